Background: an optimization exercise with open tools, aiming at small area. Do not read the settings as production practice.
Only simulation tests tie the RTL to the original design; equivalence was not proved.
Runs are listed by start time; runs that overlapped did not see each other's results, and the first one shown may already differ from the original design.
The series may have gaps, and a smaller design here may also do less where the tests do not look. No driver is modelled on the clock port, so clocking that relies on it looks cheaper here than on a real chip.

--- design/flow/design.v ---
`timescale 1ns / 1ps
module neuron_eval (
    input [31:0] a,
    input [8:0] P,
    input [8:0] L,
    input [8:0] T,
    input [1:0] We,
    input [1:0] Wo,
    output spike
);
    wire s1, c2;
    fa_m u_s1 (.x(a[0]), .y(a[2]), .z(a[4]), .s(s1), .c(c2));
    wire s3, c4;
    fa_m u_s3 (.x(a[6]), .y(a[8]), .z(a[10]), .s(s3), .c(c4));
    wire s5, c6;
    fa_m u_s5 (.x(a[12]), .y(a[14]), .z(a[16]), .s(s5), .c(c6));
    wire s7, c8;
    fa_m u_s7 (.x(a[18]), .y(a[20]), .z(a[22]), .s(s7), .c(c8));
    wire s9, c10;
    fa_m u_s9 (.x(a[24]), .y(a[26]), .z(a[28]), .s(s9), .c(c10));
    wire s11, c12;
    fa_m u_s11 (.x(a[30]), .y(s1), .z(s3), .s(s11), .c(c12));
    wire s13, c14;
    fa_m u_s13 (.x(s5), .y(s7), .z(s9), .s(s13), .c(c14));
    wire s15, c16;
    ha_m u_s15 (.x(s11), .y(s13), .s(s15), .c(c16));
    wire s17, c18;
    fa_m u_s17 (.x(c2), .y(c4), .z(c6), .s(s17), .c(c18));
    wire s19, c20;
    fa_m u_s19 (.x(c8), .y(c10), .z(c12), .s(s19), .c(c20));
    wire s21, c22;
    fa_m u_s21 (.x(c14), .y(c16), .z(s17), .s(s21), .c(c22));
    wire s23, c24;
    ha_m u_s23 (.x(s19), .y(s21), .s(s23), .c(c24));
    wire s25, c26;
    fa_m u_s25 (.x(c18), .y(c20), .z(c22), .s(s25), .c(c26));
    wire s27, c28;
    ha_m u_s27 (.x(c24), .y(s25), .s(s27), .c(c28));
    wire s29, c30;
    ha_m u_s29 (.x(c26), .y(c28), .s(s29), .c(c30));
    wire s31, c32;
    fa_m u_s31 (.x(a[1]), .y(a[3]), .z(a[5]), .s(s31), .c(c32));
    wire s33, c34;
    fa_m u_s33 (.x(a[7]), .y(a[9]), .z(a[11]), .s(s33), .c(c34));
    wire s35, c36;
    fa_m u_s35 (.x(a[13]), .y(a[15]), .z(a[17]), .s(s35), .c(c36));
    wire s37, c38;
    fa_m u_s37 (.x(a[19]), .y(a[21]), .z(a[23]), .s(s37), .c(c38));
    wire s39, c40;
    fa_m u_s39 (.x(a[25]), .y(a[27]), .z(a[29]), .s(s39), .c(c40));
    wire s41, c42;
    fa_m u_s41 (.x(a[31]), .y(s31), .z(s33), .s(s41), .c(c42));
    wire s43, c44;
    fa_m u_s43 (.x(s35), .y(s37), .z(s39), .s(s43), .c(c44));
    wire s45, c46;
    ha_m u_s45 (.x(s41), .y(s43), .s(s45), .c(c46));
    wire s47, c48;
    fa_m u_s47 (.x(c32), .y(c34), .z(c36), .s(s47), .c(c48));
    wire s49, c50;
    fa_m u_s49 (.x(c38), .y(c40), .z(c42), .s(s49), .c(c50));
    wire s51, c52;
    fa_m u_s51 (.x(c44), .y(c46), .z(s47), .s(s51), .c(c52));
    wire s53, c54;
    ha_m u_s53 (.x(s49), .y(s51), .s(s53), .c(c54));
    wire s55, c56;
    fa_m u_s55 (.x(c48), .y(c50), .z(c52), .s(s55), .c(c56));
    wire s57, c58;
    ha_m u_s57 (.x(c54), .y(s55), .s(s57), .c(c58));
    wire s59, c60;
    ha_m u_s59 (.x(c56), .y(c58), .s(s59), .c(c60));
    wire ae0 = We[0] & s15;
    wire ao0 = Wo[0] & s45;
    wire ne0 = ~(We[1] & s15);
    wire no0 = ~(Wo[1] & s45);
    wire ae1 = We[0] & s23;
    wire ao1 = Wo[0] & s53;
    wire ne1 = ~(We[1] & s23);
    wire no1 = ~(Wo[1] & s53);
    wire ae2 = We[0] & s27;
    wire ao2 = Wo[0] & s57;
    wire ne2 = ~(We[1] & s27);
    wire no2 = ~(Wo[1] & s57);
    wire ae3 = We[0] & s29;
    wire ao3 = Wo[0] & s59;
    wire ne3 = ~(We[1] & s29);
    wire no3 = ~(Wo[1] & s59);
    wire ae4 = We[0] & c30;
    wire ao4 = Wo[0] & c60;
    wire ne4 = ~(We[1] & c30);
    wire no4 = ~(Wo[1] & c60);
    wire s61, c62;
    fa_m u_s61 (.x(P[0]), .y(L[0]), .z(ae0), .s(s61), .c(c62));
    wire s63, c64;
    ha_m u_s63 (.x(ao0), .y(s61), .s(s63), .c(c64));
    wire s65, c66;
    fa_m u_s65 (.x(P[1]), .y(L[1]), .z(ne0), .s(s65), .c(c66));
    wire s67, c68;
    fa_m u_s67 (.x(no0), .y(ae1), .z(ao1), .s(s67), .c(c68));
    wire s69, c70;
    fa_m u_s69 (.x(c62), .y(c64), .z(s65), .s(s69), .c(c70));
    wire s71, c72;
    ha_m u_s71 (.x(s67), .y(s69), .s(s71), .c(c72));
    wire s73, c74;
    fa_m u_s73 (.x(P[2]), .y(L[2]), .z(ne1), .s(s73), .c(c74));
    wire s75, c76;
    fa_m u_s75 (.x(no1), .y(ae2), .z(ao2), .s(s75), .c(c76));
    wire s77, c78;
    fa_m u_s77 (.x(c66), .y(c68), .z(c70), .s(s77), .c(c78));
    wire s79, c80;
    fa_m u_s79 (.x(c72), .y(s73), .z(s75), .s(s79), .c(c80));
    wire s81, c82;
    ha_m u_s81 (.x(s77), .y(s79), .s(s81), .c(c82));
    wire s83, c84;
    fa_m u_s83 (.x(P[3]), .y(L[3]), .z(ne2), .s(s83), .c(c84));
    wire s85, c86;
    fa_m u_s85 (.x(no2), .y(ae3), .z(ao3), .s(s85), .c(c86));
    wire s87, c88;
    fa_m u_s87 (.x(c74), .y(c76), .z(c78), .s(s87), .c(c88));
    wire s89, c90;
    fa_m u_s89 (.x(c80), .y(c82), .z(s83), .s(s89), .c(c90));
    wire s91, c92;
    fa_m u_s91 (.x(s85), .y(s87), .z(s89), .s(s91), .c(c92));
    wire s93, c94;
    fa_m u_s93 (.x(P[4]), .y(L[4]), .z(ne3), .s(s93), .c(c94));
    wire s95, c96;
    fa_m u_s95 (.x(no3), .y(ae4), .z(ao4), .s(s95), .c(c96));
    wire s97, c98;
    fa_m u_s97 (.x(c84), .y(c86), .z(c88), .s(s97), .c(c98));
    wire s99, c100;
    fa_m u_s99 (.x(c90), .y(c92), .z(s93), .s(s99), .c(c100));
    wire s101, c102;
    fa_m u_s101 (.x(s95), .y(s97), .z(s99), .s(s101), .c(c102));
    wire s103, c104;
    fa_m u_s103 (.x(P[5]), .y(L[5]), .z(ne4), .s(s103), .c(c104));
    wire s105, c106;
    fa_m u_s105 (.x(no4), .y(c94), .z(c96), .s(s105), .c(c106));
    wire s107, c108;
    fa_m u_s107 (.x(c98), .y(c100), .z(c102), .s(s107), .c(c108));
    wire s109, c110;
    fa_m u_s109 (.x(s103), .y(s105), .z(s107), .s(s109), .c(c110));
    wire s111, c112;
    fa_m u_s111 (.x(P[6]), .y(L[6]), .z(c104), .s(s111), .c(c112));
    wire s113, c114;
    fa_m u_s113 (.x(c106), .y(c108), .z(c110), .s(s113), .c(c114));
    wire s115, c116;
    ha_m u_s115 (.x(s111), .y(s113), .s(s115), .c(c116));
    wire s117, c118;
    fa_m u_s117 (.x(P[7]), .y(L[7]), .z(c112), .s(s117), .c(c118));
    wire s119, c120;
    fa_m u_s119 (.x(c114), .y(c116), .z(s117), .s(s119), .c(c120));
    wire s121, c122;
    fa_m u_s121 (.x(P[8]), .y(L[8]), .z(c118), .s(s121), .c(c122));
    wire s123, c124;
    ha_m u_s123 (.x(c120), .y(s121), .s(s123), .c(c124));
    wire [8:0] Vf = {s123, s119, s115, s109, s101, s91, s81, s71, s63};
    assign spike = Vf > {~T[8], T[7:0]};
endmodule
module fa_m (input x, input y, input z, output s, output c);
    assign s = x ^ y ^ z;
    assign c = (x & y) | (z & (x ^ y));
endmodule
module ha_m (input x, input y, output s, output c);
    assign s = x ^ y;
    assign c = x & y;
endmodule
`timescale 1ns / 1ps
module neuron_network (
    input clk_i,
    input wb_rst_i,
    input wbs_cyc_i,
    input wbs_stb_i,
    input wbs_we_i,
    input [3:0] wbs_sel_i,
    input [31:0] wbs_adr_i,
    input [31:0] wbs_dat_i,
    output reg wbs_ack_o,
    output [31:0] wbs_dat_o
);
    wire [31:0] adr = wbs_adr_i;
    wire wr = wbs_cyc_i & wbs_stb_i & wbs_we_i;
    wire rd = wbs_cyc_i & wbs_stb_i & ~wbs_we_i & (adr[18:17] == 2'b10);
    wire [31:0] lane = {{8{wbs_sel_i[3]}}, {8{wbs_sel_i[2]}}, {8{wbs_sel_i[1]}}, {8{wbs_sel_i[0]}}};
    wire in_hit0 = wr & (adr[31:2] == 30'h20000000);
    wire in_hit1 = wr & (adr[31:2] == 30'h20004000);
    reg [31:0] in0, in1;
    reg vin0, vin1;
    always @(posedge clk_i or posedge wb_rst_i)
        if (wb_rst_i) begin
            vin0 <= 1'b0;
            vin1 <= 1'b0;
        end else begin
            if (in_hit0) vin0 <= 1'b1;
            if (in_hit1) vin1 <= 1'b1;
        end
    genvar b;
    generate
        for (b = 0; b < 4; b = b + 1) begin : in_lane
            always @(posedge clk_i) begin
                if (in_hit0 & (wbs_sel_i[b] | ~vin0)) in0[8*b +: 8] <= wbs_dat_i[8*b +: 8] & lane[8*b +: 8];
                if (in_hit1 & (wbs_sel_i[b] | ~vin1)) in1[8*b +: 8] <= wbs_dat_i[8*b +: 8] & lane[8*b +: 8];
            end
        end
    endgenerate
    wire preg = wr & (adr[31:17] == 15'h4001) & (adr[15:12] == 4'h0);
    wire [5:0] word = adr[7:2];
    wire [31:0] d0 = wbs_dat_i & lane & {32{word == 6'd0}};
    wire [31:0] d1 = wbs_dat_i & lane & {32{word == 6'd1}};
    wire [31:0] d2 = wbs_dat_i & lane & {32{word == 6'd2}};
    wire [31:0] d3 = wbs_dat_i & lane & {32{word == 6'd3}};
    wire [7:0] p_hi = d1[31:24] + 8'd66;
    wire [3:0] w0l = wbs_sel_i & {4{word == 6'd0}};
    wire [3:0] w1l = wbs_sel_i & {4{word == 6'd1}};
    wire [3:0] w2l = wbs_sel_i & {4{word == 6'd2}};
    wire [3:0] w3l = wbs_sel_i & {4{word == 6'd3}};
    reg sel;   
    always @(posedge clk_i or posedge wb_rst_i)
        if (wb_rst_i) sel <= 1'b0;
        else sel <= adr[16];
    wire [31:0] g0 = in0 & {32{vin0 & ~sel}};
    wire [31:0] g1 = in1 & {32{vin1 & sel}};
    wire [15:0] f;        
    wire [15:0] v1all;    
    reg [15:0] pre0, pre1;
    genvar c, n;
    generate
        for (n = 0; n < 16; n = n + 1) begin : neuron
            wire [31:0] mask [0:1];
            wire [8:0] pot [0:1];
            wire [8:0] leak [0:1];
            wire [8:0] thr [0:1];
            wire [1:0] we_ [0:1];
            wire [1:0] wo_ [0:1];
            wire vld [0:1];
            for (c = 0; c < 2; c = c + 1) begin : core
                wire hit = preg & (adr[16] == c) & (adr[11:8] == n);
                reg v;
                always @(posedge clk_i or posedge wb_rst_i)
                    if (wb_rst_i) v <= 1'b0;
                    else if (hit) v <= 1'b1;
                reg [31:0] m;
                reg [8:0] p, l, t;
                reg [1:0] we, wo;
                always @(posedge clk_i) begin
                    if (hit & (w0l[0] | ~v)) m[7:0] <= d0[7:0];
                    if (hit & (w0l[1] | ~v)) m[15:8] <= d0[15:8];
                    if (hit & (w0l[2] | ~v)) m[23:16] <= d0[23:16];
                    if (hit & (w0l[3] | ~v)) m[31:24] <= d0[31:24];
                    if (hit & (w1l[3] | ~v)) p[8:1] <= p_hi;
                    if (hit & (w1l[2] | ~v)) p[0] <= d1[23];
                    if (hit & (w1l[0] | ~v)) we <= d1[6:5];
                    if (hit & (w2l[3] | ~v)) wo <= d2[29:28];
                    if (hit & (w2l[1] | ~v)) l[8:7] <= d2[9:8];
                    if (hit & (w2l[0] | ~v)) l[6:0] <= d2[7:1];
                    if (hit & (w2l[0] | ~v)) t[8] <= d2[0];
                    if (hit & (w3l[3] | ~v)) t[7:0] <= d3[31:24];
                end
                assign mask[c] = m;
                assign pot[c] = p;
                assign leak[c] = l;
                assign thr[c] = t;
                assign we_[c] = we;
                assign wo_[c] = wo;
                assign vld[c] = v;
            end
            assign v1all[n] = vld[1];
            wire [31:0] a = (mask[0] & g0) | (mask[1] & g1);
            wire [8:0] P = sel ? pot[1] : pot[0];
            wire [8:0] L = sel ? leak[1] : leak[0];
            wire [8:0] T = sel ? thr[1] : thr[0];
            wire [1:0] We = sel ? we_[1] : we_[0];
            wire [1:0] Wo = sel ? wo_[1] : wo_[0];
            wire V_ok = sel ? vld[1] : vld[0];
            wire f_raw;
            neuron_eval ev (
                .a(a), .P(P), .L(L), .T(T), .We(We), .Wo(Wo), .spike(f_raw)
            );
            assign f[n] = V_ok & f_raw;
        end
    endgenerate
    always @(posedge clk_i) begin
        if (~sel) pre0 <= f;
        if (sel) pre1 <= f;
    end
    wire [15:0] spike0 = sel ? pre0 : f;
    wire [15:0] spike1 = sel ? f : (pre1 & v1all);
    reg [15:0] out0, out1;
    reg vout0, vout1;
    always @(posedge clk_i or posedge wb_rst_i)
        if (wb_rst_i) begin
            vout0 <= 1'b0;
            vout1 <= 1'b0;
        end else begin
            if (adr[20]) vout0 <= 1'b1;
            if (adr[21]) vout1 <= 1'b1;
        end
    always @(posedge clk_i) begin
        if (adr[20]) out0 <= spike0;
        if (adr[21]) out1 <= spike1;
    end
    wire m0 = adr[31:2] == 30'h20010000;
    wire m1 = adr[31:2] == 30'h20014000;
    reg [15:0] dat;
    always @(posedge clk_i or posedge wb_rst_i)
        if (wb_rst_i) begin
            wbs_ack_o <= 1'b0;
            dat <= 16'h0000;
        end else if (rd) begin
            wbs_ack_o <= 1'b1;
            dat <= (out0 & {16{m0 & vout0}}) | (out1 & {16{m1 & vout1}});
        end
    assign wbs_dat_o = {16'h0000, dat};
endmodule
--- design/flow/run.sh ---
#!/bin/bash
# synth_recipe.tcl (not shown) runs the flow's synth.tcl, then flattens the netlist and writes it again
# the make line also repeats each setting of config.mk as NAME=value (left out here)
make -C /OpenROAD-flow-scripts/flow DESIGN_CONFIG=/design/flow/config.mk WORK_HOME=/design/flow/orfs CLKGATE_MAP_FILE= SYNTH_SCRIPT=/design/flow/synth_recipe.tcl finish
--- design/flow/config.mk ---
export PLATFORM = sky130hd
export DESIGN_NAME = neuron_network
export DESIGN_NICKNAME = neuron_network
export VERILOG_FILES = /design/flow/design.v
export SDC_FILE = /design/flow/constraint.sdc
export NUM_CORES = 4
export LEC_CHECK = 0
export CAP_MARGIN = 20
export CORE_MARGIN = 2
export CORE_UTILIZATION = 40
export SLEW_MARGIN = 20
export SYNTH_HIERARCHICAL = 1
export SYNTH_MINIMUM_KEEP_SIZE = 0
--- design/flow/constraint.sdc ---
create_clock -name core_clock -period 10.0 [get_ports {clk_i}]
set_input_delay 2.0000 -clock core_clock [delete_from_list [all_inputs] [get_ports {clk_i}]]
set_output_delay 2.0000 -clock core_clock [all_outputs]
set_load 0.01 [all_outputs]
==> results of run 1 <==
-- per-layer routing --
metal  up-vias  wire length, um  share of wire [%]
met3       560            30200                8.9
met2      2910           162000                 48
met1     31700           133000                 39
met5         -               78              0.023
met4        14            12900                3.8
li1      24000                -                  -
-- flip-flops by register name, indices dropped and copies added, names as in the netlist, 16 cells and up --
register        count
neuron.core.m    1024
in1                32
pre0               16
neuron.core.p     288
pre1               16
dat                16
neuron.core.l     288
neuron.core.v      32
out1               16
neuron.core.wo     64
neuron.core.t     288
out0               16
in0                32
neuron.core.we     64
-- kinds of logic (layout without fill, tap and decap cells) --
logic type	Yosys count	count (layout)	synth area share, %
AOI/OAI and AO/OA	1033	1033	6.88
xor gates and xnor gates	5	5	0.0417
adders and majority gates	1137	1137	19.1
buffers and inverters	479	1051	1.92
DFF	2198	2198	62.4
muxes	528	528	5.62
other	1	30	0.00357
and+or+nand+nor	781	781	4.02
-- path summary, 6_finish.rpt --
| kind | to | slack (ns) | cells after the start |
|---|---|---|---|
| min reg2reg | dat[7]$_DFFE_PP0P_ | 0.44 | 2 |
| max reg2reg | out1[4]$_DFFE_PP_ | -0.74 | 35 |
| max in group asynchronous | neuron[7].core[0].v$_DFFE_PP0P_ | 7.27 | 3 |
| min in group asynchronous | neuron[15].core[1].v$_DFFE_PP0P_ | 1.57 | 2 |
| min | dat[7]$_DFFE_PP0P_ | 0.44 | 2 |
| max | out1[4]$_DFFE_PP_ | -0.74 | 35 |
-- synthesized netlist by cell type, types with 2 or more instances --
cell      count  share of area [%]
a21oi_1     408                1.9
dfxtp_1      16               0.30
nor2b_1      54               0.32
o21ai_1      16              0.076
buf_4        20               0.14
and4_1       16               0.13
and4b_1       2              0.019
fa_1        784                 15
mux2i_1      32               0.30
a31oi_1      16              0.095
a22oi_1      16               0.11
dfrtp_1      54                1.3
xor2_1        3              0.025
nand2_2       3              0.018
xnor2_1       2              0.017
inv_1       144               0.51
nor4_1        3              0.018
mux2_2      496                5.3
nor4_4        2              0.040
nand2b_1     36               0.21
and2_1      224                1.3
or2_2         2              0.012
a22o_1      512                4.3
clkbuf_1    174               0.62
nand3_1      29               0.14
o21a_1       16               0.11
buf_1        24              0.086
buf_2       117               0.56
a21o_1       16               0.11
o21ai_0      32               0.15
nor3_1        4              0.019
nand3_2       4              0.038
nor4_2        3              0.036
edfxtp_1   2128                 61
nand2_1     258               0.92
nor2_1       51               0.18
nand4_1      19               0.11
and3_1       64               0.38
ha_1        353                4.2
nor3_4        3              0.046
-- final cells by class --
class | instances | area share, %
sequential | 2198 | 53.1
multi-input combinational | 3500 | 32.2
clock buffer | 266 | 4.73
timing repair buffer | 487 | 4.52
tap | 3515 | 3.56
clock inverter | 154 | 1.33
inverter | 144 | 0.439
antenna | 14 | 0.0284
-- metrics by stage --
step,setup TNS (ns),instance area [um2],utilization [%],setup slack (ns)
after floorplan,-0.0182,106000,-,-0.0182
after global placement,-47.54,114000,43.5,-0.947
after detailed placement,-51.99,114000,43.5,-1.03
after CTS,-37.15,122000,46.6,-0.805
after global routing,-53.43,123000,47.1,-1.02
final,-38.36,123000,47.1,-0.740
-- Yosys stat by module (local to each module, per instance) --
| module | area, um2 | times used | flops+latches | cells inside |
|---|---|---|---|---|
| ha_m | 12.5 | 208 | 0 | 1 |
| fa_m | 20.0 | 784 | 0 | 1 |
| neuron_network | 81700 | 1 | 2198 | 4370 |
| neuron_eval | 318 | 16 | 0 | 50 |
-- timing repair --
item,4_1_cts,5_1_grt
setup endpoints to repair,64,64
cloned,2,4
gates resized for setup,194,189
endpoints found under the hold margin,0,0
pin swaps,64,356
buffers inserted,5,45
-- worst max-delay path: cells and delay by family (launching register included) --
kind | cells | cell delay [ns]
adder cells (fa/ha/maj) | 20 | 7.64
AND/OR/NAND/NOR | 7 | 1.06
buffers and inverters | 5 | 0.74
flip-flops | 1 | 0.53
AO/OA/AOI/OAI | 2 | 0.24
multiplexers | 1 | 0.15
==> results.toml, run 1 <==
[clock_network]
clock-root-buffer = "clkbuf_16"
clk_pin_slew_ns = 0.06
clock-sinks = 2198
clkLatencyLatePin_ns = 0.91
cts_tree = "yes"
cts_hold_buf = 0
htree_levels = 4
cts_buffers = 222
cts_buffer_depth = 3

[synth]
synth-edff-count = 2128
avgSynthCellArea_um2 = 17.1
ys_warn_count = 7
syn-cell-area_um2 = 105000
ys_types = 46
async_flop_share_pct = 2.46
synth_ff_type = "edfxtp_1"
ys_ff_latch = 2198
synth_seq_area_share_pct = 62.4
postSynthCellCount = 6162

[sta]
finalCritPeriodShare_pct = 107
hold_slack_ns = 0.441
final_max_slew_viol_count = 0
setup_viol = 64
grt_setup_unrepaired = "yes"
period_needed_ns = 10.74
skew_ns = 0.0736
fin_ws_ns = -0.740
slew_headroom_pct = 20.8
fmax_mhz = 93.1
final_hold_viol_count = 0
tightest_slew_ns = 1.19

[global_routing]
globalRoute.busiestLayer = "met2"
first_global_vias = 60100
globalRouteMet2Util_pct = 41.2
gr-usage-met1_pct = 33.5
antenna_found_initial = 33
grt_first_pass_wirelength_um = 467000
grt.overflow.total = 0
use_met3_pct = 4.99
grt_start_max_net_pins = 121
grt_usage_pct = 25.3

[drt]
drc_errors = 0
drt_iter0_drc = 7148
wl_um = 338000
viasPerCell = 5.76
wl_per_cell_um = 32.9
ant_nets = 0
dr.pass1.iters = 5
vias = 59200

[setup_path]
crit_fanout = 8
cp.arrival_ns = 11.33
timing.rr.start = "sel$_DFF_PP0_"
startpoint_type = "register"
slowest_delay_ns = 0.59
crit_start = "sel$_DFF_PP0_"
required_ns = 10.59
worstSetupPathType = "reg2reg"
cp_common_cell = "fa_1"
cp_slowest_cell = "fa_1"
cp-end-kind = "register"

[placed_design]
place_hpwl_um = 227000
place_inst = 9797
portBuffers = 87
gp_congestion = 0.916

[cells_and_area]
layout-drive-gt1-share_pct = 26.1
nFillCells = 21900
regArea_um2 = 65600
design.final.nets = 7763
area_growth_pct = 17.4
final_cell_mix = "2128 x edfxtp_1, 631 x fa_1, 496 x mux2_2"
fin_cells = 10300
final_common_cell = "edfxtp_1"
multi_input_area_um2 = 39800

[floorplanning]
pin_count = 106
die-area_um2 = 267000
core_um2 = 262000
rows = 188
chipHeight_um = 517
start_util_pct = 40.1
die_w_um = 517

[min_path]
holdCritStartpoint = "out1[7]$_DFFE_PP_"
hold_class = "reg2reg"

[job]
max_cap_violations = 0

[run_status]
outcome = "finished with violations"
failed_checks = "negative setup slack"
Power of run 1 is not shown: the default activity estimate is doubtful for this run.
==> run 2: changes to the inputs <==
==> design/flow/design.v (replaced) <==
`timescale 1ns / 1ps
module neuron_eval (
    input [31:0] m0, m1, g0, g1,
    input [8:0] p0, p1, l0, l1, tq0, tq1,
    input [1:0] we0, we1, wo0, wo1,
    input v0, v1, sel, nsel,
    output spike
);
    wire an0 = ~((m0[0] & g0[0]) | (m1[0] & g1[0]));
    wire an1 = ~((m0[1] & g0[1]) | (m1[1] & g1[1]));
    wire an2 = ~((m0[2] & g0[2]) | (m1[2] & g1[2]));
    wire an3 = ~((m0[3] & g0[3]) | (m1[3] & g1[3]));
    wire an4 = ~((m0[4] & g0[4]) | (m1[4] & g1[4]));
    wire an5 = ~((m0[5] & g0[5]) | (m1[5] & g1[5]));
    wire an6 = ~((m0[6] & g0[6]) | (m1[6] & g1[6]));
    wire an7 = ~((m0[7] & g0[7]) | (m1[7] & g1[7]));
    wire an8 = ~((m0[8] & g0[8]) | (m1[8] & g1[8]));
    wire an9 = ~((m0[9] & g0[9]) | (m1[9] & g1[9]));
    wire an10 = ~((m0[10] & g0[10]) | (m1[10] & g1[10]));
    wire an11 = ~((m0[11] & g0[11]) | (m1[11] & g1[11]));
    wire an12 = ~((m0[12] & g0[12]) | (m1[12] & g1[12]));
    wire an13 = ~((m0[13] & g0[13]) | (m1[13] & g1[13]));
    wire an14 = ~((m0[14] & g0[14]) | (m1[14] & g1[14]));
    wire an15 = ~((m0[15] & g0[15]) | (m1[15] & g1[15]));
    wire an16 = ~((m0[16] & g0[16]) | (m1[16] & g1[16]));
    wire an17 = ~((m0[17] & g0[17]) | (m1[17] & g1[17]));
    wire an18 = ~((m0[18] & g0[18]) | (m1[18] & g1[18]));
    wire an19 = ~((m0[19] & g0[19]) | (m1[19] & g1[19]));
    wire an20 = ~((m0[20] & g0[20]) | (m1[20] & g1[20]));
    wire an21 = ~((m0[21] & g0[21]) | (m1[21] & g1[21]));
    wire an22 = ~((m0[22] & g0[22]) | (m1[22] & g1[22]));
    wire an23 = ~((m0[23] & g0[23]) | (m1[23] & g1[23]));
    wire an24 = ~((m0[24] & g0[24]) | (m1[24] & g1[24]));
    wire an25 = ~((m0[25] & g0[25]) | (m1[25] & g1[25]));
    wire an26 = ~((m0[26] & g0[26]) | (m1[26] & g1[26]));
    wire an27 = ~((m0[27] & g0[27]) | (m1[27] & g1[27]));
    wire an28 = ~((m0[28] & g0[28]) | (m1[28] & g1[28]));
    wire an29 = ~((m0[29] & g0[29]) | (m1[29] & g1[29]));
    wire an30 = ~((m0[30] & g0[30]) | (m1[30] & g1[30]));
    wire an31 = ~((m0[31] & g0[31]) | (m1[31] & g1[31]));
    wire wen0 = ~((we1[0] & sel) | (we0[0] & nsel));
    wire wen1 = ~((we1[1] & sel) | (we0[1] & nsel));
    wire won0 = ~((wo1[0] & sel) | (wo0[0] & nsel));
    wire won1 = ~((wo1[1] & sel) | (wo0[1] & nsel));
    wire s1, c2;
    fa_m u_s1 (.x(an0), .y(an2), .z(an4), .s(s1), .c(c2));
    wire s3, c4;
    fa_m u_s3 (.x(an6), .y(an8), .z(an10), .s(s3), .c(c4));
    wire s5, c6;
    fa_m u_s5 (.x(an12), .y(an14), .z(an16), .s(s5), .c(c6));
    wire s7, c8;
    fa_m u_s7 (.x(an18), .y(an20), .z(an22), .s(s7), .c(c8));
    wire s9, c10;
    fa_m u_s9 (.x(an24), .y(an26), .z(an28), .s(s9), .c(c10));
    wire s11, c12;
    fa_m u_s11 (.x(s1), .y(s3), .z(s5), .s(s11), .c(c12));
    wire s13, c14;
    fa_m u_s13 (.x(s7), .y(s9), .z(s11), .s(s13), .c(c14));
    wire s15, c16;
    fa_m u_s15 (.x(c2), .y(c4), .z(c6), .s(s15), .c(c16));
    wire s17, c18;
    fa_m u_s17 (.x(c8), .y(c10), .z(c12), .s(s17), .c(c18));
    wire s19, c20;
    fa_m u_s19 (.x(s15), .y(c14), .z(s17), .s(s19), .c(c20));
    wire s21, c22;
    fa_m u_s21 (.x(c16), .y(c18), .z(c20), .s(s21), .c(c22));
    wire s23, c24;
    fa_m u_s23 (.x(an1), .y(an3), .z(an5), .s(s23), .c(c24));
    wire s25, c26;
    fa_m u_s25 (.x(an7), .y(an9), .z(an11), .s(s25), .c(c26));
    wire s27, c28;
    fa_m u_s27 (.x(an13), .y(an15), .z(an17), .s(s27), .c(c28));
    wire s29, c30;
    fa_m u_s29 (.x(an19), .y(an21), .z(an23), .s(s29), .c(c30));
    wire s31, c32;
    fa_m u_s31 (.x(an25), .y(an27), .z(an29), .s(s31), .c(c32));
    wire s33, c34;
    fa_m u_s33 (.x(s23), .y(s25), .z(s27), .s(s33), .c(c34));
    wire s35, c36;
    fa_m u_s35 (.x(s29), .y(s31), .z(s33), .s(s35), .c(c36));
    wire s37, c38;
    fa_m u_s37 (.x(c24), .y(c26), .z(c28), .s(s37), .c(c38));
    wire s39, c40;
    fa_m u_s39 (.x(c30), .y(c32), .z(c34), .s(s39), .c(c40));
    wire s41, c42;
    fa_m u_s41 (.x(s37), .y(c36), .z(s39), .s(s41), .c(c42));
    wire s43, c44;
    fa_m u_s43 (.x(c38), .y(c40), .z(c42), .s(s43), .c(c44));
    wire t45 = ~(wen0 | s13);
    wire t46 = ~(wen1 | s13);
    wire t47 = ~(wen0 | s19);
    wire t48 = ~(wen1 | s19);
    wire t49 = ~(wen0 | s21);
    wire t50 = ~(wen1 | s21);
    wire t51 = ~(wen0 | c22);
    wire t52 = ~(wen1 | c22);
    wire t53 = ~(wen0 | an30);
    wire t54 = ~(wen1 | an30);
    wire t55 = ~(won0 | s35);
    wire t56 = ~(won1 | s35);
    wire t57 = ~(won0 | s41);
    wire t58 = ~(won1 | s41);
    wire t59 = ~(won0 | s43);
    wire t60 = ~(won1 | s43);
    wire t61 = ~(won0 | c44);
    wire t62 = ~(won1 | c44);
    wire t63 = ~(won0 | an31);
    wire t64 = ~(won1 | an31);
    wire p65 = ((p1[0] & sel) | (p0[0] & nsel));
    wire l66 = ((l1[0] & sel) | (l0[0] & nsel));
    wire pn67 = ~((p1[1] & sel) | (p0[1] & nsel));
    wire ln68 = ~((l1[1] & sel) | (l0[1] & nsel));
    wire pn69 = ~((p1[2] & sel) | (p0[2] & nsel));
    wire ln70 = ~((l1[2] & sel) | (l0[2] & nsel));
    wire p71 = ((p1[3] & sel) | (p0[3] & nsel));
    wire l72 = ((l1[3] & sel) | (l0[3] & nsel));
    wire p73 = ((p1[4] & sel) | (p0[4] & nsel));
    wire l74 = ((l1[4] & sel) | (l0[4] & nsel));
    wire p75 = ((p1[5] & sel) | (p0[5] & nsel));
    wire l76 = ((l1[5] & sel) | (l0[5] & nsel));
    wire p77 = ((p1[6] & sel) | (p0[6] & nsel));
    wire l78 = ((l1[6] & sel) | (l0[6] & nsel));
    wire p79 = ((p1[7] & sel) | (p0[7] & nsel));
    wire l80 = ((l1[7] & sel) | (l0[7] & nsel));
    wire p81 = ((p1[8] & sel) | (p0[8] & nsel));
    wire l82 = ((l1[8] & sel) | (l0[8] & nsel));
    wire s83, c84;
    fa_m u_s83 (.x(p65), .y(l66), .z(t53), .s(s83), .c(c84));
    wire s85, c86;
    fa_m u_s85 (.x(t63), .y(s83), .z(t45), .s(s85), .c(c86));
    wire s87, c88;
    ha_m u_s87 (.x(t55), .y(s85), .s(s87), .c(c88));
    wire s89, c90;
    fa_m u_s89 (.x(pn67), .y(ln68), .z(t54), .s(s89), .c(c90));
    wire i91 = ~c84;
    wire s92, c93;
    fa_m u_s92 (.x(t64), .y(i91), .z(s89), .s(s92), .c(c93));
    wire s94, c95;
    fa_m u_s94 (.x(s92), .y(t46), .z(t56), .s(s94), .c(c95));
    wire s96, c97;
    fa_m u_s96 (.x(t47), .y(t57), .z(c86), .s(s96), .c(c97));
    wire i98 = ~s94;
    wire s99, c100;
    fa_m u_s99 (.x(i98), .y(c88), .z(s96), .s(s99), .c(c100));
    wire s101, c102;
    fa_m u_s101 (.x(pn69), .y(ln70), .z(c90), .s(s101), .c(c102));
    wire s103, c104;
    fa_m u_s103 (.x(s101), .y(c93), .z(t48), .s(s103), .c(c104));
    wire s105, c106;
    fa_m u_s105 (.x(t49), .y(t59), .z(c97), .s(s105), .c(c106));
    wire s107, c108;
    fa_m u_s107 (.x(t58), .y(c95), .z(s103), .s(s107), .c(c108));
    wire i109 = ~s107;
    wire s110, c111;
    fa_m u_s110 (.x(c100), .y(s105), .z(i109), .s(s110), .c(c111));
    wire i112 = ~c102;
    wire s113, c114;
    fa_m u_s113 (.x(p71), .y(l72), .z(i112), .s(s113), .c(c114));
    wire s115, c116;
    fa_m u_s115 (.x(s113), .y(t51), .z(t61), .s(s115), .c(c116));
    wire s117, c118;
    fa_m u_s117 (.x(t50), .y(t60), .z(c104), .s(s117), .c(c118));
    wire i119 = ~c108;
    wire s120, c121;
    fa_m u_s120 (.x(c106), .y(s115), .z(i119), .s(s120), .c(c121));
    wire i122 = ~s117;
    wire s123, c124;
    fa_m u_s123 (.x(i122), .y(c111), .z(s120), .s(s123), .c(c124));
    wire s125, c126;
    fa_m u_s125 (.x(p73), .y(l74), .z(c114), .s(s125), .c(c126));
    wire i127 = ~s125;
    wire s128, c129;
    fa_m u_s128 (.x(i127), .y(t52), .z(t62), .s(s128), .c(c129));
    wire i130 = ~c116;
    wire s131, c132;
    fa_m u_s131 (.x(i130), .y(c118), .z(s128), .s(s131), .c(c132));
    wire i133 = ~s131;
    wire s134, c135;
    fa_m u_s134 (.x(i133), .y(c121), .z(c124), .s(s134), .c(c135));
    wire s136, c137;
    fa_m u_s136 (.x(p75), .y(l76), .z(c126), .s(s136), .c(c137));
    wire i138 = ~s136;
    wire s139, c140;
    fa_m u_s139 (.x(i138), .y(c129), .z(c132), .s(s139), .c(c140));
    wire i141 = ~s139;
    wire s142, c143;
    ha_m u_s142 (.x(i141), .y(c135), .s(s142), .c(c143));
    wire s144, c145;
    fa_m u_s144 (.x(p77), .y(l78), .z(c137), .s(s144), .c(c145));
    wire i146 = ~c140;
    wire s147, c148;
    fa_m u_s147 (.x(s144), .y(i146), .z(c143), .s(s147), .c(c148));
    wire s149, c150;
    fa_m u_s149 (.x(p79), .y(l80), .z(c145), .s(s149), .c(c150));
    wire s151, c152;
    ha_m u_s151 (.x(s149), .y(c148), .s(s151), .c(c152));
    wire s153, c154;
    fa_m u_s153 (.x(p81), .y(l82), .z(c150), .s(s153), .c(c154));
    wire s155, c156;
    ha_m u_s155 (.x(s153), .y(c152), .s(s155), .c(c156));
    wire tq157 = ((tq1[0] & sel) | (tq0[0] & nsel));
    wire k158 = s87 & tq157;
    wire tq159 = ((tq1[1] & sel) | (tq0[1] & nsel));
    wire k160 = (s99 & tq159) | (k158 & (s99 | tq159));
    wire tq161 = ((tq1[2] & sel) | (tq0[2] & nsel));
    wire k162 = (s110 & tq161) | (k160 & (s110 | tq161));
    wire tq163 = ((tq1[3] & sel) | (tq0[3] & nsel));
    wire k164 = (s123 & tq163) | (k162 & (s123 | tq163));
    wire tq165 = ((tq1[4] & sel) | (tq0[4] & nsel));
    wire k166 = (s134 & tq165) | (k164 & (s134 | tq165));
    wire tq167 = ((tq1[5] & sel) | (tq0[5] & nsel));
    wire k168 = (s142 & tq167) | (k166 & (s142 | tq167));
    wire tq169 = ((tq1[6] & sel) | (tq0[6] & nsel));
    wire k170 = (s147 & tq169) | (k168 & (s147 | tq169));
    wire tq171 = ((tq1[7] & sel) | (tq0[7] & nsel));
    wire k172 = (s151 & tq171) | (k170 & (s151 | tq171));
    wire tq173 = ((tq1[8] & sel) | (tq0[8] & nsel));
    wire k174 = (s155 & tq173) | (k172 & (s155 | tq173));
    assign spike = (sel ? v1 : v0) & k174;
endmodule
module fa_m (input x, input y, input z, output s, output c);
    assign s = x ^ y ^ z;
    assign c = (x & y) | (z & (x ^ y));
endmodule
module ha_m (input x, input y, output s, output c);
    assign s = x ^ y;
    assign c = x & y;
endmodule
`timescale 1ns / 1ps
module neuron_network (
    input clk_i,
    input wb_rst_i,
    input wbs_cyc_i,
    input wbs_stb_i,
    input wbs_we_i,
    input [3:0] wbs_sel_i,
    input [31:0] wbs_adr_i,
    input [31:0] wbs_dat_i,
    output reg wbs_ack_o,
    output [31:0] wbs_dat_o
);
    wire [31:0] adr = wbs_adr_i;
    wire wr = wbs_cyc_i & wbs_stb_i & wbs_we_i;
    wire rd = wbs_cyc_i & wbs_stb_i & ~wbs_we_i & (adr[18:17] == 2'b10);
    wire [31:0] lane = {{8{wbs_sel_i[3]}}, {8{wbs_sel_i[2]}}, {8{wbs_sel_i[1]}}, {8{wbs_sel_i[0]}}};
    wire in_hit0 = wr & (adr[31:2] == 30'h20000000);
    wire in_hit1 = wr & (adr[31:2] == 30'h20004000);
    reg [31:0] in0, in1;
    reg vin0, vin1;
    always @(posedge clk_i or posedge wb_rst_i)
        if (wb_rst_i) begin
            vin0 <= 1'b0;
            vin1 <= 1'b0;
        end else begin
            if (in_hit0) vin0 <= 1'b1;
            if (in_hit1) vin1 <= 1'b1;
        end
    genvar b;
    generate
        for (b = 0; b < 4; b = b + 1) begin : in_lane
            always @(posedge clk_i) begin
                if (in_hit0 & (wbs_sel_i[b] | ~vin0)) in0[8*b +: 8] <= wbs_dat_i[8*b +: 8] & lane[8*b +: 8];
                if (in_hit1 & (wbs_sel_i[b] | ~vin1)) in1[8*b +: 8] <= wbs_dat_i[8*b +: 8] & lane[8*b +: 8];
            end
        end
    endgenerate
    wire preg = wr & (adr[31:17] == 15'h4001) & (adr[15:12] == 4'h0);
    wire [5:0] word = adr[7:2];
    wire [31:0] d0 = wbs_dat_i & lane & {32{word == 6'd0}};
    wire [31:0] d1 = wbs_dat_i & lane & {32{word == 6'd1}};
    wire [31:0] d2 = wbs_dat_i & lane & {32{word == 6'd2}};
    wire [31:0] d3 = wbs_dat_i & lane & {32{word == 6'd3}};
    wire [3:0] w0l = wbs_sel_i & {4{word == 6'd0}};
    wire [3:0] w1l = wbs_sel_i & {4{word == 6'd1}};
    wire [3:0] w2l = wbs_sel_i & {4{word == 6'd2}};
    wire [3:0] w3l = wbs_sel_i & {4{word == 6'd3}};
    wire [7:0] p_hi = d1[31:24] + 8'd96;
    wire [7:0] t_lo = ~d3[31:24];
    reg sel;   
    always @(posedge clk_i or posedge wb_rst_i)
        if (wb_rst_i) sel <= 1'b0;
        else sel <= adr[16];
    wire nsel = ~sel;
    wire [31:0] g0 = in0 & {32{vin0 & nsel}};
    wire [31:0] g1 = in1 & {32{vin1 & sel}};
    wire [15:0] f;        
    wire [15:0] v1all;    
    genvar c, n;
    generate
        for (n = 0; n < 16; n = n + 1) begin : neuron
            wire [31:0] mask [0:1];
            wire [8:0] pot [0:1];
            wire [8:0] leak [0:1];
            wire [8:0] thr [0:1];
            wire [1:0] we_ [0:1];
            wire [1:0] wo_ [0:1];
            wire vld [0:1];
            for (c = 0; c < 2; c = c + 1) begin : core
                wire hit = preg & (adr[16] == c) & (adr[11:8] == n);
                reg v;
                always @(posedge clk_i or posedge wb_rst_i)
                    if (wb_rst_i) v <= 1'b0;
                    else if (hit) v <= 1'b1;
                reg [31:0] m;
                reg [8:0] p, l, t;
                reg [1:0] we, wo;
                always @(posedge clk_i) begin
                    if (hit & (w0l[0] | ~v)) m[7:0] <= d0[7:0];
                    if (hit & (w0l[1] | ~v)) m[15:8] <= d0[15:8];
                    if (hit & (w0l[2] | ~v)) m[23:16] <= d0[23:16];
                    if (hit & (w0l[3] | ~v)) m[31:24] <= d0[31:24];
                    if (hit & (w1l[3] | ~v)) p[8:1] <= p_hi;
                    if (hit & (w1l[2] | ~v)) p[0] <= d1[23];
                    if (hit & (w1l[0] | ~v)) we <= d1[6:5];
                    if (hit & (w2l[3] | ~v)) wo <= d2[29:28];
                    if (hit & (w2l[1] | ~v)) l[8:7] <= d2[9:8];
                    if (hit & (w2l[0] | ~v)) l[6:0] <= d2[7:1];
                    if (hit & (w2l[0] | ~v)) t[8] <= d2[0];
                    if (hit & (w3l[3] | ~v)) t[7:0] <= t_lo;
                end
                assign mask[c] = m;
                assign pot[c] = p;
                assign leak[c] = l;
                assign thr[c] = t;
                assign we_[c] = we;
                assign wo_[c] = wo;
                assign vld[c] = v;
            end
            assign v1all[n] = vld[1];
            neuron_eval ev (
                .m0(mask[0]), .m1(mask[1]), .g0(g0), .g1(g1),
                .p0(pot[0]), .p1(pot[1]), .l0(leak[0]), .l1(leak[1]),
                .tq0(thr[0]), .tq1(thr[1]),
                .we0(we_[0]), .we1(we_[1]), .wo0(wo_[0]), .wo1(wo_[1]),
                .v0(vld[0]), .v1(vld[1]), .sel(sel), .nsel(nsel),
                .spike(f[n])
            );
        end
    endgenerate
    reg [15:0] q;
    always @(posedge clk_i)
        if (adr[16] != sel) q <= f;
    wire [15:0] spike0 = sel ? q : f;
    wire [15:0] spike1 = sel ? f : (q & v1all);
    reg [15:0] out0, out1;
    reg vout0, vout1;
    always @(posedge clk_i or posedge wb_rst_i)
        if (wb_rst_i) begin
            vout0 <= 1'b0;
            vout1 <= 1'b0;
        end else begin
            if (adr[20]) vout0 <= 1'b1;
            if (adr[21]) vout1 <= 1'b1;
        end
    always @(posedge clk_i) begin
        if (adr[20]) out0 <= spike0;
        if (adr[21]) out1 <= spike1;
    end
    wire m0 = adr[31:2] == 30'h20010000;
    wire m1 = adr[31:2] == 30'h20014000;
    reg [15:0] dat;
    always @(posedge clk_i or posedge wb_rst_i)
        if (wb_rst_i) begin
            wbs_ack_o <= 1'b0;
            dat <= 16'h0000;
        end else if (rd) begin
            wbs_ack_o <= 1'b1;
            dat <= (out0 & {16{m0 & vout0}}) | (out1 & {16{m1 & vout1}});
        end
    assign wbs_dat_o = {16'h0000, dat};
endmodule
==> run 2 against run 1 <==
The run now finishes clean. Core utilization down 2.1 points. Worst setup slack better by 1.5 ns. Non-clock buffer count is 224 lower. Die area decreased by 4.9%. First-iteration DRC count shrank 12%. Hold slack about the same. Register-to-register slack better by 1.5 ns. Critical endpoint is now out0[10]$_DFFE_PP_. Largest cell class unchanged.
==> results.toml, run 2 <==
[run_status]
outcome = "finished clean"

[sta]
setup_viol = 0
fmax_mhz = 108
final_max_slew_viol_count = 0
period_needed_ns = 9.27
skew_ns = 0.0207
finalCritPeriodShare_pct = 92.7
final_hold_viol_count = 0
fin_setup_tns_ns = 0
slew_headroom_pct = 20.1
tightest_slew_ns = 1.20
grt_setup_unrepaired = "no"

[cells_and_area]
design.final.nets = 7072
largest_reg_flops = 1024
final_cell_mix = "2128 x edfxtp_1, 784 x fa_1, 688 x a22oi_1"
area_growth_pct = 11.9
final_area_um2 = 112000
regMostFlops = "neuron.core.m"
regArea_um2 = 65300
nFillCells = 21400
fin_cells = 9664
multi_input_area_um2 = 32600
layout-drive-gt1-share_pct = 9.76
final_common_cell = "edfxtp_1"

[clock_network]
cts_buffer_depth = 3
cts_resized = 0
cts_buffers = 212
clock-sinks = 2182
htree_levels = 4
cts_tree = "yes"
clock-root-buffer = "clkbuf_16"
cts_hold_buf = 0
cts_setup_buffers = 0
clkLatencyLatePin_ns = 0.86
clk_pin_slew_ns = 0.06

[setup_path]
cp_common_cell = "fa_1"
startpoint_type = "register"
crit_chain = "nor2b_1 > buf_4 > and2_1 > buf_4 > a22oi_1 > fa_1 > fa_1 > fa_1 > fa_1 > nor2_1 > fa_1 > fa_1 > inv_1 > fa_1 > fa_1 > fa_1 > ha_1 > fa_1 > ha_1 > ha_1 > nand2_1 > nand3_1 > o211a_1 > mux2_2"
worstSetupPathType = "reg2reg"
crit_fanout = 34
required_ns = 10.60
path_delay_family = "adder cells"
crit_buf_inv = 3
cp_slowest_cell = "fa_1"
slowest_delay_ns = 0.70
cp.arrival_ns = 9.87
cp-end-kind = "register"

[floorplanning]
start_util_pct = 40.2
chipHeight_um = 504
rows = 183
pin_count = 106
core_um2 = 248000
die_w_um = 504
die-area_um2 = 254000

[synth]
synth_top_area_cell = "edfxtp_1"
ys_types = 45
ys_warn_count = 7
synth_area_leaders = "edfxtp_1 64%, fa_1 16%, a22oi_1 5.2%, a22o_1 3.2%, a21oi_1 1.9%"
synth_ff_type = "edfxtp_1"
ys_ff_latch = 2182
syn-cell-area_um2 = 99900
async_flop_share_pct = 2.47
yosysMostFrequentCell = "edfxtp_1"
netlist.area_leader.share_pct = 63.9
synth_seq_area_share_pct = 65.3
ys_top_cells_by_count = "2128 x edfxtp_1, 784 x fa_1, 688 x a22oi_1"
synth-edff-count = 2128
postSynthCellCount = 5936
avgSynthCellArea_um2 = 16.8

[drt]
viasPerCell = 5.96
drt_iter0_drc = 6307
vias = 57600
dr.pass1.iters = 8
drc_errors = 0
wl_per_cell_um = 32.6
ant_nets = 0
wl_um = 315000

[global_routing]
grt.overflow.total = 0
first_global_vias = 58900
grt_usage_pct = 24.5
grt_start_max_net_pins = 113
antenna_found_initial = 15
grt_first_pass_wirelength_um = 439000

[placed_design]
place_hpwl_um = 201000
portBuffers = 87
placed_area_um2 = 105000
gp_congestion = 0.908
place_inst = 9264

[min_path]
hold_class = "reg2reg"

[job]
max_cap_violations = 0
-- run 2: routing by layer --
metal / vias up / global-route usage, % / routed length [um]
li1: 23300 / - / -
met1: 30700 / 28.8 / 111000
met2: 2877 / 41.7 / 157000
met3: 768 / 4.42 / 25000
met4: 0 / 14.9 / 22400
met5: - / 0 / 0
-- run 2: per-module statistics from Yosys, one instance, submodules excluded --
module	copies in the design	cell area [um2]	cells	flip-flops and latches
neuron_eval	16	823	124	0
neuron_network	1	70300	3104	2182
fa_m	784	20.0	1	0
ha_m	64	12.5	1	0
-- run 2: logic make-up (layout without fill, tap and decap cells) --
| group | Yosys count | count (layout) | share of synthesized area, % |
|---|---|---|---|
| flops | 2182 | 2182 | 65.3 |
| simple gates | 765 | 765 | 3.71 |
| xor+xnor | 2 | 2 | 0.0175 |
| fa+ha+maj | 865 | 865 | 16.7 |
| mux | 16 | 16 | 0.180 |
| other cells | 1 | 26 | 0.00375 |
| buf+inv | 497 | 870 | 2.37 |
| compound gates | 1608 | 1608 | 11.7 |
-- run 2: worst paths after layout --
kind / from / to / slack (ns) / cells after the start
max reg2reg: sel$_DFF_PP0_ / out0[10]$_DFFE_PP_ / 0.73 / 24
min reg2reg: out1[15]$_DFFE_PP_ / dat[15]$_DFFE_PP0P_ / 0.44 / 2
min in group asynchronous: wb_rst_i / dat[0]$_DFFE_PP0P_ / 1.56 / 2
min: out1[15]$_DFFE_PP_ / dat[15]$_DFFE_PP0P_ / 0.44 / 2
max: sel$_DFF_PP0_ / out0[10]$_DFFE_PP_ / 0.73 / 24
max in group asynchronous: wb_rst_i / vin1$_DFFE_PP0P_ / 7.22 / 3
-- run 2: cell type report --
cell class | count | area share, %
multi-input combinational | 3272 | 29.1
inverter | 219 | 0.743
sequential | 2182 | 58.3
timing repair buffer | 263 | 2.02
tap | 3330 | 3.73
clock buffer | 286 | 5.18
clock inverter | 102 | 0.855
antenna | 10 | 0.0224
-- run 2: worst min-delay path, cell delays in order (launching register included) --
cell	delay, ns
edfxtp_1	0.32
nand2_1	0.05
nand2_1	0.05
-- run 2: per-stage QoR --
stage / utilization [%] / hold WS, ns / setup WS, ns
floorplan: - / 0.422 / 1.72
global placement: 42.3 / 0.438 / 0.837
detailed placement: 42.3 / 0.435 / 0.777
CTS: 45.0 / 0.444 / 0.773
global route: 45.0 / 0.469 / 0.479
finish: 45.0 / 0.442 / 0.726
Power of run 2 is not shown: the default activity estimate is doubtful for this run.
==> run 3: changes to the inputs <==
--- a/design/flow/config.mk
+++ b/design/flow/config.mk
@@ -7,7 +7,10 @@
 export LEC_CHECK = 0
 export CAP_MARGIN = 20
 export CORE_MARGIN = 2
-export CORE_UTILIZATION = 40
+export CORE_UTILIZATION = 70
+export CTS_CLUSTER_DIAMETER = 100
+export CTS_CLUSTER_SIZE = 25
+export PLACE_DENSITY = 0.8
 export SLEW_MARGIN = 20
 export SYNTH_HIERARCHICAL = 1
 export SYNTH_MINIMUM_KEEP_SIZE = 0
==> run 3 against run 2 <==
Clock skew rose by 0.012 ns. Routed wire length decreased by 6.8%. Critical path depth decreased by 1. Via count rose by 3.5%. Largest cell class unchanged. Register-to-register slack worse by 0.10 ns.
==> results.toml, run 3 <==
[run_status]
outcome = "finished clean"

[synth]
synth_ff_type = "edfxtp_1"
netlist.area_leader.share_pct = 63.9
synth_top_area_cell = "edfxtp_1"
ys_warn_count = 7
ys_top_cells_by_count = "2128 x edfxtp_1, 784 x fa_1, 688 x a22oi_1"
avgSynthCellArea_um2 = 16.8
synth_area_leaders = "edfxtp_1 64%, fa_1 16%, a22oi_1 5.2%, a22o_1 3.2%, a21oi_1 1.9%"
async_flop_share_pct = 2.47
ys_ff_latch = 2182
synth_seq_area_share_pct = 65.3
yosysMostFrequentCell = "edfxtp_1"
postSynthCellCount = 5936
ys_types = 45
synth-edff-count = 2128
syn-cell-area_um2 = 99900

[sta]
tightest_slew_ns = 1.31
skew_ns = 0.0324
final_hold_viol_count = 0
slew_headroom_pct = 12.7
hold_slack_ns = 0.455
finalCritPeriodShare_pct = 93.8
final_max_slew_viol_count = 0
setup_viol = 0
period_needed_ns = 9.38
fin_setup_tns_ns = 0
fmax_mhz = 107
grt_setup_unrepaired = "no"

[drt]
vias = 59700
wl_per_cell_um = 36.9
drt_iter0_drc = 9753
drc_errors = 0
wl_um = 294000
viasPerCell = 7.48
ant_nets = 0
dr.pass1.iters = 9

[setup_path]
timing.rr.start = "sel$_DFF_PP0_"
worstSetupEndpoint = "out0[6]$_DFFE_PP_"
cp_slowest_cell = "and2_1"
cp_common_cell = "fa_1"
r2r_slack_ns = 0.62
required_ns = 10.51
crit_fanout = 28
crit_start = "sel$_DFF_PP0_"
crit_buf_inv = 2
timing.rr.end = "out0[6]$_DFFE_PP_"
r2r_cells = 23
worst-path-stages = 23
startpoint_type = "register"
crit_chain = "nor2b_1 > buf_4 > and2_1 > a22oi_1 > fa_1 > fa_1 > fa_1 > fa_1 > nor2_1 > fa_1 > fa_1 > inv_1 > fa_1 > fa_1 > fa_1 > ha_1 > fa_1 > ha_1 > ha_1 > nand2_1 > nand3_1 > o211a_1 > mux2_2"
cp-end-kind = "register"
slowest_delay_ns = 0.76
cp.arrival_ns = 9.89
path_delay_family = "adder cells"
worstSetupPathType = "reg2reg"

[clock_network]
cts_hold_buf = 0
cts_setup_buffers = 0
cts_buffer_depth = 3
cts_tree = "yes"
clk_pin_slew_ns = 0.10
cts_buffers = 97
clock-root-buffer = "clkbuf_16"
cts_resized = 0
clock-sinks = 2182
clkLatencyLatePin_ns = 0.78
htree_levels = 3

[cells_and_area]
area_growth_pct = 5.83
largest_reg_flops = 1024
design.final.nets = 6916
regMostFlops = "neuron.core.m"
final_common_cell = "edfxtp_1"
layout-drive-gt1-share_pct = 6.22
final_cell_mix = "2128 x edfxtp_1, 784 x fa_1, 688 x a22oi_1"
regArea_um2 = 65300
nFillCells = 8229
multi_input_area_um2 = 32500

[global_routing]
first_global_vias = 59300
grt_first_pass_wirelength_um = 412000
grt.overflow.total = 0
grt_start_max_net_pins = 155
grt_usage_pct = 40.7
antenna_found_initial = 8

[floorplanning]
die_w_um = 382
chipHeight_um = 382
core_um2 = 142000
rows = 138
pin_count = 106
die-area_um2 = 146000
start_util_pct = 70.6

[placed_design]
portBuffers = 87
place_hpwl_um = 186000
gp_congestion = 0.954

[job]
max_cap_violations = 0

[min_path]
holdCritStartpoint = "out1[5]$_DFFE_PP_"
hold_class = "reg2reg"
run 3: logic make-up (layout without fill, tap and decap cells):
logic type / count (synthesis) / in the layout / synth area share (%)
buffers and inverters: 497 / 620 / 2.37
flip-flops: 2182 / 2182 / 65.3
AO/OA/AOI/OAI: 1608 / 1608 / 11.7
AND/OR/NAND/NOR: 765 / 765 / 3.71
multiplexers: 16 / 16 / 0.180
adder cells (fa/ha/maj): 865 / 865 / 16.7
other: 1 / 24 / 0.00375
XOR/XNOR: 2 / 2 / 0.0175
run 3: worst register-to-register path, cell delays in order (launching register included):
cell and delay [ns]:
dfrtp_4 0.66, nor2b_1 0.27, buf_4 0.30, and2_1 0.78, a22oi_1 0.31, fa_1 0.66
fa_1 0.48, fa_1 0.45, fa_1 0.63, nor2_1 0.09, fa_1 0.50, fa_1 0.52
inv_1 0.06, fa_1 0.42, fa_1 0.46, fa_1 0.41, ha_1 0.25, fa_1 0.45
ha_1 0.22, ha_1 0.31, nand2_1 0.11, nand3_1 0.08, o211a_1 0.39, mux2_2 0.34
run 3: worst min path at each step:
stage                                to  slack (ns)  cells after the start
global placement    dat[11]$_DFFE_PP0P_        0.43                      2
detailed placement   dat[5]$_DFFE_PP0P_        0.43                      2
finish               dat[5]$_DFFE_PP0P_        0.45                      2
floorplan            dat[0]$_DFFE_PP0P_        0.42                      2
global route         dat[5]$_DFFE_PP0P_        0.47                      2
CTS                  dat[5]$_DFFE_PP0P_        0.46                      2
run 3: per-stage QoR:
stage                     util, %  cells  cell area (um2)  setup WS [ns]
final                        74.7   7972           106000          0.624
after global routing         74.7   7964           106000          0.472
after CTS                    74.7   7964           106000          0.742
after detailed placement     72.7   7785           103000          0.743
after global placement       72.7   7785           103000          0.945
after floorplan                 -   5951           100000           1.72
run 3: layout make-up:
cell class	instances	share of cell area, %
timing repair buffer	222	1.82
antenna	8	0.0189
inverter	219	0.786
multi-input combinational	3272	30.8
tap	1890	2.24
sequential	2182	61.7
clock buffer	175	2.61
clock inverter	4	0.0438
run 3: Yosys stat by module (local to each module, per instance):
| module | copies in the design | area [um2] | cells inside |
|---|---|---|---|
| ha_m | 64 | 12.5 | 1 |
| fa_m | 784 | 20.0 | 1 |
| neuron_network | 1 | 70300 | 3104 |
| neuron_eval | 16 | 823 | 124 |
run 3: metal layers:
metal | track usage [%] | up-vias | wire length, um
li1 | - | 22800 | -
met1 | 52.3 | 30400 | 93400
met2 | 61.0 | 5305 | 133000
met3 | 13.6 | 1141 | 44700
met4 | 24.9 | 4 | 23000
met5 | 0.628 | - | 80
Power of run 3 is not shown: the default activity estimate is doubtful for this run.
==> run 4: changes to the inputs <==
--- a/design/flow/design.v
+++ b/design/flow/design.v
@@ -87,31 +87,31 @@
     wire s43, c44;
     fa_m u_s43 (.x(c38), .y(c40), .z(c42), .s(s43), .c(c44));
     wire t45 = ~(wen0 | s13);
-    wire t46 = ~(wen1 | s13);
+    wire t46 = wen1 | s13;
     wire t47 = ~(wen0 | s19);
-    wire t48 = ~(wen1 | s19);
+    wire t48 = wen1 | s19;
     wire t49 = ~(wen0 | s21);
-    wire t50 = ~(wen1 | s21);
+    wire t50 = wen1 | s21;
     wire t51 = ~(wen0 | c22);
-    wire t52 = ~(wen1 | c22);
+    wire t52 = wen1 | c22;
     wire t53 = ~(wen0 | an30);
-    wire t54 = ~(wen1 | an30);
+    wire t54 = wen1 | an30;
     wire t55 = ~(won0 | s35);
-    wire t56 = ~(won1 | s35);
+    wire t56 = won1 | s35;
     wire t57 = ~(won0 | s41);
-    wire t58 = ~(won1 | s41);
+    wire t58 = won1 | s41;
     wire t59 = ~(won0 | s43);
-    wire t60 = ~(won1 | s43);
+    wire t60 = won1 | s43;
     wire t61 = ~(won0 | c44);
-    wire t62 = ~(won1 | c44);
+    wire t62 = won1 | c44;
     wire t63 = ~(won0 | an31);
-    wire t64 = ~(won1 | an31);
+    wire t64 = won1 | an31;
     wire p65 = ((p1[0] & sel) | (p0[0] & nsel));
     wire l66 = ((l1[0] & sel) | (l0[0] & nsel));
-    wire pn67 = ~((p1[1] & sel) | (p0[1] & nsel));
-    wire ln68 = ~((l1[1] & sel) | (l0[1] & nsel));
-    wire pn69 = ~((p1[2] & sel) | (p0[2] & nsel));
-    wire ln70 = ~((l1[2] & sel) | (l0[2] & nsel));
+    wire p67 = ((p1[1] & sel) | (p0[1] & nsel));
+    wire l68 = ((l1[1] & sel) | (l0[1] & nsel));
+    wire p69 = ((p1[2] & sel) | (p0[2] & nsel));
+    wire l70 = ((l1[2] & sel) | (l0[2] & nsel));
     wire p71 = ((p1[3] & sel) | (p0[3] & nsel));
     wire l72 = ((l1[3] & sel) | (l0[3] & nsel));
     wire p73 = ((p1[4] & sel) | (p0[4] & nsel));
@@ -131,92 +131,80 @@
     wire s87, c88;
     ha_m u_s87 (.x(t55), .y(s85), .s(s87), .c(c88));
     wire s89, c90;
-    fa_m u_s89 (.x(pn67), .y(ln68), .z(t54), .s(s89), .c(c90));
-    wire i91 = ~c84;
-    wire s92, c93;
-    fa_m u_s92 (.x(t64), .y(i91), .z(s89), .s(s92), .c(c93));
-    wire s94, c95;
-    fa_m u_s94 (.x(s92), .y(t46), .z(t56), .s(s94), .c(c95));
-    wire s96, c97;
-    fa_m u_s96 (.x(t47), .y(t57), .z(c86), .s(s96), .c(c97));
-    wire i98 = ~s94;
+    fa_m u_s89 (.x(p67), .y(l68), .z(t54), .s(s89), .c(c90));
+    wire s91, c92;
+    fa_m u_s91 (.x(t64), .y(c84), .z(s89), .s(s91), .c(c92));
+    wire s93, c94;
+    fa_m u_s93 (.x(s91), .y(t46), .z(t56), .s(s93), .c(c94));
+    wire s95, c96;
+    fa_m u_s95 (.x(t47), .y(t57), .z(c86), .s(s95), .c(c96));
+    wire s97, c98;
+    fa_m u_s97 (.x(s93), .y(c88), .z(s95), .s(s97), .c(c98));
     wire s99, c100;
-    fa_m u_s99 (.x(i98), .y(c88), .z(s96), .s(s99), .c(c100));
+    fa_m u_s99 (.x(p69), .y(l70), .z(c90), .s(s99), .c(c100));
     wire s101, c102;
-    fa_m u_s101 (.x(pn69), .y(ln70), .z(c90), .s(s101), .c(c102));
+    fa_m u_s101 (.x(c92), .y(s99), .z(t48), .s(s101), .c(c102));
     wire s103, c104;
-    fa_m u_s103 (.x(s101), .y(c93), .z(t48), .s(s103), .c(c104));
+    fa_m u_s103 (.x(t58), .y(c94), .z(t49), .s(s103), .c(c104));
     wire s105, c106;
-    fa_m u_s105 (.x(t49), .y(t59), .z(c97), .s(s105), .c(c106));
+    fa_m u_s105 (.x(t59), .y(c96), .z(s101), .s(s105), .c(c106));
     wire s107, c108;
-    fa_m u_s107 (.x(t58), .y(c95), .z(s103), .s(s107), .c(c108));
-    wire i109 = ~s107;
-    wire s110, c111;
-    fa_m u_s110 (.x(c100), .y(s105), .z(i109), .s(s110), .c(c111));
-    wire i112 = ~c102;
+    fa_m u_s107 (.x(c98), .y(s103), .z(s105), .s(s107), .c(c108));
+    wire s109, c110;
+    fa_m u_s109 (.x(p71), .y(l72), .z(c100), .s(s109), .c(c110));
+    wire s111, c112;
+    fa_m u_s111 (.x(s109), .y(t51), .z(t61), .s(s111), .c(c112));
     wire s113, c114;
-    fa_m u_s113 (.x(p71), .y(l72), .z(i112), .s(s113), .c(c114));
+    fa_m u_s113 (.x(t50), .y(t60), .z(c102), .s(s113), .c(c114));
     wire s115, c116;
-    fa_m u_s115 (.x(s113), .y(t51), .z(t61), .s(s115), .c(c116));
+    fa_m u_s115 (.x(c104), .y(s111), .z(c106), .s(s115), .c(c116));
     wire s117, c118;
-    fa_m u_s117 (.x(t50), .y(t60), .z(c104), .s(s117), .c(c118));
-    wire i119 = ~c108;
-    wire s120, c121;
-    fa_m u_s120 (.x(c106), .y(s115), .z(i119), .s(s120), .c(c121));
-    wire i122 = ~s117;
+    fa_m u_s117 (.x(s113), .y(c108), .z(s115), .s(s117), .c(c118));
+    wire s119, c120;
+    fa_m u_s119 (.x(p73), .y(l74), .z(c110), .s(s119), .c(c120));
+    wire s121, c122;
+    fa_m u_s121 (.x(s119), .y(t52), .z(t62), .s(s121), .c(c122));
     wire s123, c124;
-    fa_m u_s123 (.x(i122), .y(c111), .z(s120), .s(s123), .c(c124));
+    fa_m u_s123 (.x(c112), .y(c114), .z(s121), .s(s123), .c(c124));
     wire s125, c126;
-    fa_m u_s125 (.x(p73), .y(l74), .z(c114), .s(s125), .c(c126));
-    wire i127 = ~s125;
-    wire s128, c129;
-    fa_m u_s128 (.x(i127), .y(t52), .z(t62), .s(s128), .c(c129));
-    wire i130 = ~c116;
+    fa_m u_s125 (.x(c116), .y(s123), .z(c118), .s(s125), .c(c126));
+    wire s127, c128;
+    fa_m u_s127 (.x(p75), .y(l76), .z(c120), .s(s127), .c(c128));
+    wire s129, c130;
+    fa_m u_s129 (.x(s127), .y(c122), .z(c124), .s(s129), .c(c130));
     wire s131, c132;
-    fa_m u_s131 (.x(i130), .y(c118), .z(s128), .s(s131), .c(c132));
-    wire i133 = ~s131;
-    wire s134, c135;
-    fa_m u_s134 (.x(i133), .y(c121), .z(c124), .s(s134), .c(c135));
-    wire s136, c137;
-    fa_m u_s136 (.x(p75), .y(l76), .z(c126), .s(s136), .c(c137));
-    wire i138 = ~s136;
+    ha_m u_s131 (.x(s129), .y(c126), .s(s131), .c(c132));
+    wire s133, c134;
+    fa_m u_s133 (.x(p77), .y(l78), .z(c128), .s(s133), .c(c134));
+    wire s135, c136;
+    fa_m u_s135 (.x(s133), .y(c130), .z(c132), .s(s135), .c(c136));
+    wire s137, c138;
+    fa_m u_s137 (.x(p79), .y(l80), .z(c134), .s(s137), .c(c138));
     wire s139, c140;
-    fa_m u_s139 (.x(i138), .y(c129), .z(c132), .s(s139), .c(c140));
-    wire i141 = ~s139;
-    wire s142, c143;
-    ha_m u_s142 (.x(i141), .y(c135), .s(s142), .c(c143));
-    wire s144, c145;
-    fa_m u_s144 (.x(p77), .y(l78), .z(c137), .s(s144), .c(c145));
-    wire i146 = ~c140;
-    wire s147, c148;
-    fa_m u_s147 (.x(s144), .y(i146), .z(c143), .s(s147), .c(c148));
-    wire s149, c150;
-    fa_m u_s149 (.x(p79), .y(l80), .z(c145), .s(s149), .c(c150));
-    wire s151, c152;
-    ha_m u_s151 (.x(s149), .y(c148), .s(s151), .c(c152));
-    wire s153, c154;
-    fa_m u_s153 (.x(p81), .y(l82), .z(c150), .s(s153), .c(c154));
-    wire s155, c156;
-    ha_m u_s155 (.x(s153), .y(c152), .s(s155), .c(c156));
-    wire tq157 = ((tq1[0] & sel) | (tq0[0] & nsel));
-    wire k158 = s87 & tq157;
-    wire tq159 = ((tq1[1] & sel) | (tq0[1] & nsel));
-    wire k160 = (s99 & tq159) | (k158 & (s99 | tq159));
-    wire tq161 = ((tq1[2] & sel) | (tq0[2] & nsel));
-    wire k162 = (s110 & tq161) | (k160 & (s110 | tq161));
-    wire tq163 = ((tq1[3] & sel) | (tq0[3] & nsel));
-    wire k164 = (s123 & tq163) | (k162 & (s123 | tq163));
-    wire tq165 = ((tq1[4] & sel) | (tq0[4] & nsel));
-    wire k166 = (s134 & tq165) | (k164 & (s134 | tq165));
-    wire tq167 = ((tq1[5] & sel) | (tq0[5] & nsel));
-    wire k168 = (s142 & tq167) | (k166 & (s142 | tq167));
-    wire tq169 = ((tq1[6] & sel) | (tq0[6] & nsel));
-    wire k170 = (s147 & tq169) | (k168 & (s147 | tq169));
-    wire tq171 = ((tq1[7] & sel) | (tq0[7] & nsel));
-    wire k172 = (s151 & tq171) | (k170 & (s151 | tq171));
-    wire tq173 = ((tq1[8] & sel) | (tq0[8] & nsel));
-    wire k174 = (s155 & tq173) | (k172 & (s155 | tq173));
-    assign spike = (sel ? v1 : v0) & k174;
+    ha_m u_s139 (.x(s137), .y(c136), .s(s139), .c(c140));
+    wire s141, c142;
+    fa_m u_s141 (.x(p81), .y(l82), .z(c138), .s(s141), .c(c142));
+    wire s143, c144;
+    ha_m u_s143 (.x(s141), .y(c140), .s(s143), .c(c144));
+    wire tq145 = ((tq1[0] & sel) | (tq0[0] & nsel));
+    wire k146 = s87 & tq145;
+    wire tq147 = ((tq1[1] & sel) | (tq0[1] & nsel));
+    wire k148 = (s97 & tq147) | (k146 & (s97 | tq147));
+    wire tq149 = ((tq1[2] & sel) | (tq0[2] & nsel));
+    wire k150 = (s107 & tq149) | (k148 & (s107 | tq149));
+    wire tq151 = ((tq1[3] & sel) | (tq0[3] & nsel));
+    wire k152 = (s117 & tq151) | (k150 & (s117 | tq151));
+    wire tq153 = ((tq1[4] & sel) | (tq0[4] & nsel));
+    wire k154 = (s125 & tq153) | (k152 & (s125 | tq153));
+    wire tq155 = ((tq1[5] & sel) | (tq0[5] & nsel));
+    wire k156 = (s131 & tq155) | (k154 & (s131 | tq155));
+    wire tq157 = ((tq1[6] & sel) | (tq0[6] & nsel));
+    wire k158 = (s135 & tq157) | (k156 & (s135 | tq157));
+    wire tq159 = ((tq1[7] & sel) | (tq0[7] & nsel));
+    wire k160 = (s139 & tq159) | (k158 & (s139 | tq159));
+    wire tq161 = ((tq1[8] & sel) | (tq0[8] & nsel));
+    wire k162 = (s143 & tq161) | (k160 & (s143 | tq161));
+    assign spike = (sel ? v1 : v0) & k162;
 endmodule
 module fa_m (input x, input y, input z, output s, output c);
     assign s = x ^ y ^ z;
@@ -226,6 +214,18 @@
     assign s = x ^ y;
     assign c = x & y;
 endmodule
+module xor_m (input x, input y, output s);
+    assign s = x ^ y;
+endmodule
+module nor_m (input x, input y, output s);
+    assign s = ~(x | y);
+endmodule
+module xnor_m (input x, input y, output s);
+    assign s = ~(x ^ y);
+endmodule
+module andn_m (input x, input y, output s);
+    assign s = x & ~y;
+endmodule
 `timescale 1ns / 1ps
 module neuron_network (
     input clk_i,
==> run 4 against run 3 <==
First-iteration DRC count decreased by 4.7%. Final area about the same. Synthesized cell count decreased by 3.2%. Flip-flop and latch count unchanged. Global-route usage increased by 0.059 points. Non-clock buffer count increased by 47. Clock skew increased by 0.0014 ns. Critical path depth decreased by 1. Clock-buffer cell count decreased by 9. Critical path type unchanged. Critical endpoint is now out0[5]$_DFFE_PP_. Highest routed layer unchanged.
==> results.toml, run 4 <==
[sta]
fmax_mhz = 103
final_hold_viol_count = 0
tightest_slew_ns = 1.26
slew_headroom_pct = 15.8
hold_slack_ns = 0.455
setup_viol = 0
finalCritPeriodShare_pct = 97.4
final_max_slew_viol_count = 0
fin_setup_tns_ns = 0
grt_setup_unrepaired = "no"
skew_ns = 0.0338
period_needed_ns = 9.74

[clock_network]
cts_resized = 0
cts_setup_buffers = 0
cts_buffers = 97
htree_levels = 3
cts_buffer_depth = 3
cts_hold_buf = 0
clock-root-buffer = "clkbuf_16"
clkLatencyLatePin_ns = 0.77
clock-sinks = 2182
cts_tree = "yes"
clk_pin_slew_ns = 0.10

[synth]
netlist.area_leader.share_pct = 64.1
avgSynthCellArea_um2 = 17.4
synth_top_area_cell = "edfxtp_1"
yosysMostFrequentCell = "edfxtp_1"
ys_warn_count = 7
ys_ff_latch = 2182
synth_ff_type = "edfxtp_1"
postSynthCellCount = 5744
synth_area_leaders = "edfxtp_1 64%, fa_1 16%, a22oi_1 4.7%, a22o_1 3.8%, a21oi_1 1.9%"
synth-edff-count = 2128
ys_types = 45
ys_top_cells_by_count = "2128 x edfxtp_1, 784 x fa_1, 624 x a22oi_1"
syn-cell-area_um2 = 99700
async_flop_share_pct = 2.47
synth_seq_area_share_pct = 65.5

[drt]
dr.pass1.iters = 8
drc_errors = 0
viasPerCell = 7.52
vias = 58800
wl_um = 295000
wl_per_cell_um = 37.7
ant_nets = 0
drt_iter0_drc = 9298

[cells_and_area]
largest_reg_flops = 1024
nFillCells = 8063
design.final.nets = 6771
layout-drive-gt1-share_pct = 9.74
fin_cells = 7817
area_growth_pct = 6.18
final_cell_mix = "2128 x edfxtp_1, 784 x fa_1, 624 x a22oi_1"
final_area_um2 = 106000
final_common_cell = "edfxtp_1"
regMostFlops = "neuron.core.m"

[floorplanning]
die-area_um2 = 145000
die_w_um = 381
core_um2 = 141000
pin_count = 106
chipHeight_um = 381
rows = 138
start_util_pct = 70.5

[placed_design]
portBuffers = 87
gp_congestion = 0.982
place_hpwl_um = 191000
place_inst = 7639
placed_area_um2 = 103000

[setup_path]
worstSetupPathType = "reg2reg"
crit_buf_inv = 1
path_delay_family = "adder cells"
cp-end-kind = "register"
cp.arrival_ns = 10.26
crit_fanout = 25
slowest_delay_ns = 0.89
cp_slowest_cell = "and2_1"
cp_common_cell = "fa_1"
startpoint_type = "register"
required_ns = 10.52
crit_chain = "nor2b_1 > buf_4 > and2_1 > a22oi_1 > fa_1 > fa_1 > fa_1 > fa_1 > or2_2 > fa_1 > fa_1 > fa_1 > fa_1 > fa_1 > ha_1 > fa_1 > ha_1 > ha_1 > nand2_1 > nand3_1 > o211a_1 > mux2_2"

[global_routing]
grt_usage_pct = 40.8
grt_start_max_net_pins = 124
grt_first_pass_wirelength_um = 412000
first_global_vias = 59000
grt.overflow.total = 0
antenna_found_initial = 24

[min_path]
hold_class = "reg2reg"

[run_status]
outcome = "finished clean"

[job]
max_cap_violations = 0
-- run 4: cell types whose count changed in the layout (fill, tap and decap cells not counted), moves of 2 or more --
cell and change:
and3_4 +2, diode_2 -2, a22oi_1 -64, nor2_1 -160
and2_1 +2, a22o_1 +64, clkbuf_1 -9, and2_2 -2
buf_4 +45, or2_2 +160, inv_1 -192, and3_1 +7
and3_2 -9
-- run 4: metal layers --
layer / up-vias / track usage, % / share of wire [%]
met1: 29900 / 52.4 / 32
met2: 5298 / 60.5 / 45
met5: - / 0.298 / 0.063
li1: 22500 / - / -
met3: 1063 / 14.0 / 15
met4: 18 / 25.8 / 7.9
-- run 4: worst min-delay path, delay by kind of cell (launching register included) --
| kind | cells | cell delay [ns] |
|---|---|---|
| and+or+nand+nor | 2 | 0.09 |
| DFF | 1 | 0.33 |
-- run 4: final timing paths --
kind / start / endpoint / slack (ns) / cells past startpoint
min in group asynchronous: wb_rst_i / neuron[11].core[0].v$_DFFE_PP0P_ / 1.72 / 2
setup reg to reg: sel$_DFF_PP0_ / out0[5]$_DFFE_PP_ / 0.26 / 22
setup / recovery: sel$_DFF_PP0_ / out0[5]$_DFFE_PP_ / 0.26 / 22
hold reg to reg: out1[7]$_DFFE_PP_ / dat[7]$_DFFE_PP0P_ / 0.45 / 2
max in group asynchronous: wb_rst_i / neuron[2].core[0].v$_DFFE_PP0P_ / 7.04 / 3
hold / removal: out1[7]$_DFFE_PP_ / dat[7]$_DFFE_PP0P_ / 0.45 / 2
-- run 4: through the flow --
| step | setup WS [ns] | utilization (%) |
|---|---|---|
| 6_report | 0.256 | 74.9 |
| 4_1_cts | 0.455 | 74.8 |
| 3_3_place_gp | 0.682 | 72.8 |
| 3_5_place_dp | 0.569 | 72.9 |
| 5_1_grt | 0.116 | 74.8 |
| 2_1_floorplan | 1.59 | - |
-- run 4: cell type report --
class | count | area [um2] | share of cell area (%)
Sequential cell | 2182 | 65300 | 61.6
Clock inverter | 5 | 51.3 | 0.0485
Tap cell | 1890 | 2360 | 2.23
Clock buffer | 166 | 2730 | 2.58
Antenna cell | 6 | 15.0 | 0.0142
Multi-Input combinational cell | 3272 | 33000 | 31.2
Inverter | 27 | 109 | 0.103
Timing Repair Buffer | 269 | 2310 | 2.18
-- run 4: cells by family (layout without fill, tap and decap cells) --
group	count (synthesis)	after routing	share of synthesized area, %
adders and majority gates	865	865	16.7
xor gates and xnor gates	2	2	0.0176
buffers and inverters	305	467	1.65
muxes	16	16	0.181
other	1	22	0.00376
DFF	2182	2182	65.5
AOI/OAI and AO/OA	1608	1608	11.8
and+or+nand+nor	765	765	4.12
-- run 4: Yosys stat by module, one instance, submodules excluded --
module	flip-flops and latches	area, um2	cells inside	times used
fa_m	0	20.0	1	784
ha_m	0	12.5	1	64
neuron_eval	0	808	112	16
neuron_network	2182	70300	3104	1
Power of run 4 is not shown: the default activity estimate is doubtful for this run.
==> run 5: changes to the inputs <==
==> design/flow/flow/run.sh (new file) <==
#!/bin/bash
set -euo pipefail
export BUFFER_PORTS_ARGS="-buffer_cell sky130_fd_sc_hd__buf_1"
export CTS_ARGS="-sink_clustering_enable -repair_clock_nets -sink_clustering_size 25 -sink_clustering_max_diameter 100 -dont_use_dummy_load"
bash standard.sh > standard.log 2>&1
==> design/flow/standard.sh (new file) <==
#!/bin/bash
# synth_recipe.tcl (not shown) runs the flow's synth.tcl, then flattens the netlist and writes it again
# the make line also repeats each setting of config.mk as NAME=value (left out here)
make -C /OpenROAD-flow-scripts/flow DESIGN_CONFIG=/design/flow/config.mk WORK_HOME=/design/flow/orfs CLKGATE_MAP_FILE= SYNTH_SCRIPT=/design/flow/synth_recipe.tcl "${@:-finish}"
removed: design/flow/run.sh
==> run 5 against run 4 <==
Final area is 0.87% lower. Critical path depth is the same. Maximum frequency grew 2.0%. Global-route usage fell by 0.20 points. Cell count down 0.86%. Critical path type unchanged.
==> results.toml, run 5 <==
[cells_and_area]
fin_cells = 7750
regMostFlops = "neuron.core.m"
area_growth_pct = 5.25
design.final.nets = 6765
final_common_cell = "edfxtp_1"
layout-drive-gt1-share_pct = 9.62
final_cell_mix = "2128 x edfxtp_1, 784 x fa_1, 624 x a22oi_1"
largest_reg_flops = 1024
final_core_util_pct = 74.2

[drt]
drc_errors = 0
wl_um = 294000
drt_iter0_drc = 9339
vias = 58500
wl_per_cell_um = 38.0
ant_nets = 0
dr.pass1.iters = 8
viasPerCell = 7.55

[floorplanning]
pin_count = 106
die-area_um2 = 145000
core_um2 = 141000
die_w_um = 381
rows = 138
chipHeight_um = 381
start_util_pct = 70.5

[sta]
final_hold_viol_count = 0
fin_ws_ns = 0.445
slew_headroom_pct = 13.4
grt_setup_unrepaired = "no"
tightest_slew_ns = 1.30
fmax_mhz = 105
finalCritPeriodShare_pct = 95.6
skew_ns = 0.0700
setup_viol = 0
final_max_slew_viol_count = 0
fin_setup_tns_ns = 0
period_needed_ns = 9.56

[setup_path]
cp_slowest_cell = "and2_1"
cp.arrival_ns = 10.07
crit_fanout = 32
required_ns = 10.51
worstSetupPathType = "reg2reg"
slowest_delay_ns = 0.79
cp-end-kind = "register"
startpoint_type = "register"
crit_chain = "nor2b_1 > buf_4 > and2_1 > a22oi_1 > fa_1 > fa_1 > fa_1 > fa_1 > or2_2 > fa_1 > fa_1 > fa_1 > fa_1 > fa_1 > ha_1 > fa_1 > ha_1 > ha_1 > nand2_1 > nand3_1 > o211a_1 > mux2_2"
cp_common_cell = "fa_1"

[clock_network]
clock-sinks = 2182
cts_setup_buffers = 0
htree_levels = 3
clkLatencyLatePin_ns = 0.77
cts_buffers = 98
cts_tree = "yes"
cts_hold_buf = 0
clk_pin_slew_ns = 0.10
clock-root-buffer = "clkbuf_16"
cts_buffer_depth = 3
cts_resized = 0

[synth]
ys_warn_count = 7
synth_ff_type = "edfxtp_1"
synth_seq_area_share_pct = 65.5
netlist.area_leader.share_pct = 64.1
ys_ff_latch = 2182
syn-cell-area_um2 = 99700
ys_top_cells_by_count = "2128 x edfxtp_1, 784 x fa_1, 624 x a22oi_1"
postSynthCellCount = 5744
yosysMostFrequentCell = "edfxtp_1"
avgSynthCellArea_um2 = 17.4
synth_area_leaders = "edfxtp_1 64%, fa_1 16%, a22oi_1 4.7%, a22o_1 3.8%, a21oi_1 1.9%"
ys_types = 45
async_flop_share_pct = 2.47
synth-edff-count = 2128
synth_top_area_cell = "edfxtp_1"

[run_status]
outcome = "finished clean"

[min_path]
hold_class = "reg2reg"

[global_routing]
antenna_found_initial = 21
grt_start_max_net_pins = 130
grt_usage_pct = 40.6
grt_first_pass_wirelength_um = 408000
first_global_vias = 58300
grt.overflow.total = 0

[placed_design]
place_inst = 7630
gp_congestion = 0.984
dpl_worst_slack_ns = 0.677
portBuffers = 87
place_hpwl_um = 189000

[job]
max_cap_violations = 0
==> run 5: area by class of cell <==
cell class                 count  area [um2]
fill                        8142       36500
sequential                  2182       65300
timing repair buffer         262        1690
multi-input combinational   3272       33000
clock buffer                  98        2450
antenna                       19        47.5
tap                         1890        2360
inverter                      27         109
==> run 5: kinds of logic after synthesis <==
kind of cell / Yosys count / synth area share [%]
flip-flops: 2182 / 65.5
AND/OR/NAND/NOR: 765 / 4.12
AO/OA/AOI/OAI: 1608 / 11.8
adder cells (fa/ha/maj): 865 / 16.7
XOR/XNOR: 2 / 0.0176
multiplexers: 16 / 0.181
other: 1 / 0.00376
buffers and inverters: 305 / 1.65
==> run 5: per-module statistics from Yosys (local to each module, per instance) <==
| module | cells inside | flip-flops and latches |
|---|---|---|
| neuron_eval | 112 | 0 |
| ha_m | 1 | 0 |
| fa_m | 1 | 0 |
| neuron_network | 3104 | 2182 |
==> run 5: metal layers <==
layer / part of all wire (%) / GRT usage (%)
met5: 0.11 / 1.12
met4: 7.9 / 24.9
met3: 16 / 16.5
met2: 44 / 59.2
met1: 32 / 51.4
==> run 5: worst paths after layout <==
kind | startpoint | endpoint | slack [ns] | cells past startpoint
setup / recovery | sel$_DFF_PP0_ | out0[8]$_DFFE_PP_ | 0.44 | 22
hold / removal | out1[11]$_DFFE_PP_ | dat[11]$_DFFE_PP0P_ | 0.45 | 2
setup reg to reg | sel$_DFF_PP0_ | out0[8]$_DFFE_PP_ | 0.44 | 22
hold reg to reg | out1[11]$_DFFE_PP_ | dat[11]$_DFFE_PP0P_ | 0.45 | 2
max in group asynchronous | wb_rst_i | sel$_DFF_PP0_ | 7.25 | 3
min in group asynchronous | wb_rst_i | dat[10]$_DFFE_PP0P_ | 1.41 | 2
==> run 5: metrics by stage <==
stage | area, um2 | hold slack, ns
after floorplan | 99700 | 0.422
after global placement | 102000 | 0.435
after detailed placement | 102000 | 0.434
after CTS | 105000 | 0.457
after global routing | 105000 | 0.470
final | 105000 | 0.449
==> run 5: worst max-delay path, delay by kind of cell, from the launching register on <==
| kind | cells | cell delay [ns] |
|---|---|---|
| fa+ha+maj | 13 | 5.63 |
| simple gates | 5 | 1.51 |
| compound gates | 2 | 0.71 |
| flops | 1 | 0.66 |
| mux | 1 | 0.36 |
| buf+inv | 1 | 0.33 |
Power of run 5 is not shown: the default activity estimate is doubtful for this run.
==> run 6: changes to the inputs <==
==> design/flow/flow/run.sh (replaced) <==
#!/bin/bash
set -euo pipefail
export BUFFER_PORTS_ARGS="-buffer_cell sky130_fd_sc_hd__buf_1"
export CTS_ARGS="-sink_clustering_enable -repair_clock_nets -sink_clustering_size 28 -sink_clustering_max_diameter 100 -dont_use_dummy_load"
bash standard.sh > standard.log 2>&1
--- a/design/flow/config.mk
+++ b/design/flow/config.mk
@@ -9,7 +9,7 @@
 export CORE_MARGIN = 2
 export CORE_UTILIZATION = 70
 export CTS_CLUSTER_DIAMETER = 100
-export CTS_CLUSTER_SIZE = 25
+export CTS_CLUSTER_SIZE = 28
 export PLACE_DENSITY = 0.8
 export SLEW_MARGIN = 20
 export SYNTH_HIERARCHICAL = 1
==> run 6 against run 5 <==
Clock-buffer cell count shrank 11. Maximum frequency barely moved. Still clean. Synthesized cell count did not move. Worst setup slack lost 0.0022 ns. Die area is the same. Core utilization decreased by 0.20 points. Via count decreased by 0.29%. Non-clock buffer count unchanged. Critical endpoint unchanged. Routed wire length fell by 0.36%.
==> results.toml, run 6 <==
[clock_network]
cts_hold_buf = 0
cts_buffer_depth = 3
cts_buffers = 87
clock-root-buffer = "clkbuf_16"
cts_setup_buffers = 0
htree_levels = 3
cts_tree = "yes"
cts_resized = 0
clkLatencyLatePin_ns = 0.75
clk_pin_slew_ns = 0.11
clock-sinks = 2182

[drt]
ant_nets = 0
viasPerCell = 7.54
vias = 58300
dr.pass1.iters = 10
wl_per_cell_um = 37.9
drt_iter0_drc = 9204
drc_errors = 0
wl_um = 293000

[synth]
postSynthCellCount = 5744
synth_ff_type = "edfxtp_1"
netlist.area_leader.share_pct = 64.1
ys_top_cells_by_count = "2128 x edfxtp_1, 784 x fa_1, 624 x a22oi_1"
ys_warn_count = 7
syn-cell-area_um2 = 99700
yosysMostFrequentCell = "edfxtp_1"
synth_area_leaders = "edfxtp_1 64%, fa_1 16%, a22oi_1 4.7%, a22o_1 3.8%, a21oi_1 1.9%"
synth_seq_area_share_pct = 65.5
ys_ff_latch = 2182
synth_top_area_cell = "edfxtp_1"
ys_types = 45
async_flop_share_pct = 2.47
synth-edff-count = 2128
avgSynthCellArea_um2 = 17.4

[placed_design]
portBuffers = 87
place_inst = 7630
gp_congestion = 0.984
dpl_worst_slack_ns = 0.677
place_hpwl_um = 189000

[cells_and_area]
final_common_cell = "edfxtp_1"
fin_cells = 7737
final_cell_mix = "2128 x edfxtp_1, 784 x fa_1, 624 x a22oi_1"
area_growth_pct = 4.97
largest_reg_flops = 1024
design.final.nets = 6754
regMostFlops = "neuron.core.m"
layout-drive-gt1-share_pct = 9.45

[sta]
fin_setup_tns_ns = 0
hold_slack_ns = 0.442
period_needed_ns = 9.56
final_hold_viol_count = 0
fmax_mhz = 105
final_max_slew_viol_count = 0
setup_viol = 0
skew_ns = 0.0280
tightest_slew_ns = 1.28
fin_ws_ns = 0.442
slew_headroom_pct = 14.0
finalCritPeriodShare_pct = 95.6
grt_setup_unrepaired = "no"

[floorplanning]
die-area_um2 = 145000
chipHeight_um = 381
pin_count = 106
core_um2 = 141000
rows = 138
start_util_pct = 70.5
die_w_um = 381

[global_routing]
use_met3_pct = 15.8
antenna_found_initial = 18
grt_usage_pct = 40.5
first_global_vias = 58400
grt_start_max_net_pins = 130
globalRouteMet2Util_pct = 59.1
grt_first_pass_wirelength_um = 407000
gr-usage-met1_pct = 51.5
globalRoute.busiestLayer = "met2"
grt.overflow.total = 0

[min_path]
hold_class = "reg2reg"

[setup_path]
r2r_slack_ns = 0.44
crit_fanout = 32
worstSetupEndpoint = "out0[8]$_DFFE_PP_"
r2r_cells = 22
worstSetupPathType = "reg2reg"
startpoint_type = "register"
required_ns = 10.51
timing.rr.start = "sel$_DFF_PP0_"
cp-end-kind = "register"
crit_start = "sel$_DFF_PP0_"
timing.rr.end = "out0[8]$_DFFE_PP_"
cp.arrival_ns = 10.07

[job]
max_cap_violations = 0

[run_status]
outcome = "finished clean"
run 6: cell count changes in the layout (fill, tap and decap cells not counted), sizes merged:
cell / change
diode: -2
clkbuf: -11
run 6: how the worst min path moves through the flow:
stage,startpoint,end,slack [ns],cells past startpoint
6_report,out1[11]$_DFFE_PP_,dat[11]$_DFFE_PP0P_,0.44,2
5_1_grt,out1[13]$_DFFE_PP_,dat[13]$_DFFE_PP0P_,0.46,2
4_1_cts,out1[13]$_DFFE_PP_,dat[13]$_DFFE_PP0P_,0.45,2
3_5_place_dp,out1[11]$_DFFE_PP_,dat[11]$_DFFE_PP0P_,0.43,2
3_3_place_gp,out1[3]$_DFFE_PP_,dat[3]$_DFFE_PP0P_,0.43,2
2_1_floorplan,out1[0]$_DFFE_PP_,dat[0]$_DFFE_PP0P_,0.42,2
run 6: routing by layer:
layer	wire, um	vias to the layer above
met4	22900	18
met5	279	-
li1	-	22400
met2	130000	5226
met3	45800	1080
met1	94000	29600
run 6: per-stage QoR:
stage | area (um2) | utilization [%]
4_1_cts | 105000 | 73.9
6_report | 105000 | 74.0
5_1_grt | 105000 | 74.0
3_3_place_gp | 102000 | 72.4
2_1_floorplan | 99700 | -
3_5_place_dp | 102000 | 72.4
run 6: kinds of logic after synthesis:
kind of cell / synth area share, %
and+or+nand+nor: 4.12
xor gates and xnor gates: 0.0176
DFF: 65.5
muxes: 0.181
buffers and inverters: 1.65
adders and majority gates: 16.7
AOI/OAI and AO/OA: 11.8
other: 0.00376
run 6: layout make-up:
class / count / area [um2]
fill: 8213 / 36800
multi-input combinational: 3272 / 33000
sequential: 2182 / 65300
timing repair buffer: 262 / 1690
tap: 1890 / 2360
inverter: 27 / 109
antenna: 17 / 42.5
clock buffer: 87 / 2180
run 6: critical path, stage by stage, from the launching register on:
cell and delay (ns):
dfrtp_4 0.66, nor2b_1 0.18, buf_4 0.34, and2_1 0.81, a22oi_1 0.27, fa_1 0.57
fa_1 0.57, fa_1 0.47, fa_1 0.55, or2_2 0.33, fa_1 0.54, fa_1 0.45
fa_1 0.44, fa_1 0.48, fa_1 0.44, ha_1 0.24, fa_1 0.41, ha_1 0.21
ha_1 0.31, nand2_1 0.11, nand3_1 0.08, o211a_1 0.44, mux2_2 0.36
run 6: per-module statistics from Yosys, one instance, submodules excluded:
module	flops+latches	times used	cells
neuron_network	2182	1	3104
neuron_eval	0	16	112
ha_m	0	64	1
fa_m	0	784	1
Power of run 6 is not shown: the default activity estimate is doubtful for this run.
==> run 7: changes to the inputs <==
--- a/design/flow/config.mk
+++ b/design/flow/config.mk
@@ -7,10 +7,10 @@
 export LEC_CHECK = 0
 export CAP_MARGIN = 20
 export CORE_MARGIN = 2
-export CORE_UTILIZATION = 70
+export CORE_UTILIZATION = 78
 export CTS_CLUSTER_DIAMETER = 100
 export CTS_CLUSTER_SIZE = 28
-export PLACE_DENSITY = 0.8
+export PLACE_DENSITY = 0.86
 export SLEW_MARGIN = 20
 export SYNTH_HIERARCHICAL = 1
 export SYNTH_MINIMUM_KEEP_SIZE = 0
==> run 7 against run 6 <==
Hold slack improved by 0.0047 ns. Flip-flop and latch count unchanged. Die area decreased by 10%. Worst setup slack worse by 0.20 ns. First-iteration DRC count is 22% higher. Core utilization is 8.0 points higher. Non-clock buffer count decreased by 32. Cell count decreased by 3.4%. Sequential share of layout area rose by 0.24 points. Via count grew 3.5%. Register-to-register slack got worse by 0.20 ns. Critical path type unchanged. Largest cell class unchanged.
==> results.toml, run 7 <==
[sta]
fmax_mhz = 102
grt_setup_unrepaired = "no"
skew_ns = 0.0531
setup_viol = 0
fin_setup_tns_ns = 0
tightest_slew_ns = 1.30
final_max_slew_viol_count = 0
finalCritPeriodShare_pct = 97.6
slew_headroom_pct = 13.1
final_hold_viol_count = 0
period_needed_ns = 9.76

[global_routing]
grt_start_max_net_pins = 118
first_global_vias = 60900
grt_first_pass_wirelength_um = 423000
antenna_found_initial = 19
grt.overflow.total = 0
grt_usage_pct = 47.3

[clock_network]
htree_levels = 3
clock-root-buffer = "clkbuf_16"
cts_resized = 0
cts_hold_buf = 0
clock-sinks = 2182
clkLatencyLatePin_ns = 0.77
clk_pin_slew_ns = 0.11
cts_buffer_depth = 3
cts_tree = "yes"
cts_setup_buffers = 0
cts_buffers = 87

[synth]
synth_ff_type = "edfxtp_1"
synth-edff-count = 2128
netlist.area_leader.share_pct = 64.1
synth_top_area_cell = "edfxtp_1"
avgSynthCellArea_um2 = 17.4
ys_warn_count = 7
yosysMostFrequentCell = "edfxtp_1"
ys_top_cells_by_count = "2128 x edfxtp_1, 784 x fa_1, 624 x a22oi_1"
async_flop_share_pct = 2.47
ys_types = 45
synth_area_leaders = "edfxtp_1 64%, fa_1 16%, a22oi_1 4.7%, a22o_1 3.8%, a21oi_1 1.9%"
synth_seq_area_share_pct = 65.5
postSynthCellCount = 5744
syn-cell-area_um2 = 99700
ys_ff_latch = 2182

[cells_and_area]
regMostFlops = "neuron.core.m"
multi_input_area_um2 = 33100
final_cell_mix = "2128 x edfxtp_1, 784 x fa_1, 624 x a22oi_1"
largest_reg_flops = 1024
layout-drive-gt1-share_pct = 9.23
regArea_um2 = 65300
design.final.nets = 6722
final_common_cell = "edfxtp_1"
area_growth_pct = 4.57
nFillCells = 5981

[drt]
ant_nets = 0
wl_um = 304000
viasPerCell = 8.08
wl_per_cell_um = 40.7
drt_iter0_drc = 11300
drc_errors = 0
vias = 60400
dr.pass1.iters = 14

[min_path]
min_path_cells = 2
hold_class = "reg2reg"
holdCritStartpoint = "out1[8]$_DFFE_PP_"

[floorplanning]
chipHeight_um = 362
start_util_pct = 78.4
pin_count = 106
rows = 131
die_w_um = 362
core_um2 = 127000
die-area_um2 = 131000

[setup_path]
crit_start = "vin1$_DFFE_PP0P_"
r2r_slack_ns = 0.24
startpoint_type = "register"
timing.rr.end = "out0[4]$_DFFE_PP_"
timing.rr.start = "vin1$_DFFE_PP0P_"
crit_fanout = 37
r2r_cells = 21
required_ns = 10.52
worstSetupEndpoint = "out0[4]$_DFFE_PP_"
cp.arrival_ns = 10.27
worstSetupPathType = "reg2reg"
cp-end-kind = "register"

[run_status]
outcome = "finished clean"

[placed_design]
portBuffers = 87
gp_congestion = 1.00
place_hpwl_um = 191000

[job]
max_cap_violations = 0
==> run 7: cell counts after synthesis <==
Identical to the previous run, type by type.
==> run 7: kinds of logic (layout without fill, tap and decap cells) <==
group | after synthesis | count (layout) | synth area share (%)
AND/OR/NAND/NOR | 765 | 765 | 4.12
adder cells (fa/ha/maj) | 865 | 865 | 16.7
other | 1 | 32 | 0.00376
XOR/XNOR | 2 | 2 | 0.0176
AO/OA/AOI/OAI | 1608 | 1608 | 11.8
multiplexers | 16 | 16 | 0.181
flip-flops | 2182 | 2182 | 65.5
buffers and inverters | 305 | 344 | 1.65
==> run 7: through the flow <==
step                      util (%)  instances  hold slack, ns  cell area [um2]  setup WS, ns
final                         82.0       7476           0.447           104000         0.243
after detailed placement      80.2       7373           0.438           102000         0.778
after CTS                     81.9       7460           0.436           104000         0.745
after floorplan                  -       5759           0.422            99700          1.59
after global placement        80.2       7372           0.432           102000          1.02
after global routing          81.9       7463           0.486           104000         0.246
==> run 7: layout make-up <==
class | instances | area share (%)
timing repair buffer | 230 | 1.46
tap | 1662 | 1.99
multi-input combinational | 3272 | 31.7
sequential | 2182 | 62.6
clock buffer | 87 | 2.09
inverter | 27 | 0.104
antenna | 16 | 0.0384
==> run 7: routing by layer <==
| metal | vias to the layer above | wire length (um) | GRT usage, % |
|---|---|---|---|
| met2 | 6392 | 133000 | 68.7 |
| met3 | 1651 | 52700 | 20.7 |
| li1 | 22400 | - | - |
| met4 | 24 | 30600 | 35.4 |
| met1 | 29900 | 87800 | 56.6 |
| met5 | - | 365 | 0.851 |
==> run 7: worst min path at each step <==
stage                          endpoint  slack, ns
floorplan            dat[0]$_DFFE_PP0P_       0.42
finish               dat[8]$_DFFE_PP0P_       0.45
global placement     dat[0]$_DFFE_PP0P_       0.43
detailed placement   dat[2]$_DFFE_PP0P_       0.44
global route        dat[13]$_DFFE_PP0P_       0.49
CTS                  dat[8]$_DFFE_PP0P_       0.44
==> run 7: worst max-delay path: stages (launching register included) <==
cell     delay [ns]
dfrtp_1        1.15
and3_1         1.09
buf_4          0.49
a22oi_1        0.17
fa_1           0.59
fa_1           0.48
fa_1           0.46
fa_1           0.60
nor2_1         0.08
fa_1           0.46
fa_1           0.53
fa_1           0.45
fa_1           0.46
fa_1           0.40
ha_1           0.23
fa_1           0.40
ha_1           0.23
ha_1           0.34
nand2_1        0.11
nand3_1        0.08
o211a_1        0.36
mux2_2         0.32
==> run 7: Yosys stat by module, one instance, submodules excluded <==
module          cells inside  flip-flops and latches
neuron_eval              112                       0
fa_m                       1                       0
neuron_network          3104                    2182
ha_m                       1                       0
Power of run 7 is not shown: the default activity estimate is doubtful for this run.

==> what the ideal ports hide <==
Ports are ideal in the flow. The routed layouts listed here were re-timed in OpenROAD. Step 1 (the two cells are an assumption about what drives the block):
set clk [get_ports {clk_i}]
set_driving_cell -lib_cell sky130_fd_sc_hd__clkbuf_16 $clk
set_driving_cell -lib_cell sky130_fd_sc_hd__buf_2 [delete_from_list [all_inputs] $clk]
Step 2 also shifts input and output timing later by t, the mid clock arrival at the registers, as if the neighbouring blocks saw the same clock. Three values: no drivers, after step 1, after step 2; two values: the first two.
| run | t (ns) | setup slack, ns | cell pins on the clock port's net |
|---|---|---|---|
| run 1 | 0.964 | -0.740 / -0.740 / -0.740 | 1 |
| run 2 | 0.927 | 0.726 / 0.726 / 0.726 | 1 |
| run 3 | 0.849 | 0.624 / 0.624 / 0.624 | 1 |
| run 4 | 0.843 | 0.256 / 0.256 / 0.256 | 1 |
| run 5 | 0.827 | 0.445 / 0.445 / 0.445 | 1 |
| run 6 | 0.819 | 0.442 / 0.442 / 0.442 | 1 |
| run 7 | 0.829 | 0.243 / 0.243 / 0.243 | 1 |
